This is an optimization exercise on Yosys and OpenROAD, whose aim is small area, a short achievable clock period and few clock cycles, not a production implementation.
Function was checked by simulation only, so behaviour that the tests miss may differ from the original.
The runs stand in the order in which they began. Some may have run side by side, so a run need not build on the results above it, and the first need not be the original design.
Not every run is shown, and edits may drop behaviour that the tests do not exercise.
No activity file was given, so power comes from the tool's default toggle rates.

## design/flow/constraint.sdc

```tcl
create_clock -name core_clock -period 10.0 [get_ports {clk}]
set_input_delay 2.0000 -clock core_clock [delete_from_list [all_inputs] [get_ports {clk}]]
set_output_delay 2.0000 -clock core_clock [all_outputs]
set_load 0.01 [all_outputs]
```

## design/flow/config.mk

```make
export PLATFORM = sky130hd
export DESIGN_NAME = mat_mul
export DESIGN_NICKNAME = mat_mul
export VERILOG_FILES = /design/flow/design.v
export SDC_FILE = /design/flow/constraint.sdc
export NUM_CORES = 4
export LEC_CHECK = 0
export CAP_MARGIN = 20
export CORE_MARGIN = 2
export CORE_UTILIZATION = 40
export SLEW_MARGIN = 20
```

## design/flow/design.v

```verilog
`timescale 1ns / 1ps
module Bin_CSD_converter (a, csd);
input  [15:0] a ;
output reg [33:0] csd ;
integer i ;
reg [17:0] b ;
reg carry, carry_next ;
always @(*)
begin
    b = {2'b00, a} ;
    carry = 1'b0 ;
    csd = 34'd0 ;
    for (i = 0; i < 17; i = i + 1)
        begin
            carry_next = (b[i] & b[i+1]) | (b[i] & carry) | (b[i+1] & carry) ;
            if (b[i] ^ carry)
                csd[2*i +: 2] = carry_next ? 2'b11 : 2'b01 ;
            carry = carry_next ;
        end
end
endmodule
`timescale 1ns / 1ps
module mul_16 (clk, rst, start, q1, csd, product, done);
input clk, rst, start ;
input [15:0] q1 ;
input [33:0] csd ;
output reg [31:0] product ;
output reg done ;
reg [31:0] shift_q1 ;
reg [33:0] digits ;
reg [4:0] count ;
reg busy ;
always @(posedge clk)
begin
    if (rst)
        begin
            busy <= 1'b0 ;
            done <= 1'b0 ;
        end
    else if (start)
        begin
            shift_q1 <= {16'd0, q1} ;
            digits <= csd ;
            product <= 32'd0 ;
            count <= 5'd0 ;
            busy <= 1'b1 ;
            done <= 1'b0 ;
        end
    else if (busy)
        begin
            case (digits[1:0])
                2'b01: product <= product + shift_q1 ;
                2'b11: product <= product - shift_q1 ;
                default: product <= product ;
            endcase
            shift_q1 <= {shift_q1[30:0], 1'b0} ;
            digits <= {2'b00, digits[33:2]} ;
            count <= count + 5'd1 ;
            if (count == 5'd16)
                begin
                    busy <= 1'b0 ;
                    done <= 1'b1 ;
                end
        end
end
endmodule
`timescale 1ns / 1ps
module mat_mul (clk, rst, load, data, address, done, product);
input clk, rst, load ;
input [15:0] data ;
input [3:0] address ;
output reg done ;
output reg [31:0] product ;
localparam S_LOAD = 2'd0, S_START = 2'd1, S_WAIT = 2'd2, S_DONE = 2'd3 ;
reg [1:0] state ;
reg [4:0] count ;
reg [1:0] row ;
reg start_mul ;
reg [15:0] q1 [0:15] ;
reg [33:0] csd_q2 [0:15] ;
reg [31:0] result [0:15] ;
reg [15:0] row_value_1, row_value_2, row_value_3, row_value_4 ;
wire [33:0] csd_data ;
wire [31:0] par_product [0:15] ;
wire [15:0] done_mul ;
wire [31:0] sum [0:3] ;
Bin_CSD_converter csd_conv (.a(data), .csd(csd_data)) ;
genvar n ;
generate
    for (n = 0; n < 16; n = n + 1)
        begin : mat
            wire [15:0] row_value = (n < 4)  ? row_value_1 :
                                    (n < 8)  ? row_value_2 :
                                    (n < 12) ? row_value_3 : row_value_4 ;
            mul_16 mul (.clk(clk), .rst(rst), .start(start_mul), .q1(row_value),
                        .csd(csd_q2[n]), .product(par_product[n]), .done(done_mul[n])) ;
        end
endgenerate
assign sum[0] = (par_product[0] + par_product[4]) + (par_product[8]  + par_product[12]) ;
assign sum[1] = (par_product[1] + par_product[5]) + (par_product[9]  + par_product[13]) ;
assign sum[2] = (par_product[2] + par_product[6]) + (par_product[10] + par_product[14]) ;
assign sum[3] = (par_product[3] + par_product[7]) + (par_product[11] + par_product[15]) ;
always @(posedge clk)
    product <= result[address] ;
always @(posedge clk)
begin
    if (rst)
        begin
            state <= S_LOAD ;
            count <= 5'd0 ;
            row <= 2'd0 ;
            start_mul <= 1'b0 ;
            done <= 1'b0 ;
        end
    else
        case (state)
            S_LOAD, S_DONE:
                if (load)
                    begin
                        if (count[4] == 1'b0)
                            csd_q2[count[3:0]] <= csd_data ;
                        else
                            q1[count[3:0]] <= data ;
                        count <= count + 5'd1 ;
                        done <= 1'b0 ;
                        if (count == 5'd31)
                            begin
                                row <= 2'd0 ;
                                state <= S_START ;
                            end
                        else
                            state <= S_LOAD ;
                    end
            S_START:
                begin
                    row_value_1 <= q1[{row, 2'b00}] ;
                    row_value_2 <= q1[{row, 2'b01}] ;
                    row_value_3 <= q1[{row, 2'b10}] ;
                    row_value_4 <= q1[{row, 2'b11}] ;
                    start_mul <= 1'b1 ;
                    state <= S_WAIT ;
                end
            S_WAIT:
                begin
                    start_mul <= 1'b0 ;
                    if (done_mul == 16'hffff && !start_mul)
                        begin
                            result[{row, 2'b00}] <= sum[0] ;
                            result[{row, 2'b01}] <= sum[1] ;
                            result[{row, 2'b10}] <= sum[2] ;
                            result[{row, 2'b11}] <= sum[3] ;
                            if (row == 2'd3)
                                begin
                                    done <= 1'b1 ;
                                    count <= 5'd0 ;
                                    state <= S_DONE ;
                                end
                            else
                                begin
                                    row <= row + 2'd1 ;
                                    state <= S_START ;
                                end
                        end
                end
        endcase
end
endmodule
```

## design/flow/run.sh

```bash
#!/bin/bash
# synth_recipe.tcl (not shown) runs the flow's synth.tcl, then flattens the netlist and writes it again
# the make line also repeats each setting of config.mk as NAME=value (left out here)
make -C /OpenROAD-flow-scripts/flow DESIGN_CONFIG=/design/flow/config.mk WORK_HOME=/design/flow/orfs CLKGATE_MAP_FILE= SYNTH_SCRIPT=/design/flow/synth_recipe.tcl finish
```

==> impl_metrics.csv, run 1 <==
group,metric,value,unit
synthesis,yosys.area_share.simple,0.08849,
sta,fin_crit_sh,0.8394,
cts,path_clk_slew,0.06,ns
global_routing,grt_pass1_wl,637.0,mm
synthesis,seq_area_frac_synth,0.5842,
setup_path,cp_slowest_cell,"clkdlybuf4s50_1",
place,hpwl,308.5,mm
synthesis,synth-compound-area-share,0.09064,
synthesis,synthTopCellsByCount,"2992 x edfxtp_1, 981 x nor2_1, 693 x ha_1, 655 x xnor2_1, 522 x o21ai_0",
synthesis,post_synth_main_area_contributors,"edfxtp_1 57%, ha_1 5.5%, xnor2_1 3.7%, mux2_2 3.6%, fa_1 3.4%",
die,core,389100,um2
cts,cts_sinks,3067,
setup_path,crit_path_start_kind,"input port",
layout,layout.nets,12864,
global_routing,grt_usage,0.2135,
synthesis,post-synth-top-area-cell,"edfxtp_1",
sta,tns,0,ns
synthesis,synth_area,156400,um2
cts,clock_latency,0.97,ns
sta,finalMaxSlewViolations,0,
cts,numCtsBuffers,337,
sta,fmax,0.1191,GHz
setup_path,crit_type,"in -> reg",
cts,clock_path_buffers,4,
detailed_routing,drc,0,
global_routing,antenna_found_initial,54,
setup_path,cp-end-kind,"flop",
place,io_buffer_count,55,
layout,areaGrowthSynthToFinish,11.77,%
cts,cts_tree,"yes",
global_routing,grt_pass1_vias,98516,
setup_path,cp_max_fo,17,
setup_path,cp.arrival,9.03,ns
synthesis,avgSynthCellArea,13.42,um2
synthesis,syn_inst,11655,
global_routing,overflow,0,
die,die_w,629.3,um
setup_path,cp.required,10.63,ns
die,die_y,629.3,um
global_routing,grt_max_degree,170,
job,cap_violations,0,
setup_path,crit_path_frequent_cell,"ha_1",
die,die-area,396000,um2
synthesis,synth_fa_ha_area_frac,0.08925,
synthesis,synth.area.mux_share,0.07017,
setup_path,r2r_slack,4.01,ns
sta,final-setup-viol-count,0,
layout,drive_above_1_share,0.1262,
detailed_routing,drt-initial-drc-count,10121,
die,rows,229,
sta,finClkSkew,0.09660,ns
worst_hold_path,min_path_type,"reg -> reg",
detailed_routing,totalWireLength,434.0,mm
synthesis,async_flop_share,0,
detailed_routing,firstDrtPassIters,6,
synthesis,syn-num-nets,12635,
synthesis,synth_edf_count,2992,
synthesis,synth_top_family_by_area,"compound AO/OA/AOI/OAI gates",
synthesis,synth_top_area_share,0.5746,
cts,root_buffer,"clkbuf_16",
cts,postCtsSetupRepairBufs,0,
cts,h-tree-depth,5,
synthesis,yosysMostFrequentCell,"edfxtp_1",
detailed_routing,routed-via-count,97937,
run_status,status,"timing/DRC/antenna clean",
place,routabilityCongestion,0.9156,
sta,worst_pin_slew,1.206,ns
synthesis,yosys_warnings,3,
sta,slew_headroom,0.1904,
sta,min_period,8.394,ns
die,ioPinCount,56,
synthesis,ys.flop_type,"edfxtp_1",
detailed_routing,wire_per_inst,24.96,um
sta,rsz0062_at_grt,"no",
detailed_routing,vias_per_cell,5.631,
setup_path,cpPeakStageDelay,0.66,ns
synthesis,synth_xor_area_frac,0.05769,
detailed_routing,postRouteAntennaNets,0,
cts,hold_buffers,0,
die,floorplan.initialDensity,0.4019,
synthesis,yosysUniqueCellTypes,99,
sta,hold_violations,0,
synthesis,ys_ff_latch,3067,
cts,cts-resized-gates,0,
cells in the final DEF (no fill, tap or decap), types with 148 or more instances in the layout:
cell type and n:
nor3_1 181, clkbuf_16 344, xor2_1 368, nand2_1 458
nor2_1 960, nor2b_1 363, a21oi_1 509, ha_1 693
edfxtp_1 2992, xnor2_1 638, mux4_2 224, buf_4 148
fa_1 264, a21o_1 285, inv_1 452, nand3_1 174
o21ai_0 522, mux2_2 496
critical path: cells and delay by family:
family | cells | cell delay [ns]
simple gates | 15 | 3.14
fa+ha+maj | 13 | 2.98
buf+inv | 1 | 0.66
compound gates | 1 | 0.21
final timing paths:
check,from,to,cells past startpoint
max reg2reg,mat[2].mul.product[4],result[6][30],11
min reg2reg,mat[2].mul.done,mat[2].mul.done,1
max,data[0],csd_q2[1][31],30
min,mat[2].mul.done,mat[2].mul.done,1
cells by family after synthesis:
| logic type | count (synthesis) |
|---|---|
| AOI/OAI and AO/OA | 2221 |
| xor gates and xnor gates | 1030 |
| adders and majority gates | 957 |
| buffers and inverters | 815 |
| DFF | 3067 |
| muxes | 753 |
| and+or+nand+nor | 2812 |
per-layer routing:
layer / vias to the layer above / track usage / share of wire
li1: 44197 / - / -
met1: 49642 / 0.2940 / 0.43
met2: 3341 / 0.3441 / 0.46
met3: 735 / 0.02926 / 0.067
met4: 22 / 0.07948 / 0.037
met5: - / 0 / 0.00031
flip-flops by register name, summed over array words and instances (netlist names), 16 cells and up:
register,cells
csd_q2,528
row_value_3,16
row_value_1,16
mat.mul.count,80
mat.mul.done,16
result,512
mat.mul.busy,16
row_value_4,16
row_value_2,16
q1,256
mat.mul.shift_q1,512
mat.mul.digits,528
mat.mul.product,512
product,32
stage by stage:
step / util / cells / area, um2 / hold WS [ns] / setup WS, ns
final: 0.4492 / 17392 / 174800 / 0.4852 / 1.606
after global routing: 0.4490 / 17360 / 174700 / 0.5091 / 1.282
after CTS: 0.4487 / 17354 / 174600 / 0.4851 / 1.640
after detailed placement: 0.4214 / 16738 / 164000 / 0.4696 / 0.6385
after global placement: 0.4210 / 16736 / 163800 / 0.4662 / 0.3611
after floorplan: - / 11655 / 156400 / 0.4369 / 1.392
final cells by class:
| cell class | instances | area [um2] |
|---|---|---|
| multi-input cells | 7773 | 62480 |
| repair buffers | 214 | 1873 |
| well taps | 5197 | 6502 |
| flip-flops and latches | 3067 | 91360 |
| diodes | 34 | 85.08 |
| inverters | 491 | 1866 |
| fillers | 34624 | 214300 |
| clock inverters | 186 | 1624 |
| clock buffers | 430 | 8991 |
Testbench counts, summed over its fixed seeds: cycles 24,768.
Power of run 1 is not shown: the default activity estimate is doubtful for this run.
==> run 2, diff against run 1 <==
==> design/flow/design.v (replaced) <==
module mul_16 (v, a, a3, b, as, ac, ns, nc);
input v;
input [15:0] a;
input [17:0] a3;
input [15:0] b;
input [31:0] as, ac;
output [31:0] ns, nc;
wire [7:0] s1, s2, s3;
genvar j;
generate for (j = 0; j < 8; j = j + 1) begin : dig
    assign s1[j] = v & ~b[2*j+1] &  b[2*j];
    assign s2[j] = v &  b[2*j+1] & ~b[2*j];
    assign s3[j] = v &  b[2*j+1] &  b[2*j];
end endgenerate
wire pp0_0;
wire pp0_1;
wire pp0_2;
wire pp0_3;
wire pp0_4;
wire pp0_5;
wire pp0_6;
wire pp0_7;
wire pp0_8;
wire pp0_9;
wire pp0_10;
wire pp0_11;
wire pp0_12;
wire pp0_13;
wire pp0_14;
wire pp0_15;
wire pp0_16;
wire pp0_17;
wire pp1_0;
wire pp1_1;
wire pp1_2;
wire pp1_3;
wire pp1_4;
wire pp1_5;
wire pp1_6;
wire pp1_7;
wire pp1_8;
wire pp1_9;
wire pp1_10;
wire pp1_11;
wire pp1_12;
wire pp1_13;
wire pp1_14;
wire pp1_15;
wire pp1_16;
wire pp1_17;
wire pp2_0;
wire pp2_1;
wire pp2_2;
wire pp2_3;
wire pp2_4;
wire pp2_5;
wire pp2_6;
wire pp2_7;
wire pp2_8;
wire pp2_9;
wire pp2_10;
wire pp2_11;
wire pp2_12;
wire pp2_13;
wire pp2_14;
wire pp2_15;
wire pp2_16;
wire pp2_17;
wire pp3_0;
wire pp3_1;
wire pp3_2;
wire pp3_3;
wire pp3_4;
wire pp3_5;
wire pp3_6;
wire pp3_7;
wire pp3_8;
wire pp3_9;
wire pp3_10;
wire pp3_11;
wire pp3_12;
wire pp3_13;
wire pp3_14;
wire pp3_15;
wire pp3_16;
wire pp3_17;
wire pp4_0;
wire pp4_1;
wire pp4_2;
wire pp4_3;
wire pp4_4;
wire pp4_5;
wire pp4_6;
wire pp4_7;
wire pp4_8;
wire pp4_9;
wire pp4_10;
wire pp4_11;
wire pp4_12;
wire pp4_13;
wire pp4_14;
wire pp4_15;
wire pp4_16;
wire pp4_17;
wire pp5_0;
wire pp5_1;
wire pp5_2;
wire pp5_3;
wire pp5_4;
wire pp5_5;
wire pp5_6;
wire pp5_7;
wire pp5_8;
wire pp5_9;
wire pp5_10;
wire pp5_11;
wire pp5_12;
wire pp5_13;
wire pp5_14;
wire pp5_15;
wire pp5_16;
wire pp5_17;
wire pp6_0;
wire pp6_1;
wire pp6_2;
wire pp6_3;
wire pp6_4;
wire pp6_5;
wire pp6_6;
wire pp6_7;
wire pp6_8;
wire pp6_9;
wire pp6_10;
wire pp6_11;
wire pp6_12;
wire pp6_13;
wire pp6_14;
wire pp6_15;
wire pp6_16;
wire pp6_17;
wire pp7_0;
wire pp7_1;
wire pp7_2;
wire pp7_3;
wire pp7_4;
wire pp7_5;
wire pp7_6;
wire pp7_7;
wire pp7_8;
wire pp7_9;
wire pp7_10;
wire pp7_11;
wire pp7_12;
wire pp7_13;
wire pp7_14;
wire pp7_15;
wire pp7_16;
wire pp7_17;
wire fs0;
wire fc0;
wire fs1;
wire fc1;
wire fs2;
wire fc2;
wire fs3;
wire fc3;
wire fs4;
wire fc4;
wire fs5;
wire fc5;
wire fs6;
wire fc6;
wire fs7;
wire fc7;
wire fs8;
wire fc8;
wire fs9;
wire fc9;
wire fs10;
wire fc10;
wire fs11;
wire fc11;
wire fs12;
wire fc12;
wire fs13;
wire fc13;
wire fs14;
wire fc14;
wire fs15;
wire fc15;
wire fs16;
wire fc16;
wire fs17;
wire fc17;
wire fs18;
wire fc18;
wire fs19;
wire fc19;
wire fs20;
wire fc20;
wire fs21;
wire fc21;
wire fs22;
wire fc22;
wire fs23;
wire fc23;
wire fs24;
wire fc24;
wire fs25;
wire fc25;
wire fs26;
wire fc26;
wire fs27;
wire fc27;
wire fs28;
wire fc28;
wire fs29;
wire fc29;
wire fs30;
wire fc30;
wire fs31;
wire fc31;
wire fs32;
wire fc32;
wire fs33;
wire fc33;
wire fs34;
wire fc34;
wire fs35;
wire fc35;
wire fs36;
wire fc36;
wire fs37;
wire fc37;
wire fs38;
wire fc38;
wire fs39;
wire fc39;
wire fs40;
wire fc40;
wire fs41;
wire fc41;
wire fs42;
wire fc42;
wire fs43;
wire fc43;
wire fs44;
wire fc44;
wire fs45;
wire fc45;
wire fs46;
wire fc46;
wire fs47;
wire fc47;
wire fs48;
wire fc48;
wire fs49;
wire fc49;
wire fs50;
wire fc50;
wire fs51;
wire fc51;
wire fs52;
wire fc52;
wire fs53;
wire fc53;
wire fs54;
wire fc54;
wire fs55;
wire fc55;
wire fs56;
wire fc56;
wire fs57;
wire fc57;
wire fs58;
wire fc58;
wire fs59;
wire fc59;
wire fs60;
wire fc60;
wire fs61;
wire fc61;
wire fs62;
wire fc62;
wire fs63;
wire fc63;
wire fs64;
wire fc64;
wire fs65;
wire fc65;
wire fs66;
wire fc66;
wire fs67;
wire fc67;
wire fs68;
wire fc68;
wire fs69;
wire fc69;
wire fs70;
wire fc70;
wire fs71;
wire fc71;
wire fs72;
wire fc72;
wire fs73;
wire fc73;
wire fs74;
wire fc74;
wire fs75;
wire fc75;
wire fs76;
wire fc76;
wire fs77;
wire fc77;
wire fs78;
wire fc78;
wire fs79;
wire fc79;
wire fs80;
wire fc80;
wire fs81;
wire fc81;
wire fs82;
wire fc82;
wire fs83;
wire fc83;
wire fs84;
wire fc84;
wire fs85;
wire fc85;
wire fs86;
wire fc86;
wire fs87;
wire fc87;
wire fs88;
wire fc88;
wire fs89;
wire fc89;
wire fs90;
wire fc90;
wire fs91;
wire fc91;
wire fs92;
wire fc92;
wire fs93;
wire fc93;
wire fs94;
wire fc94;
wire fs95;
wire fc95;
wire fs96;
wire fc96;
wire fs97;
wire fc97;
wire fs98;
wire fc98;
wire fs99;
wire fc99;
wire fs100;
wire fc100;
wire fs101;
wire fc101;
wire fs102;
wire fc102;
wire fs103;
wire fc103;
wire fs104;
wire fc104;
wire fs105;
wire fc105;
wire fs106;
wire fc106;
wire fs107;
wire fc107;
wire fs108;
wire fc108;
wire fs109;
wire fc109;
wire fs110;
wire fc110;
wire fs111;
wire fc111;
wire fs112;
wire fc112;
wire fs113;
wire fc113;
wire fs114;
wire fc114;
wire fs115;
wire fc115;
wire fs116;
wire fc116;
wire fs117;
wire fc117;
wire fs118;
wire fc118;
wire fs119;
wire fc119;
wire fs120;
wire fc120;
wire fs121;
wire fc121;
wire fs122;
wire fc122;
wire fs123;
wire fc123;
wire fs124;
wire fc124;
wire fs125;
wire fc125;
wire fs126;
wire fc126;
wire fs127;
wire fc127;
wire fs128;
wire fc128;
wire fs129;
wire fc129;
wire fs130;
wire fc130;
wire fs131;
wire fc131;
wire fs132;
wire fc132;
wire fs133;
wire fc133;
wire fs134;
wire fc134;
wire fs135;
wire fc135;
wire fs136;
wire fc136;
wire fs137;
wire fc137;
wire fs138;
wire fc138;
wire fs139;
wire fc139;
wire fs140;
wire fc140;
wire fs141;
wire fc141;
wire fs142;
wire fc142;
wire fs143;
wire fc143;
wire fs144;
wire fc144;
wire fs145;
wire fc145;
wire fs146;
wire fc146;
wire fs147;
wire fc147;
wire fs148;
wire fc148;
wire fs149;
wire fc149;
wire fs150;
wire fc150;
wire fs151;
wire fc151;
wire fs152;
wire fc152;
wire fs153;
wire fc153;
wire fs154;
wire fc154;
wire fs155;
wire fc155;
wire fs156;
wire fc156;
wire fs157;
wire fc157;
assign pp0_0 = (s1[0] & a[0]) | (s3[0] & a3[0]);
assign pp0_1 = (s1[0] & a[1]) | (s2[0] & a[0]) | (s3[0] & a3[1]);
assign pp0_2 = (s1[0] & a[2]) | (s2[0] & a[1]) | (s3[0] & a3[2]);
assign pp0_3 = (s1[0] & a[3]) | (s2[0] & a[2]) | (s3[0] & a3[3]);
assign pp0_4 = (s1[0] & a[4]) | (s2[0] & a[3]) | (s3[0] & a3[4]);
assign pp0_5 = (s1[0] & a[5]) | (s2[0] & a[4]) | (s3[0] & a3[5]);
assign pp0_6 = (s1[0] & a[6]) | (s2[0] & a[5]) | (s3[0] & a3[6]);
assign pp0_7 = (s1[0] & a[7]) | (s2[0] & a[6]) | (s3[0] & a3[7]);
assign pp0_8 = (s1[0] & a[8]) | (s2[0] & a[7]) | (s3[0] & a3[8]);
assign pp0_9 = (s1[0] & a[9]) | (s2[0] & a[8]) | (s3[0] & a3[9]);
assign pp0_10 = (s1[0] & a[10]) | (s2[0] & a[9]) | (s3[0] & a3[10]);
assign pp0_11 = (s1[0] & a[11]) | (s2[0] & a[10]) | (s3[0] & a3[11]);
assign pp0_12 = (s1[0] & a[12]) | (s2[0] & a[11]) | (s3[0] & a3[12]);
assign pp0_13 = (s1[0] & a[13]) | (s2[0] & a[12]) | (s3[0] & a3[13]);
assign pp0_14 = (s1[0] & a[14]) | (s2[0] & a[13]) | (s3[0] & a3[14]);
assign pp0_15 = (s1[0] & a[15]) | (s2[0] & a[14]) | (s3[0] & a3[15]);
assign pp0_16 = (s2[0] & a[15]) | (s3[0] & a3[16]);
assign pp0_17 = (s3[0] & a3[17]);
assign pp1_0 = (s1[1] & a[0]) | (s3[1] & a3[0]);
assign pp1_1 = (s1[1] & a[1]) | (s2[1] & a[0]) | (s3[1] & a3[1]);
assign pp1_2 = (s1[1] & a[2]) | (s2[1] & a[1]) | (s3[1] & a3[2]);
assign pp1_3 = (s1[1] & a[3]) | (s2[1] & a[2]) | (s3[1] & a3[3]);
assign pp1_4 = (s1[1] & a[4]) | (s2[1] & a[3]) | (s3[1] & a3[4]);
assign pp1_5 = (s1[1] & a[5]) | (s2[1] & a[4]) | (s3[1] & a3[5]);
assign pp1_6 = (s1[1] & a[6]) | (s2[1] & a[5]) | (s3[1] & a3[6]);
assign pp1_7 = (s1[1] & a[7]) | (s2[1] & a[6]) | (s3[1] & a3[7]);
assign pp1_8 = (s1[1] & a[8]) | (s2[1] & a[7]) | (s3[1] & a3[8]);
assign pp1_9 = (s1[1] & a[9]) | (s2[1] & a[8]) | (s3[1] & a3[9]);
assign pp1_10 = (s1[1] & a[10]) | (s2[1] & a[9]) | (s3[1] & a3[10]);
assign pp1_11 = (s1[1] & a[11]) | (s2[1] & a[10]) | (s3[1] & a3[11]);
assign pp1_12 = (s1[1] & a[12]) | (s2[1] & a[11]) | (s3[1] & a3[12]);
assign pp1_13 = (s1[1] & a[13]) | (s2[1] & a[12]) | (s3[1] & a3[13]);
assign pp1_14 = (s1[1] & a[14]) | (s2[1] & a[13]) | (s3[1] & a3[14]);
assign pp1_15 = (s1[1] & a[15]) | (s2[1] & a[14]) | (s3[1] & a3[15]);
assign pp1_16 = (s2[1] & a[15]) | (s3[1] & a3[16]);
assign pp1_17 = (s3[1] & a3[17]);
assign pp2_0 = (s1[2] & a[0]) | (s3[2] & a3[0]);
assign pp2_1 = (s1[2] & a[1]) | (s2[2] & a[0]) | (s3[2] & a3[1]);
assign pp2_2 = (s1[2] & a[2]) | (s2[2] & a[1]) | (s3[2] & a3[2]);
assign pp2_3 = (s1[2] & a[3]) | (s2[2] & a[2]) | (s3[2] & a3[3]);
assign pp2_4 = (s1[2] & a[4]) | (s2[2] & a[3]) | (s3[2] & a3[4]);
assign pp2_5 = (s1[2] & a[5]) | (s2[2] & a[4]) | (s3[2] & a3[5]);
assign pp2_6 = (s1[2] & a[6]) | (s2[2] & a[5]) | (s3[2] & a3[6]);
assign pp2_7 = (s1[2] & a[7]) | (s2[2] & a[6]) | (s3[2] & a3[7]);
assign pp2_8 = (s1[2] & a[8]) | (s2[2] & a[7]) | (s3[2] & a3[8]);
assign pp2_9 = (s1[2] & a[9]) | (s2[2] & a[8]) | (s3[2] & a3[9]);
assign pp2_10 = (s1[2] & a[10]) | (s2[2] & a[9]) | (s3[2] & a3[10]);
assign pp2_11 = (s1[2] & a[11]) | (s2[2] & a[10]) | (s3[2] & a3[11]);
assign pp2_12 = (s1[2] & a[12]) | (s2[2] & a[11]) | (s3[2] & a3[12]);
assign pp2_13 = (s1[2] & a[13]) | (s2[2] & a[12]) | (s3[2] & a3[13]);
assign pp2_14 = (s1[2] & a[14]) | (s2[2] & a[13]) | (s3[2] & a3[14]);
assign pp2_15 = (s1[2] & a[15]) | (s2[2] & a[14]) | (s3[2] & a3[15]);
assign pp2_16 = (s2[2] & a[15]) | (s3[2] & a3[16]);
assign pp2_17 = (s3[2] & a3[17]);
assign pp3_0 = (s1[3] & a[0]) | (s3[3] & a3[0]);
assign pp3_1 = (s1[3] & a[1]) | (s2[3] & a[0]) | (s3[3] & a3[1]);
assign pp3_2 = (s1[3] & a[2]) | (s2[3] & a[1]) | (s3[3] & a3[2]);
assign pp3_3 = (s1[3] & a[3]) | (s2[3] & a[2]) | (s3[3] & a3[3]);
assign pp3_4 = (s1[3] & a[4]) | (s2[3] & a[3]) | (s3[3] & a3[4]);
assign pp3_5 = (s1[3] & a[5]) | (s2[3] & a[4]) | (s3[3] & a3[5]);
assign pp3_6 = (s1[3] & a[6]) | (s2[3] & a[5]) | (s3[3] & a3[6]);
assign pp3_7 = (s1[3] & a[7]) | (s2[3] & a[6]) | (s3[3] & a3[7]);
assign pp3_8 = (s1[3] & a[8]) | (s2[3] & a[7]) | (s3[3] & a3[8]);
assign pp3_9 = (s1[3] & a[9]) | (s2[3] & a[8]) | (s3[3] & a3[9]);
assign pp3_10 = (s1[3] & a[10]) | (s2[3] & a[9]) | (s3[3] & a3[10]);
assign pp3_11 = (s1[3] & a[11]) | (s2[3] & a[10]) | (s3[3] & a3[11]);
assign pp3_12 = (s1[3] & a[12]) | (s2[3] & a[11]) | (s3[3] & a3[12]);
assign pp3_13 = (s1[3] & a[13]) | (s2[3] & a[12]) | (s3[3] & a3[13]);
assign pp3_14 = (s1[3] & a[14]) | (s2[3] & a[13]) | (s3[3] & a3[14]);
assign pp3_15 = (s1[3] & a[15]) | (s2[3] & a[14]) | (s3[3] & a3[15]);
assign pp3_16 = (s2[3] & a[15]) | (s3[3] & a3[16]);
assign pp3_17 = (s3[3] & a3[17]);
assign pp4_0 = (s1[4] & a[0]) | (s3[4] & a3[0]);
assign pp4_1 = (s1[4] & a[1]) | (s2[4] & a[0]) | (s3[4] & a3[1]);
assign pp4_2 = (s1[4] & a[2]) | (s2[4] & a[1]) | (s3[4] & a3[2]);
assign pp4_3 = (s1[4] & a[3]) | (s2[4] & a[2]) | (s3[4] & a3[3]);
assign pp4_4 = (s1[4] & a[4]) | (s2[4] & a[3]) | (s3[4] & a3[4]);
assign pp4_5 = (s1[4] & a[5]) | (s2[4] & a[4]) | (s3[4] & a3[5]);
assign pp4_6 = (s1[4] & a[6]) | (s2[4] & a[5]) | (s3[4] & a3[6]);
assign pp4_7 = (s1[4] & a[7]) | (s2[4] & a[6]) | (s3[4] & a3[7]);
assign pp4_8 = (s1[4] & a[8]) | (s2[4] & a[7]) | (s3[4] & a3[8]);
assign pp4_9 = (s1[4] & a[9]) | (s2[4] & a[8]) | (s3[4] & a3[9]);
assign pp4_10 = (s1[4] & a[10]) | (s2[4] & a[9]) | (s3[4] & a3[10]);
assign pp4_11 = (s1[4] & a[11]) | (s2[4] & a[10]) | (s3[4] & a3[11]);
assign pp4_12 = (s1[4] & a[12]) | (s2[4] & a[11]) | (s3[4] & a3[12]);
assign pp4_13 = (s1[4] & a[13]) | (s2[4] & a[12]) | (s3[4] & a3[13]);
assign pp4_14 = (s1[4] & a[14]) | (s2[4] & a[13]) | (s3[4] & a3[14]);
assign pp4_15 = (s1[4] & a[15]) | (s2[4] & a[14]) | (s3[4] & a3[15]);
assign pp4_16 = (s2[4] & a[15]) | (s3[4] & a3[16]);
assign pp4_17 = (s3[4] & a3[17]);
assign pp5_0 = (s1[5] & a[0]) | (s3[5] & a3[0]);
assign pp5_1 = (s1[5] & a[1]) | (s2[5] & a[0]) | (s3[5] & a3[1]);
assign pp5_2 = (s1[5] & a[2]) | (s2[5] & a[1]) | (s3[5] & a3[2]);
assign pp5_3 = (s1[5] & a[3]) | (s2[5] & a[2]) | (s3[5] & a3[3]);
assign pp5_4 = (s1[5] & a[4]) | (s2[5] & a[3]) | (s3[5] & a3[4]);
assign pp5_5 = (s1[5] & a[5]) | (s2[5] & a[4]) | (s3[5] & a3[5]);
assign pp5_6 = (s1[5] & a[6]) | (s2[5] & a[5]) | (s3[5] & a3[6]);
assign pp5_7 = (s1[5] & a[7]) | (s2[5] & a[6]) | (s3[5] & a3[7]);
assign pp5_8 = (s1[5] & a[8]) | (s2[5] & a[7]) | (s3[5] & a3[8]);
assign pp5_9 = (s1[5] & a[9]) | (s2[5] & a[8]) | (s3[5] & a3[9]);
assign pp5_10 = (s1[5] & a[10]) | (s2[5] & a[9]) | (s3[5] & a3[10]);
assign pp5_11 = (s1[5] & a[11]) | (s2[5] & a[10]) | (s3[5] & a3[11]);
assign pp5_12 = (s1[5] & a[12]) | (s2[5] & a[11]) | (s3[5] & a3[12]);
assign pp5_13 = (s1[5] & a[13]) | (s2[5] & a[12]) | (s3[5] & a3[13]);
assign pp5_14 = (s1[5] & a[14]) | (s2[5] & a[13]) | (s3[5] & a3[14]);
assign pp5_15 = (s1[5] & a[15]) | (s2[5] & a[14]) | (s3[5] & a3[15]);
assign pp5_16 = (s2[5] & a[15]) | (s3[5] & a3[16]);
assign pp5_17 = (s3[5] & a3[17]);
assign pp6_0 = (s1[6] & a[0]) | (s3[6] & a3[0]);
assign pp6_1 = (s1[6] & a[1]) | (s2[6] & a[0]) | (s3[6] & a3[1]);
assign pp6_2 = (s1[6] & a[2]) | (s2[6] & a[1]) | (s3[6] & a3[2]);
assign pp6_3 = (s1[6] & a[3]) | (s2[6] & a[2]) | (s3[6] & a3[3]);
assign pp6_4 = (s1[6] & a[4]) | (s2[6] & a[3]) | (s3[6] & a3[4]);
assign pp6_5 = (s1[6] & a[5]) | (s2[6] & a[4]) | (s3[6] & a3[5]);
assign pp6_6 = (s1[6] & a[6]) | (s2[6] & a[5]) | (s3[6] & a3[6]);
assign pp6_7 = (s1[6] & a[7]) | (s2[6] & a[6]) | (s3[6] & a3[7]);
assign pp6_8 = (s1[6] & a[8]) | (s2[6] & a[7]) | (s3[6] & a3[8]);
assign pp6_9 = (s1[6] & a[9]) | (s2[6] & a[8]) | (s3[6] & a3[9]);
assign pp6_10 = (s1[6] & a[10]) | (s2[6] & a[9]) | (s3[6] & a3[10]);
assign pp6_11 = (s1[6] & a[11]) | (s2[6] & a[10]) | (s3[6] & a3[11]);
assign pp6_12 = (s1[6] & a[12]) | (s2[6] & a[11]) | (s3[6] & a3[12]);
assign pp6_13 = (s1[6] & a[13]) | (s2[6] & a[12]) | (s3[6] & a3[13]);
assign pp6_14 = (s1[6] & a[14]) | (s2[6] & a[13]) | (s3[6] & a3[14]);
assign pp6_15 = (s1[6] & a[15]) | (s2[6] & a[14]) | (s3[6] & a3[15]);
assign pp6_16 = (s2[6] & a[15]) | (s3[6] & a3[16]);
assign pp6_17 = (s3[6] & a3[17]);
assign pp7_0 = (s1[7] & a[0]) | (s3[7] & a3[0]);
assign pp7_1 = (s1[7] & a[1]) | (s2[7] & a[0]) | (s3[7] & a3[1]);
assign pp7_2 = (s1[7] & a[2]) | (s2[7] & a[1]) | (s3[7] & a3[2]);
assign pp7_3 = (s1[7] & a[3]) | (s2[7] & a[2]) | (s3[7] & a3[3]);
assign pp7_4 = (s1[7] & a[4]) | (s2[7] & a[3]) | (s3[7] & a3[4]);
assign pp7_5 = (s1[7] & a[5]) | (s2[7] & a[4]) | (s3[7] & a3[5]);
assign pp7_6 = (s1[7] & a[6]) | (s2[7] & a[5]) | (s3[7] & a3[6]);
assign pp7_7 = (s1[7] & a[7]) | (s2[7] & a[6]) | (s3[7] & a3[7]);
assign pp7_8 = (s1[7] & a[8]) | (s2[7] & a[7]) | (s3[7] & a3[8]);
assign pp7_9 = (s1[7] & a[9]) | (s2[7] & a[8]) | (s3[7] & a3[9]);
assign pp7_10 = (s1[7] & a[10]) | (s2[7] & a[9]) | (s3[7] & a3[10]);
assign pp7_11 = (s1[7] & a[11]) | (s2[7] & a[10]) | (s3[7] & a3[11]);
assign pp7_12 = (s1[7] & a[12]) | (s2[7] & a[11]) | (s3[7] & a3[12]);
assign pp7_13 = (s1[7] & a[13]) | (s2[7] & a[12]) | (s3[7] & a3[13]);
assign pp7_14 = (s1[7] & a[14]) | (s2[7] & a[13]) | (s3[7] & a3[14]);
assign pp7_15 = (s1[7] & a[15]) | (s2[7] & a[14]) | (s3[7] & a3[15]);
assign pp7_16 = (s2[7] & a[15]) | (s3[7] & a3[16]);
assign pp7_17 = (s3[7] & a3[17]);
assign fs0 = as[0] ^ pp0_0;
assign fc0 = as[0] & pp0_0;
assign fs1 = ac[1] ^ as[1] ^ pp0_1;
assign fc1 = (ac[1] & as[1]) | (ac[1] & pp0_1) | (as[1] & pp0_1);
assign fs2 = as[2] ^ pp0_2 ^ pp1_0;
assign fc2 = (as[2] & pp0_2) | (as[2] & pp1_0) | (pp0_2 & pp1_0);
assign fs3 = fc1 ^ fs2;
assign fc3 = fc1 & fs2;
assign fs4 = ac[3] ^ as[3] ^ pp0_3;
assign fc4 = (ac[3] & as[3]) | (ac[3] & pp0_3) | (as[3] & pp0_3);
assign fs5 = pp1_1 ^ fc2 ^ fs4;
assign fc5 = (pp1_1 & fc2) | (pp1_1 & fs4) | (fc2 & fs4);
assign fs6 = as[4] ^ pp0_4 ^ pp1_2;
assign fc6 = (as[4] & pp0_4) | (as[4] & pp1_2) | (pp0_4 & pp1_2);
assign fs7 = pp2_0 ^ fc4 ^ fs6;
assign fc7 = (pp2_0 & fc4) | (pp2_0 & fs6) | (fc4 & fs6);
assign fs8 = fc5 ^ fs7;
assign fc8 = fc5 & fs7;
assign fs9 = ac[5] ^ as[5] ^ pp0_5;
assign fc9 = (ac[5] & as[5]) | (ac[5] & pp0_5) | (as[5] & pp0_5);
assign fs10 = pp1_3 ^ pp2_1 ^ fc6;
assign fc10 = (pp1_3 & pp2_1) | (pp1_3 & fc6) | (pp2_1 & fc6);
assign fs11 = fs9 ^ fc7 ^ fs10;
assign fc11 = (fs9 & fc7) | (fs9 & fs10) | (fc7 & fs10);
assign fs12 = as[6] ^ pp0_6 ^ pp1_4;
assign fc12 = (as[6] & pp0_6) | (as[6] & pp1_4) | (pp0_6 & pp1_4);
assign fs13 = pp2_2 ^ pp3_0 ^ fc9;
assign fc13 = (pp2_2 & pp3_0) | (pp2_2 & fc9) | (pp3_0 & fc9);
assign fs14 = fs12 ^ fc10 ^ fs13;
assign fc14 = (fs12 & fc10) | (fs12 & fs13) | (fc10 & fs13);
assign fs15 = fc11 ^ fs14;
assign fc15 = fc11 & fs14;
assign fs16 = ac[7] ^ as[7] ^ pp0_7;
assign fc16 = (ac[7] & as[7]) | (ac[7] & pp0_7) | (as[7] & pp0_7);
assign fs17 = pp1_5 ^ pp2_3 ^ pp3_1;
assign fc17 = (pp1_5 & pp2_3) | (pp1_5 & pp3_1) | (pp2_3 & pp3_1);
assign fs18 = fc12 ^ fs16 ^ fs17;
assign fc18 = (fc12 & fs16) | (fc12 & fs17) | (fs16 & fs17);
assign fs19 = fc13 ^ fs18 ^ fc14;
assign fc19 = (fc13 & fs18) | (fc13 & fc14) | (fs18 & fc14);
assign fs20 = as[8] ^ pp0_8 ^ pp1_6;
assign fc20 = (as[8] & pp0_8) | (as[8] & pp1_6) | (pp0_8 & pp1_6);
assign fs21 = pp2_4 ^ pp3_2 ^ pp4_0;
assign fc21 = (pp2_4 & pp3_2) | (pp2_4 & pp4_0) | (pp3_2 & pp4_0);
assign fs22 = fc16 ^ fc17 ^ fs20;
assign fc22 = (fc16 & fc17) | (fc16 & fs20) | (fc17 & fs20);
assign fs23 = fs21 ^ fc18 ^ fs22;
assign fc23 = (fs21 & fc18) | (fs21 & fs22) | (fc18 & fs22);
assign fs24 = fs23 ^ fc19;
assign fc24 = fs23 & fc19;
assign fs25 = ac[9] ^ as[9] ^ pp0_9;
assign fc25 = (ac[9] & as[9]) | (ac[9] & pp0_9) | (as[9] & pp0_9);
assign fs26 = pp1_7 ^ pp2_5 ^ pp3_3;
assign fc26 = (pp1_7 & pp2_5) | (pp1_7 & pp3_3) | (pp2_5 & pp3_3);
assign fs27 = pp4_1 ^ fc20 ^ fc21;
assign fc27 = (pp4_1 & fc20) | (pp4_1 & fc21) | (fc20 & fc21);
assign fs28 = fs25 ^ fs26 ^ fc22;
assign fc28 = (fs25 & fs26) | (fs25 & fc22) | (fs26 & fc22);
assign fs29 = fs27 ^ fc23 ^ fs28;
assign fc29 = (fs27 & fc23) | (fs27 & fs28) | (fc23 & fs28);
assign fs30 = as[10] ^ pp0_10 ^ pp1_8;
assign fc30 = (as[10] & pp0_10) | (as[10] & pp1_8) | (pp0_10 & pp1_8);
assign fs31 = pp2_6 ^ pp3_4 ^ pp4_2;
assign fc31 = (pp2_6 & pp3_4) | (pp2_6 & pp4_2) | (pp3_4 & pp4_2);
assign fs32 = pp5_0 ^ fc25 ^ fc26;
assign fc32 = (pp5_0 & fc25) | (pp5_0 & fc26) | (fc25 & fc26);
assign fs33 = fs30 ^ fs31 ^ fc27;
assign fc33 = (fs30 & fs31) | (fs30 & fc27) | (fs31 & fc27);
assign fs34 = fs32 ^ fc28 ^ fs33;
assign fc34 = (fs32 & fc28) | (fs32 & fs33) | (fc28 & fs33);
assign fs35 = fc29 ^ fs34;
assign fc35 = fc29 & fs34;
assign fs36 = ac[11] ^ as[11] ^ pp0_11;
assign fc36 = (ac[11] & as[11]) | (ac[11] & pp0_11) | (as[11] & pp0_11);
assign fs37 = pp1_9 ^ pp2_7 ^ pp3_5;
assign fc37 = (pp1_9 & pp2_7) | (pp1_9 & pp3_5) | (pp2_7 & pp3_5);
assign fs38 = pp4_3 ^ pp5_1 ^ fc30;
assign fc38 = (pp4_3 & pp5_1) | (pp4_3 & fc30) | (pp5_1 & fc30);
assign fs39 = fc31 ^ fs36 ^ fs37;
assign fc39 = (fc31 & fs36) | (fc31 & fs37) | (fs36 & fs37);
assign fs40 = fc32 ^ fs38 ^ fs39;
assign fc40 = (fc32 & fs38) | (fc32 & fs39) | (fs38 & fs39);
assign fs41 = fc33 ^ fs40 ^ fc34;
assign fc41 = (fc33 & fs40) | (fc33 & fc34) | (fs40 & fc34);
assign fs42 = as[12] ^ pp0_12 ^ pp1_10;
assign fc42 = (as[12] & pp0_12) | (as[12] & pp1_10) | (pp0_12 & pp1_10);
assign fs43 = pp2_8 ^ pp3_6 ^ pp4_4;
assign fc43 = (pp2_8 & pp3_6) | (pp2_8 & pp4_4) | (pp3_6 & pp4_4);
assign fs44 = pp5_2 ^ pp6_0 ^ fc36;
assign fc44 = (pp5_2 & pp6_0) | (pp5_2 & fc36) | (pp6_0 & fc36);
assign fs45 = fc37 ^ fs42 ^ fs43;
assign fc45 = (fc37 & fs42) | (fc37 & fs43) | (fs42 & fs43);
assign fs46 = fc38 ^ fc39 ^ fs44;
assign fc46 = (fc38 & fc39) | (fc38 & fs44) | (fc39 & fs44);
assign fs47 = fs45 ^ fc40 ^ fs46;
assign fc47 = (fs45 & fc40) | (fs45 & fs46) | (fc40 & fs46);
assign fs48 = fs47 ^ fc41;
assign fc48 = fs47 & fc41;
assign fs49 = ac[13] ^ as[13] ^ pp0_13;
assign fc49 = (ac[13] & as[13]) | (ac[13] & pp0_13) | (as[13] & pp0_13);
assign fs50 = pp1_11 ^ pp2_9 ^ pp3_7;
assign fc50 = (pp1_11 & pp2_9) | (pp1_11 & pp3_7) | (pp2_9 & pp3_7);
assign fs51 = pp4_5 ^ pp5_3 ^ pp6_1;
assign fc51 = (pp4_5 & pp5_3) | (pp4_5 & pp6_1) | (pp5_3 & pp6_1);
assign fs52 = fc42 ^ fc43 ^ fs49;
assign fc52 = (fc42 & fc43) | (fc42 & fs49) | (fc43 & fs49);
assign fs53 = fs50 ^ fs51 ^ fc44;
assign fc53 = (fs50 & fs51) | (fs50 & fc44) | (fs51 & fc44);
assign fs54 = fc45 ^ fs52 ^ fc46;
assign fc54 = (fc45 & fs52) | (fc45 & fc46) | (fs52 & fc46);
assign fs55 = fs53 ^ fc47 ^ fs54;
assign fc55 = (fs53 & fc47) | (fs53 & fs54) | (fc47 & fs54);
assign fs56 = as[14] ^ pp0_14 ^ pp1_12;
assign fc56 = (as[14] & pp0_14) | (as[14] & pp1_12) | (pp0_14 & pp1_12);
assign fs57 = pp2_10 ^ pp3_8 ^ pp4_6;
assign fc57 = (pp2_10 & pp3_8) | (pp2_10 & pp4_6) | (pp3_8 & pp4_6);
assign fs58 = pp5_4 ^ pp6_2 ^ pp7_0;
assign fc58 = (pp5_4 & pp6_2) | (pp5_4 & pp7_0) | (pp6_2 & pp7_0);
assign fs59 = fc49 ^ fc50 ^ fc51;
assign fc59 = (fc49 & fc50) | (fc49 & fc51) | (fc50 & fc51);
assign fs60 = fs56 ^ fs57 ^ fs58;
assign fc60 = (fs56 & fs57) | (fs56 & fs58) | (fs57 & fs58);
assign fs61 = fc52 ^ fs59 ^ fs60;
assign fc61 = (fc52 & fs59) | (fc52 & fs60) | (fs59 & fs60);
assign fs62 = fc53 ^ fs61 ^ fc54;
assign fc62 = (fc53 & fs61) | (fc53 & fc54) | (fs61 & fc54);
assign fs63 = fc55 ^ fs62;
assign fc63 = fc55 & fs62;
assign fs64 = ac[15] ^ as[15] ^ pp0_15;
assign fc64 = (ac[15] & as[15]) | (ac[15] & pp0_15) | (as[15] & pp0_15);
assign fs65 = pp1_13 ^ pp2_11 ^ pp3_9;
assign fc65 = (pp1_13 & pp2_11) | (pp1_13 & pp3_9) | (pp2_11 & pp3_9);
assign fs66 = pp4_7 ^ pp5_5 ^ pp6_3;
assign fc66 = (pp4_7 & pp5_5) | (pp4_7 & pp6_3) | (pp5_5 & pp6_3);
assign fs67 = pp7_1 ^ fc56 ^ fc57;
assign fc67 = (pp7_1 & fc56) | (pp7_1 & fc57) | (fc56 & fc57);
assign fs68 = fc58 ^ fs64 ^ fs65;
assign fc68 = (fc58 & fs64) | (fc58 & fs65) | (fs64 & fs65);
assign fs69 = fs66 ^ fc59 ^ fc60;
assign fc69 = (fs66 & fc59) | (fs66 & fc60) | (fc59 & fc60);
assign fs70 = fs67 ^ fs68 ^ fc61;
assign fc70 = (fs67 & fs68) | (fs67 & fc61) | (fs68 & fc61);
assign fs71 = fs69 ^ fs70 ^ fc62;
assign fc71 = (fs69 & fs70) | (fs69 & fc62) | (fs70 & fc62);
assign fs72 = ac[16] ^ as[16] ^ pp0_16;
assign fc72 = (ac[16] & as[16]) | (ac[16] & pp0_16) | (as[16] & pp0_16);
assign fs73 = pp1_14 ^ pp2_12 ^ pp3_10;
assign fc73 = (pp1_14 & pp2_12) | (pp1_14 & pp3_10) | (pp2_12 & pp3_10);
assign fs74 = pp4_8 ^ pp5_6 ^ pp6_4;
assign fc74 = (pp4_8 & pp5_6) | (pp4_8 & pp6_4) | (pp5_6 & pp6_4);
assign fs75 = pp7_2 ^ fc64 ^ fc65;
assign fc75 = (pp7_2 & fc64) | (pp7_2 & fc65) | (fc64 & fc65);
assign fs76 = fc66 ^ fs72 ^ fs73;
assign fc76 = (fc66 & fs72) | (fc66 & fs73) | (fs72 & fs73);
assign fs77 = fs74 ^ fc67 ^ fc68;
assign fc77 = (fs74 & fc67) | (fs74 & fc68) | (fc67 & fc68);
assign fs78 = fs75 ^ fs76 ^ fc69;
assign fc78 = (fs75 & fs76) | (fs75 & fc69) | (fs76 & fc69);
assign fs79 = fs77 ^ fc70 ^ fs78;
assign fc79 = (fs77 & fc70) | (fs77 & fs78) | (fc70 & fs78);
assign fs80 = ac[17] ^ as[17] ^ pp0_17;
assign fc80 = (ac[17] & as[17]) | (ac[17] & pp0_17) | (as[17] & pp0_17);
assign fs81 = pp1_15 ^ pp2_13 ^ pp3_11;
assign fc81 = (pp1_15 & pp2_13) | (pp1_15 & pp3_11) | (pp2_13 & pp3_11);
assign fs82 = pp4_9 ^ pp5_7 ^ pp6_5;
assign fc82 = (pp4_9 & pp5_7) | (pp4_9 & pp6_5) | (pp5_7 & pp6_5);
assign fs83 = pp7_3 ^ fc72 ^ fc73;
assign fc83 = (pp7_3 & fc72) | (pp7_3 & fc73) | (fc72 & fc73);
assign fs84 = fc74 ^ fs80 ^ fs81;
assign fc84 = (fc74 & fs80) | (fc74 & fs81) | (fs80 & fs81);
assign fs85 = fs82 ^ fc75 ^ fc76;
assign fc85 = (fs82 & fc75) | (fs82 & fc76) | (fc75 & fc76);
assign fs86 = fs83 ^ fs84 ^ fc77;
assign fc86 = (fs83 & fs84) | (fs83 & fc77) | (fs84 & fc77);
assign fs87 = fs85 ^ fc78 ^ fs86;
assign fc87 = (fs85 & fc78) | (fs85 & fs86) | (fc78 & fs86);
assign fs88 = as[18] ^ pp1_16 ^ pp2_14;
assign fc88 = (as[18] & pp1_16) | (as[18] & pp2_14) | (pp1_16 & pp2_14);
assign fs89 = pp3_12 ^ pp4_10 ^ pp5_8;
assign fc89 = (pp3_12 & pp4_10) | (pp3_12 & pp5_8) | (pp4_10 & pp5_8);
assign fs90 = pp6_6 ^ pp7_4 ^ fc80;
assign fc90 = (pp6_6 & pp7_4) | (pp6_6 & fc80) | (pp7_4 & fc80);
assign fs91 = fc81 ^ fc82 ^ fs88;
assign fc91 = (fc81 & fc82) | (fc81 & fs88) | (fc82 & fs88);
assign fs92 = fs89 ^ fc83 ^ fc84;
assign fc92 = (fs89 & fc83) | (fs89 & fc84) | (fc83 & fc84);
assign fs93 = fs90 ^ fs91 ^ fc85;
assign fc93 = (fs90 & fs91) | (fs90 & fc85) | (fs91 & fc85);
assign fs94 = fs92 ^ fc86 ^ fs93;
assign fc94 = (fs92 & fc86) | (fs92 & fs93) | (fc86 & fs93);
assign fs95 = fc87 ^ fs94;
assign fc95 = fc87 & fs94;
assign fs96 = as[19] ^ pp1_17 ^ pp2_15;
assign fc96 = (as[19] & pp1_17) | (as[19] & pp2_15) | (pp1_17 & pp2_15);
assign fs97 = pp3_13 ^ pp4_11 ^ pp5_9;
assign fc97 = (pp3_13 & pp4_11) | (pp3_13 & pp5_9) | (pp4_11 & pp5_9);
assign fs98 = pp6_7 ^ pp7_5 ^ fc88;
assign fc98 = (pp6_7 & pp7_5) | (pp6_7 & fc88) | (pp7_5 & fc88);
assign fs99 = fc89 ^ fs96 ^ fs97;
assign fc99 = (fc89 & fs96) | (fc89 & fs97) | (fs96 & fs97);
assign fs100 = fc90 ^ fc91 ^ fs98;
assign fc100 = (fc90 & fc91) | (fc90 & fs98) | (fc91 & fs98);
assign fs101 = fs99 ^ fc92 ^ fs100;
assign fc101 = (fs99 & fc92) | (fs99 & fs100) | (fc92 & fs100);
assign fs102 = fc93 ^ fs101 ^ fc94;
assign fc102 = (fc93 & fs101) | (fc93 & fc94) | (fs101 & fc94);
assign fs103 = fc95 ^ fs102;
assign fc103 = fc95 & fs102;
assign fs104 = ac[20] ^ as[20] ^ pp2_16;
assign fc104 = (ac[20] & as[20]) | (ac[20] & pp2_16) | (as[20] & pp2_16);
assign fs105 = pp3_14 ^ pp4_12 ^ pp5_10;
assign fc105 = (pp3_14 & pp4_12) | (pp3_14 & pp5_10) | (pp4_12 & pp5_10);
assign fs106 = pp6_8 ^ pp7_6 ^ fc96;
assign fc106 = (pp6_8 & pp7_6) | (pp6_8 & fc96) | (pp7_6 & fc96);
assign fs107 = fc97 ^ fs104 ^ fs105;
assign fc107 = (fc97 & fs104) | (fc97 & fs105) | (fs104 & fs105);
assign fs108 = fc98 ^ fc99 ^ fs106;
assign fc108 = (fc98 & fc99) | (fc98 & fs106) | (fc99 & fs106);
assign fs109 = fs107 ^ fc100 ^ fs108;
assign fc109 = (fs107 & fc100) | (fs107 & fs108) | (fc100 & fs108);
assign fs110 = fc101 ^ fs109 ^ fc102;
assign fc110 = (fc101 & fs109) | (fc101 & fc102) | (fs109 & fc102);
assign fs111 = as[21] ^ pp2_17 ^ pp3_15;
assign fc111 = (as[21] & pp2_17) | (as[21] & pp3_15) | (pp2_17 & pp3_15);
assign fs112 = pp4_13 ^ pp5_11 ^ pp6_9;
assign fc112 = (pp4_13 & pp5_11) | (pp4_13 & pp6_9) | (pp5_11 & pp6_9);
assign fs113 = pp7_7 ^ fc104 ^ fc105;
assign fc113 = (pp7_7 & fc104) | (pp7_7 & fc105) | (fc104 & fc105);
assign fs114 = fs111 ^ fs112 ^ fc106;
assign fc114 = (fs111 & fs112) | (fs111 & fc106) | (fs112 & fc106);
assign fs115 = fc107 ^ fs113 ^ fc108;
assign fc115 = (fc107 & fs113) | (fc107 & fc108) | (fs113 & fc108);
assign fs116 = fs114 ^ fc109 ^ fs115;
assign fc116 = (fs114 & fc109) | (fs114 & fs115) | (fc109 & fs115);
assign fs117 = fs116 ^ fc110;
assign fc117 = fs116 & fc110;
assign fs118 = ac[22] ^ as[22] ^ pp3_16;
assign fc118 = (ac[22] & as[22]) | (ac[22] & pp3_16) | (as[22] & pp3_16);
assign fs119 = pp4_14 ^ pp5_12 ^ pp6_10;
assign fc119 = (pp4_14 & pp5_12) | (pp4_14 & pp6_10) | (pp5_12 & pp6_10);
assign fs120 = pp7_8 ^ fc111 ^ fc112;
assign fc120 = (pp7_8 & fc111) | (pp7_8 & fc112) | (fc111 & fc112);
assign fs121 = fs118 ^ fs119 ^ fc113;
assign fc121 = (fs118 & fs119) | (fs118 & fc113) | (fs119 & fc113);
assign fs122 = fs120 ^ fc114 ^ fs121;
assign fc122 = (fs120 & fc114) | (fs120 & fs121) | (fc114 & fs121);
assign fs123 = fc115 ^ fs122 ^ fc116;
assign fc123 = (fc115 & fs122) | (fc115 & fc116) | (fs122 & fc116);
assign fs124 = as[23] ^ pp3_17 ^ pp4_15;
assign fc124 = (as[23] & pp3_17) | (as[23] & pp4_15) | (pp3_17 & pp4_15);
assign fs125 = pp5_13 ^ pp6_11 ^ pp7_9;
assign fc125 = (pp5_13 & pp6_11) | (pp5_13 & pp7_9) | (pp6_11 & pp7_9);
assign fs126 = fc118 ^ fc119 ^ fs124;
assign fc126 = (fc118 & fc119) | (fc118 & fs124) | (fc119 & fs124);
assign fs127 = fs125 ^ fc120 ^ fs126;
assign fc127 = (fs125 & fc120) | (fs125 & fs126) | (fc120 & fs126);
assign fs128 = fc121 ^ fs127 ^ fc122;
assign fc128 = (fc121 & fs127) | (fc121 & fc122) | (fs127 & fc122);
assign fs129 = fs128 ^ fc123;
assign fc129 = fs128 & fc123;
assign fs130 = ac[24] ^ as[24] ^ pp4_16;
assign fc130 = (ac[24] & as[24]) | (ac[24] & pp4_16) | (as[24] & pp4_16);
assign fs131 = pp5_14 ^ pp6_12 ^ pp7_10;
assign fc131 = (pp5_14 & pp6_12) | (pp5_14 & pp7_10) | (pp6_12 & pp7_10);
assign fs132 = fc124 ^ fc125 ^ fs130;
assign fc132 = (fc124 & fc125) | (fc124 & fs130) | (fc125 & fs130);
assign fs133 = fs131 ^ fc126 ^ fs132;
assign fc133 = (fs131 & fc126) | (fs131 & fs132) | (fc126 & fs132);
assign fs134 = fc127 ^ fs133 ^ fc128;
assign fc134 = (fc127 & fs133) | (fc127 & fc128) | (fs133 & fc128);
assign fs135 = as[25] ^ pp4_17 ^ pp5_15;
assign fc135 = (as[25] & pp4_17) | (as[25] & pp5_15) | (pp4_17 & pp5_15);
assign fs136 = pp6_13 ^ pp7_11 ^ fc130;
assign fc136 = (pp6_13 & pp7_11) | (pp6_13 & fc130) | (pp7_11 & fc130);
assign fs137 = fc131 ^ fs135 ^ fc132;
assign fc137 = (fc131 & fs135) | (fc131 & fc132) | (fs135 & fc132);
assign fs138 = fs136 ^ fc133 ^ fs137;
assign fc138 = (fs136 & fc133) | (fs136 & fs137) | (fc133 & fs137);
assign fs139 = fs138 ^ fc134;
assign fc139 = fs138 & fc134;
assign fs140 = ac[26] ^ as[26] ^ pp5_16;
assign fc140 = (ac[26] & as[26]) | (ac[26] & pp5_16) | (as[26] & pp5_16);
assign fs141 = pp6_14 ^ pp7_12 ^ fc135;
assign fc141 = (pp6_14 & pp7_12) | (pp6_14 & fc135) | (pp7_12 & fc135);
assign fs142 = fs140 ^ fc136 ^ fs141;
assign fc142 = (fs140 & fc136) | (fs140 & fs141) | (fc136 & fs141);
assign fs143 = fc137 ^ fs142 ^ fc138;
assign fc143 = (fc137 & fs142) | (fc137 & fc138) | (fs142 & fc138);
assign fs144 = as[27] ^ pp5_17 ^ pp6_15;
assign fc144 = (as[27] & pp5_17) | (as[27] & pp6_15) | (pp5_17 & pp6_15);
assign fs145 = pp7_13 ^ fc140 ^ fs144;
assign fc145 = (pp7_13 & fc140) | (pp7_13 & fs144) | (fc140 & fs144);
assign fs146 = fc141 ^ fs145 ^ fc142;
assign fc146 = (fc141 & fs145) | (fc141 & fc142) | (fs145 & fc142);
assign fs147 = fs146 ^ fc143;
assign fc147 = fs146 & fc143;
assign fs148 = ac[28] ^ as[28] ^ pp6_16;
assign fc148 = (ac[28] & as[28]) | (ac[28] & pp6_16) | (as[28] & pp6_16);
assign fs149 = pp7_14 ^ fc144 ^ fs148;
assign fc149 = (pp7_14 & fc144) | (pp7_14 & fs148) | (fc144 & fs148);
assign fs150 = fc145 ^ fs149 ^ fc146;
assign fc150 = (fc145 & fs149) | (fc145 & fc146) | (fs149 & fc146);
assign fs151 = as[29] ^ pp6_17 ^ pp7_15;
assign fc151 = (as[29] & pp6_17) | (as[29] & pp7_15) | (pp6_17 & pp7_15);
assign fs152 = fc148 ^ fs151 ^ fc149;
assign fc152 = (fc148 & fs151) | (fc148 & fc149) | (fs151 & fc149);
assign fs153 = fs152 ^ fc150;
assign fc153 = fs152 & fc150;
assign fs154 = ac[30] ^ as[30] ^ pp7_16;
assign fc154 = (ac[30] & as[30]) | (ac[30] & pp7_16) | (as[30] & pp7_16);
assign fs155 = fc151 ^ fs154 ^ fc152;
assign fc155 = (fc151 & fs154) | (fc151 & fc152) | (fs154 & fc152);
assign fs156 = as[31] ^ pp7_17 ^ fc154;
assign fc156 = (as[31] & pp7_17) | (as[31] & fc154) | (pp7_17 & fc154);
assign fs157 = fs156 ^ fc155;
assign fc157 = fs156 & fc155;
assign ns[0] = fs0;
assign nc[0] = 1'b0;
assign ns[1] = fc0;
assign nc[1] = fs1;
assign ns[2] = fs3;
assign nc[2] = 1'b0;
assign ns[3] = fc3;
assign nc[3] = fs5;
assign ns[4] = fs8;
assign nc[4] = 1'b0;
assign ns[5] = fc8;
assign nc[5] = fs11;
assign ns[6] = fs15;
assign nc[6] = 1'b0;
assign ns[7] = fc15;
assign nc[7] = fs19;
assign ns[8] = fs24;
assign nc[8] = 1'b0;
assign ns[9] = fs29;
assign nc[9] = fc24;
assign ns[10] = fs35;
assign nc[10] = 1'b0;
assign ns[11] = fc35;
assign nc[11] = fs41;
assign ns[12] = fs48;
assign nc[12] = 1'b0;
assign ns[13] = fs55;
assign nc[13] = fc48;
assign ns[14] = fs63;
assign nc[14] = 1'b0;
assign ns[15] = fc63;
assign nc[15] = fs71;
assign ns[16] = fs79;
assign nc[16] = fc71;
assign ns[17] = fc79;
assign nc[17] = fs87;
assign ns[18] = fs95;
assign nc[18] = 1'b0;
assign ns[19] = fs103;
assign nc[19] = 1'b0;
assign ns[20] = fc103;
assign nc[20] = fs110;
assign ns[21] = fs117;
assign nc[21] = 1'b0;
assign ns[22] = fs123;
assign nc[22] = fc117;
assign ns[23] = fs129;
assign nc[23] = 1'b0;
assign ns[24] = fs134;
assign nc[24] = fc129;
assign ns[25] = fs139;
assign nc[25] = 1'b0;
assign ns[26] = fs143;
assign nc[26] = fc139;
assign ns[27] = fs147;
assign nc[27] = 1'b0;
assign ns[28] = fs150;
assign nc[28] = fc147;
assign ns[29] = fs153;
assign nc[29] = 1'b0;
assign ns[30] = fs155;
assign nc[30] = fc153;
assign ns[31] = fs157;
assign nc[31] = 1'b0;
endmodule
`timescale 1ns / 1ps
module mat_mul (clk, rst, load, data, address, done, product);
input clk, rst, load ;
input [15:0] data ;
input [3:0] address ;
output reg done ;
output reg [31:0] product ;
reg [4:0] count ;            
reg [15:0] a ;               
reg [17:0] a3 ;              
reg v ;                      
reg first ;                  
reg last_row_word ;          
reg last_word ;              
reg wr ;                     
reg [15:0] bw0 [0:3] ;       
reg [15:0] bw1 [0:3] ;       
reg [15:0] bw2 [0:3] ;
reg [15:0] bw3 [0:3] ;
reg [31:0] acc_s [0:3] ;     
reg [31:0] acc_c [0:3] ;
reg [127:0] row0, row1, row2 ;  
wire take_a = load & count[4] ;
wire [17:0] data3 = {2'b00, data} + {1'b0, data, 1'b0} ;
wire [31:0] nxt_s [0:3] ;
wire [31:0] nxt_c [0:3] ;
wire [127:0] res ;           
genvar c ;
generate
    for (c = 0; c < 4; c = c + 1)
        begin : col
            wire take_b = load & ~count[4] & (count[1:0] == c) ;
            always @(posedge clk)
                if (take_b | take_a)
                    begin
                        bw0[c] <= count[4] ? bw3[c] : data ;
                        bw1[c] <= bw0[c] ;
                        bw2[c] <= bw1[c] ;
                        bw3[c] <= bw2[c] ;
                    end
            wire clr = v & first ;
            mul_16 mac (.v(v), .a(a), .a3(a3), .b(bw0[c]),
                        .as(clr ? 32'd0 : acc_s[c]), .ac(clr ? 32'd0 : acc_c[c]),
                        .ns(nxt_s[c]), .nc(nxt_c[c])) ;
            always @(posedge clk)
                begin
                    acc_s[c] <= nxt_s[c] ;
                    acc_c[c] <= nxt_c[c] ;
                end
            assign res[32*c +: 32] = acc_s[c] + acc_c[c] ;
        end
endgenerate
always @(posedge clk)
begin
    a <= data ;
    a3 <= data3 ;
    first <= (count[1:0] == 2'd0) ;
    last_row_word <= (count[1:0] == 2'd3) & (count[3:2] != 2'd3) ;
    last_word <= (count[3:0] == 4'd15) ;
end
always @(posedge clk)
    if (wr)
        begin
            row0 <= row1 ;
            row1 <= row2 ;
            row2 <= res ;
        end
always @(posedge clk)
begin
    if (rst)
        begin
            count <= 5'd0 ;
            v <= 1'b0 ;
            wr <= 1'b0 ;
            done <= 1'b0 ;
        end
    else
        begin
            v <= take_a ;
            wr <= v & last_row_word ;
            if (load)
                begin
                    count <= count + 5'd1 ;
                    done <= 1'b0 ;
                end
            else if (v & last_word)
                done <= 1'b1 ;
        end
end
reg [127:0] rsel ;
always @(*)
    case (address[3:2])
        2'd0: rsel = row0 ;
        2'd1: rsel = row1 ;
        2'd2: rsel = row2 ;
        default: rsel = res ;
    endcase
always @(posedge clk)
    product <= rsel[32*address[1:0] +: 32] ;
endmodule
==> impl_metrics.csv, run 2 <==
group,metric,value,unit
detailed_routing,firstDrtPassIters,8,
detailed_routing,drc,0,
layout,layout.nets,6949,
die,rows,148,
synthesis,ys.flop_type,"edfxtp_1",
setup_path,path_cells,"buf_12 -> buf_4 -> nand3_1 -> fa_1 -> inv_1 -> fa_1 -> fa_1 -> inv_1 -> fa_1 -> fa_1 -> fa_1 -> fa_1 -> inv_1 -> ha_1",
setup_path,cp_slowest_cell,"dfxtp_4",
layout,n_fill_cell,15270,
cts,clock_latency,0.75,ns
detailed_routing,routed-via-count,46701,
synthesis,async_flop_share,0,
setup_path,crit_path_frequent_cell,"fa_1",
power_and_ir_drop,switching_share,0.2703,
synthesis,yosysMostFrequentCell,"nand2_1",
cts,cts_tree,"yes",
sta,slew_headroom,0.1925,
cts,cts-resized-gates,0,
synthesis,synth_top_area_share,0.2933,
cts,root_buffer,"clkbuf_16",
worst_hold_path,min_path_type,"reg -> reg",
cts,numCtsBuffers,98,
layout,mostFrequentLayoutCell,"nand2_1",
global_routing,grt_max_degree,196,
cts,postCtsSetupRepairBufs,0,
power_and_ir_drop,cellLeakagePower,0.02781,uW
global_routing,antenna_found_initial,14,
cts,hold_buffers,0,
power_and_ir_drop,powerDensity,128.9,nW/um2
detailed_routing,wire_per_inst,23.58,um
sta,worst_pin_slew,1.211,ns
detailed_routing,vias_per_cell,5.508,
sta,finClkSkew,0.03809,ns
place,io_buffer_count,55,
power_and_ir_drop,finalPower,9207,uW
power_and_ir_drop,p_int,6718,uW
synthesis,yosys_warnings,13,
synthesis,post_synth_main_area_contributors,"edfxtp_1 29%, fa_1 17%, mux2_2 9.2%, nand2_1 8.2%, dfxtp_1 8.2%",
synthesis,avgSynthCellArea,10.18,um2
sta,rsz0062_at_grt,"no",
synthesis,syn_inst,6436,
sta,fmax,0.1642,GHz
sta,fin_crit_sh,0.6091,
global_routing,overflow,0,
synthesis,post-synth-top-area-cell,"edfxtp_1",
setup_path,cp_max_fo,181,
synthesis,syn-num-nets,7173,
setup_path,cp-end-kind,"flop",
setup_path,crit_path_start_kind,"flop",
sta,tns,0,ns
cts,clock_path_buffers,3,
die,die_w,408.7,um
sta,min_period,6.091,ns
job,cap_violations,0,
detailed_routing,postRouteAntennaNets,0,
synthesis,ys_ff_latch,908,
layout,finalNonFillerCells,8479,
power_and_ir_drop,p_clk_frac,0.417,
power_and_ir_drop,ir_worst_vdd,0.0001368,V
sta,hold_violations,0,
layout,areaGrowthSynthToFinish,9.020,%
sta,final-setup-viol-count,0,
synthesis,yosysUniqueCellTypes,82,
layout,drive_above_1_share,0.1566,
cts,h-tree-depth,3,
synthesis,synthTopCellsByCount,"1436 x nand2_1, 640 x edfxtp_1, 592 x inv_1, 565 x fa_1, 534 x mux2_2",
die,die-area,167100,um2
global_routing,grt_pass1_wl,301.6,mm
synthesis,synth_edf_count,640,
detailed_routing,drt-initial-drc-count,4868,
layout,layout_common_cells,"1435 x nand2_1, 640 x edfxtp_1, 591 x inv_1, 565 x fa_1, 534 x mux2_2",
die,die_y,408.7,um
power_and_ir_drop,combPwrFrac,0.134,
cts,path_clk_slew,0.07,ns
cts,cts_sinks,908,
die,core,162800,um2
setup_path,cp.required,10.61,ns
place,hpwl,136.8,mm
power_and_ir_drop,p_switching,2489,uW
synthesis,seq_area_frac_synth,0.3752,
setup_path,crit_type,"reg -> reg",
global_routing,grt_pass1_vias,46118,
die,ioPinCount,56,
place,routabilityCongestion,0.8957,
setup_path,cpPeakStageDelay,0.90,ns
power_and_ir_drop,pwr-share-seq,0.449,
detailed_routing,totalWireLength,200.0,mm
die,floorplan.initialDensity,0.4026,
setup_path,cp.arrival,6.70,ns
place,post-place-cells,8285,
synthesis,synth_area,65530,um2
global_routing,grt_usage,0.2387,
sta,finalMaxSlewViolations,0,
run_status,status,"timing/DRC/antenna clean",
-- run 2: cell count changes after synthesis, moves of 197 or more --
cell,before,now
xor2_1,375,38
edfxtp_1,2992,640
fa_1,264,565
nor2_1,981,85
ha_1,693,149
xnor2_1,655,104
a21oi_1,509,75
nand2_1,458,1436
nor2b_1,364,61
a21o_1,285,15
clkbuf_1,285,482
-- run 2: per-layer routing --
| layer | vias to the layer above | share of wire | global-route usage |
|---|---|---|---|
| li1 | 20899 | - | - |
| met1 | 23420 | 0.44 | 0.3438 |
| met2 | 2000 | 0.43 | 0.3586 |
| met3 | 374 | 0.096 | 0.05257 |
| met4 | 8 | 0.029 | 0.07196 |
| met5 | - | 0.00028 | 0 |
-- run 2: cell type report --
cell class	count	area [um2]	area share
Tap cell	2175	2721	0.03809
Sequential cell	908	24610	0.3445
Timing Repair Buffer	202	1728	0.02419
Antenna cell	6	15.01	0.0002102
Clock buffer	116	2560	0.03583
Inverter	593	2226	0.03116
Multi-Input combinational cell	4409	36780	0.5148
Clock inverter	70	798.3	0.01117
-- run 2: logic make-up (layout without fill, tap and decap cells) --
logic type / count (synthesis) / count (layout) / synth area share
AO/OA/AOI/OAI: 805 / 805 / 0.07359
XOR/XNOR: 142 / 142 / 0.01898
adder cells (fa/ha/maj): 714 / 714 / 0.2011
buffers and inverters: 1119 / 981 / 0.06427
flip-flops: 908 / 908 / 0.3752
multiplexers: 659 / 659 / 0.1267
other: 0 / 6 / 0
AND/OR/NAND/NOR: 2089 / 2089 / 0.1402
-- run 2: critical path: cells and delay by family (launching register included) --
| kind | cells | cell delay [ns] |
|---|---|---|
| fa+ha+maj | 8 | 3.24 |
| buf+inv | 5 | 1.43 |
| flops | 1 | 0.90 |
| simple gates | 1 | 0.23 |
-- run 2: power groups by stage --
stage	sequential, uW	clock [uW]	combinational (uW)
finish	4140	3830	1240
global route	4140	4050	1310
CTS	4140	3910	1210
detailed placement	4220	0	1200
global placement	4220	0	1190
floorplan	4190	0	777
-- run 2: per-stage QoR --
| stage | cell area, um2 | hold slack [ns] | setup slack (ns) | utilization |
|---|---|---|---|---|
| after global routing | 71430 | 0.4189 | 3.511 | 0.4388 |
| after floorplan | 65530 | 0.3952 | 0.5192 | - |
| after CTS | 71360 | 0.4079 | 3.863 | 0.4384 |
| final | 71440 | 0.4087 | 3.909 | 0.4389 |
| after global placement | 67990 | 0.4003 | 3.958 | 0.4177 |
| after detailed placement | 68000 | 0.4045 | 3.907 | 0.4178 |
-- run 2: path summary, 6_finish.rpt --
check                                     to  cells past startpoint  startpoint  slack (ns)
worst min register to register     bw3[3][4]                      0   bw2[3][4]        0.41
worst min-delay path               bw3[3][4]                      0   bw2[3][4]        0.41
worst max-delay path            acc_s[3][21]                     14           v        3.91
worst max register to register  acc_s[3][21]                     14           v        3.91
Testbench counts for the RTL of run 2, summed over its fixed seeds: cycles 9,600.
==> run 3, diff against run 2 <==
==> design/flow/design.v (replaced) <==
module mul_16 (a, a3, b, ps, pc);
input [15:0] a;
input [17:0] a3;
input [15:0] b;
output [31:0] ps, pc;
wire [7:0] s1, s2, s3;
genvar j;
generate for (j = 0; j < 8; j = j + 1) begin : dig
    assign s1[j] = ~b[2*j+1] &  b[2*j];
    assign s2[j] =  b[2*j+1] & ~b[2*j];
    assign s3[j] =  b[2*j+1] &  b[2*j];
end endgenerate
wire pp0_0;
wire pp0_1;
wire pp0_2;
wire pp0_3;
wire pp0_4;
wire pp0_5;
wire pp0_6;
wire pp0_7;
wire pp0_8;
wire pp0_9;
wire pp0_10;
wire pp0_11;
wire pp0_12;
wire pp0_13;
wire pp0_14;
wire pp0_15;
wire pp0_16;
wire pp0_17;
wire pp1_0;
wire pp1_1;
wire pp1_2;
wire pp1_3;
wire pp1_4;
wire pp1_5;
wire pp1_6;
wire pp1_7;
wire pp1_8;
wire pp1_9;
wire pp1_10;
wire pp1_11;
wire pp1_12;
wire pp1_13;
wire pp1_14;
wire pp1_15;
wire pp1_16;
wire pp1_17;
wire pp2_0;
wire pp2_1;
wire pp2_2;
wire pp2_3;
wire pp2_4;
wire pp2_5;
wire pp2_6;
wire pp2_7;
wire pp2_8;
wire pp2_9;
wire pp2_10;
wire pp2_11;
wire pp2_12;
wire pp2_13;
wire pp2_14;
wire pp2_15;
wire pp2_16;
wire pp2_17;
wire pp3_0;
wire pp3_1;
wire pp3_2;
wire pp3_3;
wire pp3_4;
wire pp3_5;
wire pp3_6;
wire pp3_7;
wire pp3_8;
wire pp3_9;
wire pp3_10;
wire pp3_11;
wire pp3_12;
wire pp3_13;
wire pp3_14;
wire pp3_15;
wire pp3_16;
wire pp3_17;
wire pp4_0;
wire pp4_1;
wire pp4_2;
wire pp4_3;
wire pp4_4;
wire pp4_5;
wire pp4_6;
wire pp4_7;
wire pp4_8;
wire pp4_9;
wire pp4_10;
wire pp4_11;
wire pp4_12;
wire pp4_13;
wire pp4_14;
wire pp4_15;
wire pp4_16;
wire pp4_17;
wire pp5_0;
wire pp5_1;
wire pp5_2;
wire pp5_3;
wire pp5_4;
wire pp5_5;
wire pp5_6;
wire pp5_7;
wire pp5_8;
wire pp5_9;
wire pp5_10;
wire pp5_11;
wire pp5_12;
wire pp5_13;
wire pp5_14;
wire pp5_15;
wire pp5_16;
wire pp5_17;
wire pp6_0;
wire pp6_1;
wire pp6_2;
wire pp6_3;
wire pp6_4;
wire pp6_5;
wire pp6_6;
wire pp6_7;
wire pp6_8;
wire pp6_9;
wire pp6_10;
wire pp6_11;
wire pp6_12;
wire pp6_13;
wire pp6_14;
wire pp6_15;
wire pp6_16;
wire pp6_17;
wire pp7_0;
wire pp7_1;
wire pp7_2;
wire pp7_3;
wire pp7_4;
wire pp7_5;
wire pp7_6;
wire pp7_7;
wire pp7_8;
wire pp7_9;
wire pp7_10;
wire pp7_11;
wire pp7_12;
wire pp7_13;
wire pp7_14;
wire pp7_15;
wire pp7_16;
wire pp7_17;
wire fs0;
wire fc0;
wire fs1;
wire fc1;
wire fs2;
wire fc2;
wire fs3;
wire fc3;
wire fs4;
wire fc4;
wire fs5;
wire fc5;
wire fs6;
wire fc6;
wire fs7;
wire fc7;
wire fs8;
wire fc8;
wire fs9;
wire fc9;
wire fs10;
wire fc10;
wire fs11;
wire fc11;
wire fs12;
wire fc12;
wire fs13;
wire fc13;
wire fs14;
wire fc14;
wire fs15;
wire fc15;
wire fs16;
wire fc16;
wire fs17;
wire fc17;
wire fs18;
wire fc18;
wire fs19;
wire fc19;
wire fs20;
wire fc20;
wire fs21;
wire fc21;
wire fs22;
wire fc22;
wire fs23;
wire fc23;
wire fs24;
wire fc24;
wire fs25;
wire fc25;
wire fs26;
wire fc26;
wire fs27;
wire fc27;
wire fs28;
wire fc28;
wire fs29;
wire fc29;
wire fs30;
wire fc30;
wire fs31;
wire fc31;
wire fs32;
wire fc32;
wire fs33;
wire fc33;
wire fs34;
wire fc34;
wire fs35;
wire fc35;
wire fs36;
wire fc36;
wire fs37;
wire fc37;
wire fs38;
wire fc38;
wire fs39;
wire fc39;
wire fs40;
wire fc40;
wire fs41;
wire fc41;
wire fs42;
wire fc42;
wire fs43;
wire fc43;
wire fs44;
wire fc44;
wire fs45;
wire fc45;
wire fs46;
wire fc46;
wire fs47;
wire fc47;
wire fs48;
wire fc48;
wire fs49;
wire fc49;
wire fs50;
wire fc50;
wire fs51;
wire fc51;
wire fs52;
wire fc52;
wire fs53;
wire fc53;
wire fs54;
wire fc54;
wire fs55;
wire fc55;
wire fs56;
wire fc56;
wire fs57;
wire fc57;
wire fs58;
wire fc58;
wire fs59;
wire fc59;
wire fs60;
wire fc60;
wire fs61;
wire fc61;
wire fs62;
wire fc62;
wire fs63;
wire fc63;
wire fs64;
wire fc64;
wire fs65;
wire fc65;
wire fs66;
wire fc66;
wire fs67;
wire fc67;
wire fs68;
wire fc68;
wire fs69;
wire fc69;
wire fs70;
wire fc70;
wire fs71;
wire fc71;
wire fs72;
wire fc72;
wire fs73;
wire fc73;
wire fs74;
wire fc74;
wire fs75;
wire fc75;
wire fs76;
wire fc76;
wire fs77;
wire fc77;
wire fs78;
wire fc78;
wire fs79;
wire fc79;
wire fs80;
wire fc80;
wire fs81;
wire fc81;
wire fs82;
wire fc82;
wire fs83;
wire fc83;
wire fs84;
wire fc84;
wire fs85;
wire fc85;
wire fs86;
wire fc86;
wire fs87;
wire fc87;
wire fs88;
wire fc88;
wire fs89;
wire fc89;
wire fs90;
wire fc90;
wire fs91;
wire fc91;
wire fs92;
wire fc92;
wire fs93;
wire fc93;
wire fs94;
wire fc94;
wire fs95;
wire fc95;
assign pp0_0 = (s1[0] & a[0]) | (s3[0] & a3[0]);
assign pp0_1 = (s1[0] & a[1]) | (s2[0] & a[0]) | (s3[0] & a3[1]);
assign pp0_2 = (s1[0] & a[2]) | (s2[0] & a[1]) | (s3[0] & a3[2]);
assign pp0_3 = (s1[0] & a[3]) | (s2[0] & a[2]) | (s3[0] & a3[3]);
assign pp0_4 = (s1[0] & a[4]) | (s2[0] & a[3]) | (s3[0] & a3[4]);
assign pp0_5 = (s1[0] & a[5]) | (s2[0] & a[4]) | (s3[0] & a3[5]);
assign pp0_6 = (s1[0] & a[6]) | (s2[0] & a[5]) | (s3[0] & a3[6]);
assign pp0_7 = (s1[0] & a[7]) | (s2[0] & a[6]) | (s3[0] & a3[7]);
assign pp0_8 = (s1[0] & a[8]) | (s2[0] & a[7]) | (s3[0] & a3[8]);
assign pp0_9 = (s1[0] & a[9]) | (s2[0] & a[8]) | (s3[0] & a3[9]);
assign pp0_10 = (s1[0] & a[10]) | (s2[0] & a[9]) | (s3[0] & a3[10]);
assign pp0_11 = (s1[0] & a[11]) | (s2[0] & a[10]) | (s3[0] & a3[11]);
assign pp0_12 = (s1[0] & a[12]) | (s2[0] & a[11]) | (s3[0] & a3[12]);
assign pp0_13 = (s1[0] & a[13]) | (s2[0] & a[12]) | (s3[0] & a3[13]);
assign pp0_14 = (s1[0] & a[14]) | (s2[0] & a[13]) | (s3[0] & a3[14]);
assign pp0_15 = (s1[0] & a[15]) | (s2[0] & a[14]) | (s3[0] & a3[15]);
assign pp0_16 = (s2[0] & a[15]) | (s3[0] & a3[16]);
assign pp0_17 = (s3[0] & a3[17]);
assign pp1_0 = (s1[1] & a[0]) | (s3[1] & a3[0]);
assign pp1_1 = (s1[1] & a[1]) | (s2[1] & a[0]) | (s3[1] & a3[1]);
assign pp1_2 = (s1[1] & a[2]) | (s2[1] & a[1]) | (s3[1] & a3[2]);
assign pp1_3 = (s1[1] & a[3]) | (s2[1] & a[2]) | (s3[1] & a3[3]);
assign pp1_4 = (s1[1] & a[4]) | (s2[1] & a[3]) | (s3[1] & a3[4]);
assign pp1_5 = (s1[1] & a[5]) | (s2[1] & a[4]) | (s3[1] & a3[5]);
assign pp1_6 = (s1[1] & a[6]) | (s2[1] & a[5]) | (s3[1] & a3[6]);
assign pp1_7 = (s1[1] & a[7]) | (s2[1] & a[6]) | (s3[1] & a3[7]);
assign pp1_8 = (s1[1] & a[8]) | (s2[1] & a[7]) | (s3[1] & a3[8]);
assign pp1_9 = (s1[1] & a[9]) | (s2[1] & a[8]) | (s3[1] & a3[9]);
assign pp1_10 = (s1[1] & a[10]) | (s2[1] & a[9]) | (s3[1] & a3[10]);
assign pp1_11 = (s1[1] & a[11]) | (s2[1] & a[10]) | (s3[1] & a3[11]);
assign pp1_12 = (s1[1] & a[12]) | (s2[1] & a[11]) | (s3[1] & a3[12]);
assign pp1_13 = (s1[1] & a[13]) | (s2[1] & a[12]) | (s3[1] & a3[13]);
assign pp1_14 = (s1[1] & a[14]) | (s2[1] & a[13]) | (s3[1] & a3[14]);
assign pp1_15 = (s1[1] & a[15]) | (s2[1] & a[14]) | (s3[1] & a3[15]);
assign pp1_16 = (s2[1] & a[15]) | (s3[1] & a3[16]);
assign pp1_17 = (s3[1] & a3[17]);
assign pp2_0 = (s1[2] & a[0]) | (s3[2] & a3[0]);
assign pp2_1 = (s1[2] & a[1]) | (s2[2] & a[0]) | (s3[2] & a3[1]);
assign pp2_2 = (s1[2] & a[2]) | (s2[2] & a[1]) | (s3[2] & a3[2]);
assign pp2_3 = (s1[2] & a[3]) | (s2[2] & a[2]) | (s3[2] & a3[3]);
assign pp2_4 = (s1[2] & a[4]) | (s2[2] & a[3]) | (s3[2] & a3[4]);
assign pp2_5 = (s1[2] & a[5]) | (s2[2] & a[4]) | (s3[2] & a3[5]);
assign pp2_6 = (s1[2] & a[6]) | (s2[2] & a[5]) | (s3[2] & a3[6]);
assign pp2_7 = (s1[2] & a[7]) | (s2[2] & a[6]) | (s3[2] & a3[7]);
assign pp2_8 = (s1[2] & a[8]) | (s2[2] & a[7]) | (s3[2] & a3[8]);
assign pp2_9 = (s1[2] & a[9]) | (s2[2] & a[8]) | (s3[2] & a3[9]);
assign pp2_10 = (s1[2] & a[10]) | (s2[2] & a[9]) | (s3[2] & a3[10]);
assign pp2_11 = (s1[2] & a[11]) | (s2[2] & a[10]) | (s3[2] & a3[11]);
assign pp2_12 = (s1[2] & a[12]) | (s2[2] & a[11]) | (s3[2] & a3[12]);
assign pp2_13 = (s1[2] & a[13]) | (s2[2] & a[12]) | (s3[2] & a3[13]);
assign pp2_14 = (s1[2] & a[14]) | (s2[2] & a[13]) | (s3[2] & a3[14]);
assign pp2_15 = (s1[2] & a[15]) | (s2[2] & a[14]) | (s3[2] & a3[15]);
assign pp2_16 = (s2[2] & a[15]) | (s3[2] & a3[16]);
assign pp2_17 = (s3[2] & a3[17]);
assign pp3_0 = (s1[3] & a[0]) | (s3[3] & a3[0]);
assign pp3_1 = (s1[3] & a[1]) | (s2[3] & a[0]) | (s3[3] & a3[1]);
assign pp3_2 = (s1[3] & a[2]) | (s2[3] & a[1]) | (s3[3] & a3[2]);
assign pp3_3 = (s1[3] & a[3]) | (s2[3] & a[2]) | (s3[3] & a3[3]);
assign pp3_4 = (s1[3] & a[4]) | (s2[3] & a[3]) | (s3[3] & a3[4]);
assign pp3_5 = (s1[3] & a[5]) | (s2[3] & a[4]) | (s3[3] & a3[5]);
assign pp3_6 = (s1[3] & a[6]) | (s2[3] & a[5]) | (s3[3] & a3[6]);
assign pp3_7 = (s1[3] & a[7]) | (s2[3] & a[6]) | (s3[3] & a3[7]);
assign pp3_8 = (s1[3] & a[8]) | (s2[3] & a[7]) | (s3[3] & a3[8]);
assign pp3_9 = (s1[3] & a[9]) | (s2[3] & a[8]) | (s3[3] & a3[9]);
assign pp3_10 = (s1[3] & a[10]) | (s2[3] & a[9]) | (s3[3] & a3[10]);
assign pp3_11 = (s1[3] & a[11]) | (s2[3] & a[10]) | (s3[3] & a3[11]);
assign pp3_12 = (s1[3] & a[12]) | (s2[3] & a[11]) | (s3[3] & a3[12]);
assign pp3_13 = (s1[3] & a[13]) | (s2[3] & a[12]) | (s3[3] & a3[13]);
assign pp3_14 = (s1[3] & a[14]) | (s2[3] & a[13]) | (s3[3] & a3[14]);
assign pp3_15 = (s1[3] & a[15]) | (s2[3] & a[14]) | (s3[3] & a3[15]);
assign pp3_16 = (s2[3] & a[15]) | (s3[3] & a3[16]);
assign pp3_17 = (s3[3] & a3[17]);
assign pp4_0 = (s1[4] & a[0]) | (s3[4] & a3[0]);
assign pp4_1 = (s1[4] & a[1]) | (s2[4] & a[0]) | (s3[4] & a3[1]);
assign pp4_2 = (s1[4] & a[2]) | (s2[4] & a[1]) | (s3[4] & a3[2]);
assign pp4_3 = (s1[4] & a[3]) | (s2[4] & a[2]) | (s3[4] & a3[3]);
assign pp4_4 = (s1[4] & a[4]) | (s2[4] & a[3]) | (s3[4] & a3[4]);
assign pp4_5 = (s1[4] & a[5]) | (s2[4] & a[4]) | (s3[4] & a3[5]);
assign pp4_6 = (s1[4] & a[6]) | (s2[4] & a[5]) | (s3[4] & a3[6]);
assign pp4_7 = (s1[4] & a[7]) | (s2[4] & a[6]) | (s3[4] & a3[7]);
assign pp4_8 = (s1[4] & a[8]) | (s2[4] & a[7]) | (s3[4] & a3[8]);
assign pp4_9 = (s1[4] & a[9]) | (s2[4] & a[8]) | (s3[4] & a3[9]);
assign pp4_10 = (s1[4] & a[10]) | (s2[4] & a[9]) | (s3[4] & a3[10]);
assign pp4_11 = (s1[4] & a[11]) | (s2[4] & a[10]) | (s3[4] & a3[11]);
assign pp4_12 = (s1[4] & a[12]) | (s2[4] & a[11]) | (s3[4] & a3[12]);
assign pp4_13 = (s1[4] & a[13]) | (s2[4] & a[12]) | (s3[4] & a3[13]);
assign pp4_14 = (s1[4] & a[14]) | (s2[4] & a[13]) | (s3[4] & a3[14]);
assign pp4_15 = (s1[4] & a[15]) | (s2[4] & a[14]) | (s3[4] & a3[15]);
assign pp4_16 = (s2[4] & a[15]) | (s3[4] & a3[16]);
assign pp4_17 = (s3[4] & a3[17]);
assign pp5_0 = (s1[5] & a[0]) | (s3[5] & a3[0]);
assign pp5_1 = (s1[5] & a[1]) | (s2[5] & a[0]) | (s3[5] & a3[1]);
assign pp5_2 = (s1[5] & a[2]) | (s2[5] & a[1]) | (s3[5] & a3[2]);
assign pp5_3 = (s1[5] & a[3]) | (s2[5] & a[2]) | (s3[5] & a3[3]);
assign pp5_4 = (s1[5] & a[4]) | (s2[5] & a[3]) | (s3[5] & a3[4]);
assign pp5_5 = (s1[5] & a[5]) | (s2[5] & a[4]) | (s3[5] & a3[5]);
assign pp5_6 = (s1[5] & a[6]) | (s2[5] & a[5]) | (s3[5] & a3[6]);
assign pp5_7 = (s1[5] & a[7]) | (s2[5] & a[6]) | (s3[5] & a3[7]);
assign pp5_8 = (s1[5] & a[8]) | (s2[5] & a[7]) | (s3[5] & a3[8]);
assign pp5_9 = (s1[5] & a[9]) | (s2[5] & a[8]) | (s3[5] & a3[9]);
assign pp5_10 = (s1[5] & a[10]) | (s2[5] & a[9]) | (s3[5] & a3[10]);
assign pp5_11 = (s1[5] & a[11]) | (s2[5] & a[10]) | (s3[5] & a3[11]);
assign pp5_12 = (s1[5] & a[12]) | (s2[5] & a[11]) | (s3[5] & a3[12]);
assign pp5_13 = (s1[5] & a[13]) | (s2[5] & a[12]) | (s3[5] & a3[13]);
assign pp5_14 = (s1[5] & a[14]) | (s2[5] & a[13]) | (s3[5] & a3[14]);
assign pp5_15 = (s1[5] & a[15]) | (s2[5] & a[14]) | (s3[5] & a3[15]);
assign pp5_16 = (s2[5] & a[15]) | (s3[5] & a3[16]);
assign pp5_17 = (s3[5] & a3[17]);
assign pp6_0 = (s1[6] & a[0]) | (s3[6] & a3[0]);
assign pp6_1 = (s1[6] & a[1]) | (s2[6] & a[0]) | (s3[6] & a3[1]);
assign pp6_2 = (s1[6] & a[2]) | (s2[6] & a[1]) | (s3[6] & a3[2]);
assign pp6_3 = (s1[6] & a[3]) | (s2[6] & a[2]) | (s3[6] & a3[3]);
assign pp6_4 = (s1[6] & a[4]) | (s2[6] & a[3]) | (s3[6] & a3[4]);
assign pp6_5 = (s1[6] & a[5]) | (s2[6] & a[4]) | (s3[6] & a3[5]);
assign pp6_6 = (s1[6] & a[6]) | (s2[6] & a[5]) | (s3[6] & a3[6]);
assign pp6_7 = (s1[6] & a[7]) | (s2[6] & a[6]) | (s3[6] & a3[7]);
assign pp6_8 = (s1[6] & a[8]) | (s2[6] & a[7]) | (s3[6] & a3[8]);
assign pp6_9 = (s1[6] & a[9]) | (s2[6] & a[8]) | (s3[6] & a3[9]);
assign pp6_10 = (s1[6] & a[10]) | (s2[6] & a[9]) | (s3[6] & a3[10]);
assign pp6_11 = (s1[6] & a[11]) | (s2[6] & a[10]) | (s3[6] & a3[11]);
assign pp6_12 = (s1[6] & a[12]) | (s2[6] & a[11]) | (s3[6] & a3[12]);
assign pp6_13 = (s1[6] & a[13]) | (s2[6] & a[12]) | (s3[6] & a3[13]);
assign pp6_14 = (s1[6] & a[14]) | (s2[6] & a[13]) | (s3[6] & a3[14]);
assign pp6_15 = (s1[6] & a[15]) | (s2[6] & a[14]) | (s3[6] & a3[15]);
assign pp6_16 = (s2[6] & a[15]) | (s3[6] & a3[16]);
assign pp6_17 = (s3[6] & a3[17]);
assign pp7_0 = (s1[7] & a[0]) | (s3[7] & a3[0]);
assign pp7_1 = (s1[7] & a[1]) | (s2[7] & a[0]) | (s3[7] & a3[1]);
assign pp7_2 = (s1[7] & a[2]) | (s2[7] & a[1]) | (s3[7] & a3[2]);
assign pp7_3 = (s1[7] & a[3]) | (s2[7] & a[2]) | (s3[7] & a3[3]);
assign pp7_4 = (s1[7] & a[4]) | (s2[7] & a[3]) | (s3[7] & a3[4]);
assign pp7_5 = (s1[7] & a[5]) | (s2[7] & a[4]) | (s3[7] & a3[5]);
assign pp7_6 = (s1[7] & a[6]) | (s2[7] & a[5]) | (s3[7] & a3[6]);
assign pp7_7 = (s1[7] & a[7]) | (s2[7] & a[6]) | (s3[7] & a3[7]);
assign pp7_8 = (s1[7] & a[8]) | (s2[7] & a[7]) | (s3[7] & a3[8]);
assign pp7_9 = (s1[7] & a[9]) | (s2[7] & a[8]) | (s3[7] & a3[9]);
assign pp7_10 = (s1[7] & a[10]) | (s2[7] & a[9]) | (s3[7] & a3[10]);
assign pp7_11 = (s1[7] & a[11]) | (s2[7] & a[10]) | (s3[7] & a3[11]);
assign pp7_12 = (s1[7] & a[12]) | (s2[7] & a[11]) | (s3[7] & a3[12]);
assign pp7_13 = (s1[7] & a[13]) | (s2[7] & a[12]) | (s3[7] & a3[13]);
assign pp7_14 = (s1[7] & a[14]) | (s2[7] & a[13]) | (s3[7] & a3[14]);
assign pp7_15 = (s1[7] & a[15]) | (s2[7] & a[14]) | (s3[7] & a3[15]);
assign pp7_16 = (s2[7] & a[15]) | (s3[7] & a3[16]);
assign pp7_17 = (s3[7] & a3[17]);
assign fs0 = pp0_12 ^ pp1_10;
assign fc0 = pp0_12 & pp1_10;
assign fs1 = pp0_13 ^ pp1_11 ^ pp2_9;
assign fc1 = (pp0_13 & pp1_11) | (pp0_13 & pp2_9) | (pp1_11 & pp2_9);
assign fs2 = pp0_14 ^ pp1_12 ^ pp2_10;
assign fc2 = (pp0_14 & pp1_12) | (pp0_14 & pp2_10) | (pp1_12 & pp2_10);
assign fs3 = pp3_8 ^ pp4_6;
assign fc3 = pp3_8 & pp4_6;
assign fs4 = pp0_15 ^ pp1_13 ^ pp2_11;
assign fc4 = (pp0_15 & pp1_13) | (pp0_15 & pp2_11) | (pp1_13 & pp2_11);
assign fs5 = pp3_9 ^ pp4_7 ^ pp5_5;
assign fc5 = (pp3_9 & pp4_7) | (pp3_9 & pp5_5) | (pp4_7 & pp5_5);
assign fs6 = pp0_16 ^ pp1_14 ^ pp2_12;
assign fc6 = (pp0_16 & pp1_14) | (pp0_16 & pp2_12) | (pp1_14 & pp2_12);
assign fs7 = pp3_10 ^ pp4_8 ^ pp5_6;
assign fc7 = (pp3_10 & pp4_8) | (pp3_10 & pp5_6) | (pp4_8 & pp5_6);
assign fs8 = pp0_17 ^ pp1_15 ^ pp2_13;
assign fc8 = (pp0_17 & pp1_15) | (pp0_17 & pp2_13) | (pp1_15 & pp2_13);
assign fs9 = pp3_11 ^ pp4_9 ^ pp5_7;
assign fc9 = (pp3_11 & pp4_9) | (pp3_11 & pp5_7) | (pp4_9 & pp5_7);
assign fs10 = pp1_16 ^ pp2_14 ^ pp3_12;
assign fc10 = (pp1_16 & pp2_14) | (pp1_16 & pp3_12) | (pp2_14 & pp3_12);
assign fs11 = pp4_10 ^ pp5_8;
assign fc11 = pp4_10 & pp5_8;
assign fs12 = pp1_17 ^ pp2_15 ^ pp3_13;
assign fc12 = (pp1_17 & pp2_15) | (pp1_17 & pp3_13) | (pp2_15 & pp3_13);
assign fs13 = pp4_11 ^ pp5_9;
assign fc13 = pp4_11 & pp5_9;
assign fs14 = pp2_16 ^ pp3_14 ^ pp4_12;
assign fc14 = (pp2_16 & pp3_14) | (pp2_16 & pp4_12) | (pp3_14 & pp4_12);
assign fs15 = pp2_17 ^ pp3_15;
assign fc15 = pp2_17 & pp3_15;
assign fs16 = pp0_8 ^ pp1_6;
assign fc16 = pp0_8 & pp1_6;
assign fs17 = pp0_9 ^ pp1_7 ^ pp2_5;
assign fc17 = (pp0_9 & pp1_7) | (pp0_9 & pp2_5) | (pp1_7 & pp2_5);
assign fs18 = pp0_10 ^ pp1_8 ^ pp2_6;
assign fc18 = (pp0_10 & pp1_8) | (pp0_10 & pp2_6) | (pp1_8 & pp2_6);
assign fs19 = pp3_4 ^ pp4_2;
assign fc19 = pp3_4 & pp4_2;
assign fs20 = pp0_11 ^ pp1_9 ^ pp2_7;
assign fc20 = (pp0_11 & pp1_9) | (pp0_11 & pp2_7) | (pp1_9 & pp2_7);
assign fs21 = pp3_5 ^ pp4_3 ^ pp5_1;
assign fc21 = (pp3_5 & pp4_3) | (pp3_5 & pp5_1) | (pp4_3 & pp5_1);
assign fs22 = pp2_8 ^ pp3_6 ^ pp4_4;
assign fc22 = (pp2_8 & pp3_6) | (pp2_8 & pp4_4) | (pp3_6 & pp4_4);
assign fs23 = pp5_2 ^ pp6_0 ^ fs0;
assign fc23 = (pp5_2 & pp6_0) | (pp5_2 & fs0) | (pp6_0 & fs0);
assign fs24 = pp3_7 ^ pp4_5 ^ pp5_3;
assign fc24 = (pp3_7 & pp4_5) | (pp3_7 & pp5_3) | (pp4_5 & pp5_3);
assign fs25 = pp6_1 ^ fc0 ^ fs1;
assign fc25 = (pp6_1 & fc0) | (pp6_1 & fs1) | (fc0 & fs1);
assign fs26 = pp5_4 ^ pp6_2 ^ pp7_0;
assign fc26 = (pp5_4 & pp6_2) | (pp5_4 & pp7_0) | (pp6_2 & pp7_0);
assign fs27 = fs3 ^ fc1 ^ fs2;
assign fc27 = (fs3 & fc1) | (fs3 & fs2) | (fc1 & fs2);
assign fs28 = pp6_3 ^ pp7_1 ^ fc3;
assign fc28 = (pp6_3 & pp7_1) | (pp6_3 & fc3) | (pp7_1 & fc3);
assign fs29 = fc2 ^ fs4 ^ fs5;
assign fc29 = (fc2 & fs4) | (fc2 & fs5) | (fs4 & fs5);
assign fs30 = pp6_4 ^ pp7_2 ^ fc4;
assign fc30 = (pp6_4 & pp7_2) | (pp6_4 & fc4) | (pp7_2 & fc4);
assign fs31 = fc5 ^ fs6 ^ fs7;
assign fc31 = (fc5 & fs6) | (fc5 & fs7) | (fs6 & fs7);
assign fs32 = pp6_5 ^ pp7_3 ^ fc6;
assign fc32 = (pp6_5 & pp7_3) | (pp6_5 & fc6) | (pp7_3 & fc6);
assign fs33 = fc7 ^ fs8 ^ fs9;
assign fc33 = (fc7 & fs8) | (fc7 & fs9) | (fs8 & fs9);
assign fs34 = pp6_6 ^ pp7_4 ^ fs11;
assign fc34 = (pp6_6 & pp7_4) | (pp6_6 & fs11) | (pp7_4 & fs11);
assign fs35 = fc8 ^ fc9 ^ fs10;
assign fc35 = (fc8 & fc9) | (fc8 & fs10) | (fc9 & fs10);
assign fs36 = pp6_7 ^ pp7_5 ^ fc11;
assign fc36 = (pp6_7 & pp7_5) | (pp6_7 & fc11) | (pp7_5 & fc11);
assign fs37 = fs13 ^ fc10 ^ fs12;
assign fc37 = (fs13 & fc10) | (fs13 & fs12) | (fc10 & fs12);
assign fs38 = pp5_10 ^ pp6_8 ^ pp7_6;
assign fc38 = (pp5_10 & pp6_8) | (pp5_10 & pp7_6) | (pp6_8 & pp7_6);
assign fs39 = fc13 ^ fc12 ^ fs14;
assign fc39 = (fc13 & fc12) | (fc13 & fs14) | (fc12 & fs14);
assign fs40 = pp4_13 ^ pp5_11 ^ pp6_9;
assign fc40 = (pp4_13 & pp5_11) | (pp4_13 & pp6_9) | (pp5_11 & pp6_9);
assign fs41 = pp7_7 ^ fs15 ^ fc14;
assign fc41 = (pp7_7 & fs15) | (pp7_7 & fc14) | (fs15 & fc14);
assign fs42 = pp3_16 ^ pp4_14 ^ pp5_12;
assign fc42 = (pp3_16 & pp4_14) | (pp3_16 & pp5_12) | (pp4_14 & pp5_12);
assign fs43 = pp6_10 ^ pp7_8 ^ fc15;
assign fc43 = (pp6_10 & pp7_8) | (pp6_10 & fc15) | (pp7_8 & fc15);
assign fs44 = pp3_17 ^ pp4_15 ^ pp5_13;
assign fc44 = (pp3_17 & pp4_15) | (pp3_17 & pp5_13) | (pp4_15 & pp5_13);
assign fs45 = pp6_11 ^ pp7_9;
assign fc45 = pp6_11 & pp7_9;
assign fs46 = pp4_16 ^ pp5_14 ^ pp6_12;
assign fc46 = (pp4_16 & pp5_14) | (pp4_16 & pp6_12) | (pp5_14 & pp6_12);
assign fs47 = pp4_17 ^ pp5_15;
assign fc47 = pp4_17 & pp5_15;
assign fs48 = pp0_6 ^ pp1_4;
assign fc48 = pp0_6 & pp1_4;
assign fs49 = pp0_7 ^ pp1_5 ^ pp2_3;
assign fc49 = (pp0_7 & pp1_5) | (pp0_7 & pp2_3) | (pp1_5 & pp2_3);
assign fs50 = pp2_4 ^ pp3_2 ^ pp4_0;
assign fc50 = (pp2_4 & pp3_2) | (pp2_4 & pp4_0) | (pp3_2 & pp4_0);
assign fs51 = pp3_3 ^ pp4_1 ^ fc16;
assign fc51 = (pp3_3 & pp4_1) | (pp3_3 & fc16) | (pp4_1 & fc16);
assign fs52 = pp5_0 ^ fs19 ^ fc17;
assign fc52 = (pp5_0 & fs19) | (pp5_0 & fc17) | (fs19 & fc17);
assign fs53 = fc19 ^ fc18 ^ fs20;
assign fc53 = (fc19 & fc18) | (fc19 & fs20) | (fc18 & fs20);
assign fs54 = fc20 ^ fc21 ^ fs22;
assign fc54 = (fc20 & fc21) | (fc20 & fs22) | (fc21 & fs22);
assign fs55 = fc22 ^ fs24 ^ fc23;
assign fc55 = (fc22 & fs24) | (fc22 & fc23) | (fs24 & fc23);
assign fs56 = fc24 ^ fs26 ^ fc25;
assign fc56 = (fc24 & fs26) | (fc24 & fc25) | (fs26 & fc25);
assign fs57 = fc26 ^ fs28 ^ fc27;
assign fc57 = (fc26 & fs28) | (fc26 & fc27) | (fs28 & fc27);
assign fs58 = fc28 ^ fs30 ^ fc29;
assign fc58 = (fc28 & fs30) | (fc28 & fc29) | (fs30 & fc29);
assign fs59 = fc30 ^ fs32 ^ fc31;
assign fc59 = (fc30 & fs32) | (fc30 & fc31) | (fs32 & fc31);
assign fs60 = fs34 ^ fc32 ^ fc33;
assign fc60 = (fs34 & fc32) | (fs34 & fc33) | (fc32 & fc33);
assign fs61 = fc34 ^ fs36 ^ fc35;
assign fc61 = (fc34 & fs36) | (fc34 & fc35) | (fs36 & fc35);
assign fs62 = fs38 ^ fc36 ^ fc37;
assign fc62 = (fs38 & fc36) | (fs38 & fc37) | (fc36 & fc37);
assign fs63 = fc38 ^ fs40 ^ fs41;
assign fc63 = (fc38 & fs40) | (fc38 & fs41) | (fs40 & fs41);
assign fs64 = fc40 ^ fs42 ^ fs43;
assign fc64 = (fc40 & fs42) | (fc40 & fs43) | (fs42 & fs43);
assign fs65 = fs45 ^ fc42 ^ fs44;
assign fc65 = (fs45 & fc42) | (fs45 & fs44) | (fc42 & fs44);
assign fs66 = pp7_10 ^ fc45 ^ fc44;
assign fc66 = (pp7_10 & fc45) | (pp7_10 & fc44) | (fc45 & fc44);
assign fs67 = pp6_13 ^ pp7_11 ^ fs47;
assign fc67 = (pp6_13 & pp7_11) | (pp6_13 & fs47) | (pp7_11 & fs47);
assign fs68 = pp5_16 ^ pp6_14 ^ pp7_12;
assign fc68 = (pp5_16 & pp6_14) | (pp5_16 & pp7_12) | (pp6_14 & pp7_12);
assign fs69 = pp5_17 ^ pp6_15;
assign fc69 = pp5_17 & pp6_15;
assign fs70 = pp0_4 ^ pp1_2;
assign fc70 = pp0_4 & pp1_2;
assign fs71 = pp0_5 ^ pp1_3 ^ pp2_1;
assign fc71 = (pp0_5 & pp1_3) | (pp0_5 & pp2_1) | (pp1_3 & pp2_1);
assign fs72 = pp2_2 ^ pp3_0 ^ fs48;
assign fc72 = (pp2_2 & pp3_0) | (pp2_2 & fs48) | (pp3_0 & fs48);
assign fs73 = pp3_1 ^ fc48 ^ fs49;
assign fc73 = (pp3_1 & fc48) | (pp3_1 & fs49) | (fc48 & fs49);
assign fs74 = fs16 ^ fc49 ^ fs50;
assign fc74 = (fs16 & fc49) | (fs16 & fs50) | (fc49 & fs50);
assign fs75 = fc50 ^ fs17 ^ fs51;
assign fc75 = (fc50 & fs17) | (fc50 & fs51) | (fs17 & fs51);
assign fs76 = fs18 ^ fc51 ^ fs52;
assign fc76 = (fs18 & fc51) | (fs18 & fs52) | (fc51 & fs52);
assign fs77 = fs21 ^ fc52 ^ fs53;
assign fc77 = (fs21 & fc52) | (fs21 & fs53) | (fc52 & fs53);
assign fs78 = fs23 ^ fc53 ^ fs54;
assign fc78 = (fs23 & fc53) | (fs23 & fs54) | (fc53 & fs54);
assign fs79 = fc54 ^ fs25 ^ fs55;
assign fc79 = (fc54 & fs25) | (fc54 & fs55) | (fs25 & fs55);
assign fs80 = fs27 ^ fc55 ^ fs56;
assign fc80 = (fs27 & fc55) | (fs27 & fs56) | (fc55 & fs56);
assign fs81 = fs29 ^ fc56 ^ fs57;
assign fc81 = (fs29 & fc56) | (fs29 & fs57) | (fc56 & fs57);
assign fs82 = fs31 ^ fc57 ^ fs58;
assign fc82 = (fs31 & fc57) | (fs31 & fs58) | (fc57 & fs58);
assign fs83 = fs33 ^ fc58 ^ fs59;
assign fc83 = (fs33 & fc58) | (fs33 & fs59) | (fc58 & fs59);
assign fs84 = fs35 ^ fc59 ^ fs60;
assign fc84 = (fs35 & fc59) | (fs35 & fs60) | (fc59 & fs60);
assign fs85 = fs37 ^ fc60 ^ fs61;
assign fc85 = (fs37 & fc60) | (fs37 & fs61) | (fc60 & fs61);
assign fs86 = fs39 ^ fc61 ^ fs62;
assign fc86 = (fs39 & fc61) | (fs39 & fs62) | (fc61 & fs62);
assign fs87 = fc39 ^ fc62 ^ fs63;
assign fc87 = (fc39 & fc62) | (fc39 & fs63) | (fc62 & fs63);
assign fs88 = fc41 ^ fs64 ^ fc63;
assign fc88 = (fc41 & fs64) | (fc41 & fc63) | (fs64 & fc63);
assign fs89 = fc43 ^ fs65 ^ fc64;
assign fc89 = (fc43 & fs65) | (fc43 & fc64) | (fs65 & fc64);
assign fs90 = fs46 ^ fs66 ^ fc65;
assign fc90 = (fs46 & fs66) | (fs46 & fc65) | (fs66 & fc65);
assign fs91 = fc46 ^ fs67 ^ fc66;
assign fc91 = (fc46 & fs67) | (fc46 & fc66) | (fs67 & fc66);
assign fs92 = fc47 ^ fs68 ^ fc67;
assign fc92 = (fc47 & fs68) | (fc47 & fc67) | (fs68 & fc67);
assign fs93 = pp7_13 ^ fs69 ^ fc68;
assign fc93 = (pp7_13 & fs69) | (pp7_13 & fc68) | (fs69 & fc68);
assign fs94 = pp6_16 ^ pp7_14 ^ fc69;
assign fc94 = (pp6_16 & pp7_14) | (pp6_16 & fc69) | (pp7_14 & fc69);
assign fs95 = pp6_17 ^ pp7_15;
assign fc95 = pp6_17 & pp7_15;
assign ps[0] = pp0_0;
assign pc[0] = 1'b0;
assign ps[1] = pp0_1;
assign pc[1] = 1'b0;
assign ps[2] = pp0_2;
assign pc[2] = pp1_0;
assign ps[3] = pp0_3;
assign pc[3] = pp1_1;
assign ps[4] = pp2_0;
assign pc[4] = fs70;
assign ps[5] = fc70;
assign pc[5] = fs71;
assign ps[6] = fc71;
assign pc[6] = fs72;
assign ps[7] = fc72;
assign pc[7] = fs73;
assign ps[8] = fc73;
assign pc[8] = fs74;
assign ps[9] = fc74;
assign pc[9] = fs75;
assign ps[10] = fc75;
assign pc[10] = fs76;
assign ps[11] = fc76;
assign pc[11] = fs77;
assign ps[12] = fc77;
assign pc[12] = fs78;
assign ps[13] = fc78;
assign pc[13] = fs79;
assign ps[14] = fc79;
assign pc[14] = fs80;
assign ps[15] = fc80;
assign pc[15] = fs81;
assign ps[16] = fc81;
assign pc[16] = fs82;
assign ps[17] = fc82;
assign pc[17] = fs83;
assign ps[18] = fc83;
assign pc[18] = fs84;
assign ps[19] = fc84;
assign pc[19] = fs85;
assign ps[20] = fc85;
assign pc[20] = fs86;
assign ps[21] = fc86;
assign pc[21] = fs87;
assign ps[22] = fc87;
assign pc[22] = fs88;
assign ps[23] = fs89;
assign pc[23] = fc88;
assign ps[24] = fs90;
assign pc[24] = fc89;
assign ps[25] = fc90;
assign pc[25] = fs91;
assign ps[26] = fs92;
assign pc[26] = fc91;
assign ps[27] = fs93;
assign pc[27] = fc92;
assign ps[28] = fs94;
assign pc[28] = fc93;
assign ps[29] = fs95;
assign pc[29] = fc94;
assign ps[30] = pp7_16;
assign pc[30] = fc95;
assign ps[31] = pp7_17;
assign pc[31] = 1'b0;
endmodule
`timescale 1ns / 1ps
module mat_mul (clk, rst, load, data, address, done, product);
input clk, rst, load ;
input [15:0] data ;
input [3:0] address ;
output reg done ;
output reg [31:0] product ;
reg [4:0] count ;            
reg [15:0] a ;               
reg [17:0] a3 ;              
reg first1, first2 ;         
reg last1, last2 ;           
reg end1, end2, end3 ;       
reg [15:0] bw0 [0:3] ;       
reg [15:0] bw1 [0:3] ;       
reg [15:0] bw2 [0:3] ;
reg [15:0] bw3 [0:3] ;
reg [31:0] ps [0:3] ;        
reg [31:0] pc [0:3] ;
reg [127:0] acc ;            
reg [127:0] row0, row1, row2 ;  
wire take_a = load & count[4] ;
wire [17:0] data3 = {2'b00, data} + {1'b0, data, 1'b0} ;
genvar c ;
generate
    for (c = 0; c < 4; c = c + 1)
        begin : col
            wire take_b = load & ~count[4] & (count[1:0] == c) ;
            always @(posedge clk)
                if (take_b | take_a)
                    begin
                        bw0[c] <= count[4] ? bw3[c] : data ;
                        bw1[c] <= bw0[c] ;
                        bw2[c] <= bw1[c] ;
                        bw3[c] <= bw2[c] ;
                    end
            wire [31:0] nps, npc ;
            mul_16 mul (.a(a), .a3(a3), .b(bw0[c]), .ps(nps), .pc(npc)) ;
            always @(posedge clk)
                begin
                    ps[c] <= nps ;
                    pc[c] <= npc ;
                    acc[32*c +: 32] <= (first2 ? 32'd0 : acc[32*c +: 32]) + ps[c] + pc[c] ;
                end
        end
endgenerate
always @(posedge clk)
begin
    a <= take_a ? data : 16'd0 ;
    a3 <= take_a ? data3 : 18'd0 ;
end
always @(posedge clk)
    if (end3)
        begin
            row0 <= row1 ;
            row1 <= row2 ;
            row2 <= acc ;
        end
always @(posedge clk)
begin
    if (rst)
        begin
            count <= 5'd0 ;
            first1 <= 1'b0 ;
            first2 <= 1'b0 ;
            last1 <= 1'b0 ;
            last2 <= 1'b0 ;
            end1 <= 1'b0 ;
            end2 <= 1'b0 ;
            end3 <= 1'b0 ;
            done <= 1'b0 ;
        end
    else
        begin
            first1 <= take_a & (count[1:0] == 2'd0) ;
            first2 <= first1 ;
            last1 <= take_a & (count[3:0] == 4'd15) ;
            last2 <= last1 ;
            end1 <= take_a & (count[1:0] == 2'd3) & (count[3:2] != 2'd3) ;
            end2 <= end1 ;
            end3 <= end2 ;
            if (load)
                begin
                    count <= count + 5'd1 ;
                    done <= 1'b0 ;
                end
            else if (last2)
                done <= 1'b1 ;
        end
end
reg [127:0] rsel ;
always @(*)
    case (address[3:2])
        2'd0: rsel = row0 ;
        2'd1: rsel = row1 ;
        2'd2: rsel = row2 ;
        default: rsel = acc ;
    endcase
always @(posedge clk)
    product <= rsel[32*address[1:0] +: 32] ;
endmodule
==> design/flow/flow/run.sh (new file) <==
#!/bin/bash
set -euo pipefail
MARGIN=$(cat flow/margin.txt)
bash standard.sh SETUP_SLACK_MARGIN=$MARGIN finish > standard_flow.log 2>&1
==> design/flow/flow/margin.txt (new file) <==
6.5
==> design/flow/standard.sh (new file) <==
#!/bin/bash
# synth_recipe.tcl (not shown) runs the flow's synth.tcl, then flattens the netlist and writes it again
# the make line also repeats each setting of config.mk as NAME=value (left out here)
make -C /OpenROAD-flow-scripts/flow DESIGN_CONFIG=/design/flow/config.mk WORK_HOME=/design/flow/orfs CLKGATE_MAP_FILE= SYNTH_SCRIPT=/design/flow/synth_recipe.tcl "${@:-finish}"
removed: design/flow/run.sh
==> impl_metrics.csv, run 3 <==
group,metric,value,unit
synthesis,yosysUniqueCellTypes,79,
place,hpwl,123.0,mm
setup_path,ff2ff_path_depth,10,
setup_path,cp.required,8.00,ns
cts,h-tree-depth,3,
worst_hold_path,hold_path_depth,0,
synthesis,synth_edf_count,640,
cts,numCtsBuffers,115,
setup_path,path_cells,"dlygate4sd2_1",
global_routing,overflow,0,
setup_path,cp.depth,1,
place,io_buffer_count,55,
setup_path,crit_path_start_kind,"flop",
place,preCtsSetupSlack,5.091,ns
cts,cts_tree,"yes",
synthesis,seq_area_frac_synth,0.4424,
detailed_routing,drt-initial-drc-count,4442,
sta,fin_crit_sh,0.3439,
layout,areaGrowthSynthToFinish,13.10,%
detailed_routing,routed-via-count,42378,
setup_path,critical-path-top-delay-family,"flip-flops",
synthesis,synth_top_area_share,0.3012,
synthesis,post_synth_main_area_contributors,"edfxtp_1 30%, fa_1 14%, dfxtp_1 14%, mux2_2 8.6%, a22o_1 5.6%",
sta,worst_pin_slew,1.057,ns
global_routing,antenna_found_initial,15,
synthesis,synth_top_family_by_area,"adder cells",
synthesis,syn-num-nets,5829,
setup_path,crit_type,"reg -> out",
layout,layout.nets,5790,
die,rows,146,
setup_path,cp-end-kind,"output pin",
detailed_routing,postRouteAntennaNets,0,
synthesis,post-synth-top-area-cell,"edfxtp_1",
synthesis,synth_xor_area_frac,0.01812,
setup_path,cp_slowest_cell,"dfxtp_1",
layout,n_fill_cell,14147,
place,post-place-cells,6975,
layout,drive_above_1_share,0.2232,
sta,hold_violations,0,
detailed_routing,drc,0,
sta,min_period,3.439,ns
sta,finClkSkew,0.05435,ns
synthesis,syn_inst,5152,
die,core,158400,um2
setup_path,cp_max_fo,1,
cts,root_buffer,"clkbuf_16",
power_and_ir_drop,powerDensity,135.0,nW/um2
sta,slew_headroom,0.2952,
cts,clock_latency,0.76,ns
cts,clock_path_buffers,3,
global_routing,grt_pass1_wl,277.6,mm
synthesis,synth-compound-area-share,0.1201,
detailed_routing,wire_per_inst,25.85,um
layout,stdcell_area,72170,um2
global_routing,grt_usage,0.2251,
synthesis,synthTopCellsByCount,"640 x edfxtp_1, 488 x mux2_2, 453 x fa_1, 450 x dfxtp_1, 410 x a22o_1",
sta,setup_ws,6.561,ns
synthesis,synth_fa_ha_area_frac,0.1815,
die,die_w,403.4,um
detailed_routing,vias_per_cell,5.812,
place,routabilityCongestion,0.8392,
place,dpl_cell_area,66380,um2
layout,mostFrequentLayoutCell,"edfxtp_1",
synthesis,ys.flop_type,"edfxtp_1",
synthesis,synth.area.mux_share,0.1280,
cts,cts_sinks,1090,
power_and_ir_drop,cellLeakagePower,0.02998,uW
setup_path,cp.arrival,1.44,ns
synthesis,yosysMostFrequentCell,"edfxtp_1",
die,die_y,403.4,um
die,die-area,162700,um2
setup_path,cpPeakStageDelay,0.40,ns
run_status,status,"timing/DRC/antenna clean",
cts,path_clk_slew,0.07,ns
die,floorplan.initialDensity,0.4029,
global_routing,grt_max_degree,88,
worst_hold_path,min_path_type,"reg -> reg",
synthesis,synth_area,63810,um2
global_routing,grt_pass1_vias,42053,
sta,final-setup-viol-count,0,
sta,fmax,0.2908,GHz
power_and_ir_drop,ir_worst_vdd,0.0001477,V
synthesis,yosys.area_share.simple,0.06293,
synthesis,yosys_warnings,13,
synthesis,async_flop_share,0,
detailed_routing,totalWireLength,188.5,mm
layout,finalNonFillerCells,7291,
die,ioPinCount,56,
synthesis,ys_ff_latch,1090,
detailed_routing,firstDrtPassIters,6,
setup_path,cp_num_buf_inv,1,
sta,finalMaxSlewViolations,0,
synthesis,avgSynthCellArea,12.38,um2
job,cap_violations,0,
sta,tns,0,ns
layout,layout_common_cells,"640 x edfxtp_1, 488 x mux2_2, 445 x fa_1, 418 x dfxtp_1, 410 x a22o_1",
sta,rsz0062_at_grt,"yes",
[run 3: changes by cell type in the layout (fill, tap and decap cells not counted), moves of 120 or more]
cell / previous run / this run
nand2_1: 1435 / 253
o21ai_0: 472 / 84
a22o_1: 30 / 410
and2_1: 293 / 36
inv_1: 591 / 353
dfxtp_1: 249 / 418
nor2b_1: 61 / 191
fa_1: 565 / 445
[run 3: through the flow]
step / utilization / hold slack [ns] / total power [uW]
floorplan: - / 0.4003 / 5156
detailed placement: 0.4191 / 0.4045 / 5311
finish: 0.4556 / 0.4046 / 9744
global route: 0.4556 / 0.4009 / 10020
global placement: 0.4191 / 0.4002 / 5306
CTS: 0.4490 / 0.4009 / 9812
[run 3: cell type report]
type | count | area [um2] | share of cell area
Tap cell | 2072 | 2592 | 0.03592
Clock inverter | 64 | 737.0 | 0.01021
Inverter | 355 | 1338 | 0.01853
Clock buffer | 155 | 3309 | 0.04586
Timing Repair Buffer | 276 | 2744 | 0.03802
Antenna cell | 4 | 10.01 | 0.0001387
Multi-Input combinational cell | 3275 | 33150 | 0.4594
Sequential cell | 1090 | 28280 | 0.3919
[run 3: worst paths after layout]
| path | start | end | slack (ns) |
|---|---|---|---|
| worst max-delay path | product[7] | product[7] | 6.56 |
| worst min-delay path | bw2[3][3] | bw3[3][3] | 0.40 |
| worst max register to register | bw0[3][4] | pc[3][16] | 6.57 |
| worst min register to register | bw2[3][3] | bw3[3][3] | 0.40 |
[run 3: where the power goes]
group | leakage [uW] | total, uW | switching (uW) | internal [uW]
Combinational | 0.0190 | 422 | 267 | 155
Sequential | 0.00905 | 4820 | 37.4 | 4780
Clock | 0.00198 | 4500 | 1900 | 2600
[run 3: what timing repair did]
action / 4_1_cts / 5_1_grt
hold endpoints to repair: 0 / 0
endpoints found under the setup margin: 478 / 328
setup buffers: 49 / 38
gates resized for setup: 115 / 149
cloned: 1 / 4
hold buffers: 0 / 0
pin swaps: 7 / 31
[run 3: layer usage]
metal	up-vias	track usage	wire length (um)
met3	401	0.04439	15770
met2	2004	0.3338	81280
met4	12	0.06893	6216
li1	18455	-	-
met5	-	0.002081	114
met1	21506	0.3314	85080
[run 3: cells by family (layout without fill, tap and decap cells)]
kind of cell             count (synthesis)  in the layout
AND/OR/NAND/NOR                        811            811
adder cells (fa/ha/maj)                654            654
buffers and inverters                  787            850
flip-flops                            1090           1090
AO/OA/AOI/OAI                         1033           1033
XOR/XNOR                               132            132
other                                    0              4
multiplexers                           645            645
Testbench counts for the RTL of run 3, summed over its fixed seeds: cycles 9,792.
==> run 4, diff against run 3 <==
--- a/design/flow/config.mk
+++ b/design/flow/config.mk
@@ -6,6 +6,7 @@
 export NUM_CORES = 4
 export LEC_CHECK = 0
+export ABC_AREA = 1
 export CAP_MARGIN = 20
 export CORE_MARGIN = 2
-export CORE_UTILIZATION = 40
+export CORE_UTILIZATION = 70
 export SLEW_MARGIN = 20
==> impl_metrics.csv, run 4 <==
group,metric,value,unit
run_status,status,"timing/DRC/antenna clean",
place,io_buffer_count,55,
synthesis,ys.flop_type,"edfxtp_1",
synthesis,synth_edf_count,640,
synthesis,post_synth_main_area_contributors,"edfxtp_1 31%, fa_1 14%, dfxtp_1 14%, nand2_1 13%, inv_1 6.0%",
power_and_ir_drop,ir_worst_vdd,0.0001730,V
power_and_ir_drop,cellLeakagePower,0.03151,uW
synthesis,yosysUniqueCellTypes,36,
cts,path_clk_slew,0.07,ns
sta,slew_headroom,0.2344,
synthesis,post-synth-top-area-cell,"edfxtp_1",
synthesis,seq_area_frac_synth,0.4488,
cts,clock_latency,0.75,ns
detailed_routing,routed-via-count,53900,
synthesis,yosys_warnings,13,
worst_hold_path,min_path_type,"reg -> reg",
layout,areaGrowthSynthToFinish,10.19,%
detailed_routing,totalWireLength,221.5,mm
detailed_routing,vias_per_cell,6.699,
layout,layout_common_cells,"2072 x nand2_1, 977 x inv_1, 640 x edfxtp_1, 449 x fa_1, 441 x dfxtp_1",
die,ioPinCount,56,
sta,hold_violations,0,
global_routing,grt_pass1_wl,320.6,mm
power_and_ir_drop,powerDensity,142.2,nW/um2
detailed_routing,drc,0,
synthesis,async_flop_share,0,
die,rows,109,
sta,rsz0062_at_grt,"yes",
cts,cts_tree,"yes",
synthesis,ys_ff_latch,1090,
synthesis,syn_inst,6853,
detailed_routing,postRouteAntennaNets,0,
place,hpwl,142.7,mm
die,core,88650,um2
setup_path,crit_path_start_kind,"flop",
setup_path,cp.arrival,4.14,ns
power_and_ir_drop,finalPower,9858,uW
detailed_routing,wire_per_inst,27.52,um
cts,h-tree-depth,3,
setup_path,cp_slowest_cell,"fa_1",
die,die_y,303.8,um
layout,utilization,0.7818,
die,die_w,303.8,um
sta,worst_pin_slew,1.148,ns
cts,clock_path_buffers,3,
sta,finClkSkew,0.04881,ns
synthesis,synth_top_area_share,0.3056,
layout,layout.nets,7459,
synthesis,syn-num-nets,7530,
global_routing,grt_max_degree,179,
setup_path,cp.required,10.61,ns
global_routing,grt_pass1_vias,52365,
sta,finalMaxSlewViolations,0,
setup_path,cp_num_buf_inv,4,
global_routing,overflow,0,
die,floorplan.initialDensity,0.7095,
sta,fmax,0.2831,GHz
layout,drive_above_1_share,0.06238,
setup_path,cp-end-kind,"flop",
detailed_routing,drt-initial-drc-count,10582,
setup_path,path_cells,"inv_1 -> buf_4 -> o221ai_1 -> ha_1 -> fa_1 -> inv_1 -> fa_1 -> inv_1 -> fa_1",
sta,min_period,3.532,ns
sta,fin_crit_sh,0.3532,
cts,cts_sinks,1090,
cts,numCtsBuffers,107,
setup_path,cpPeakStageDelay,0.70,ns
sta,final-setup-viol-count,0,
synthesis,yosysMostFrequentCell,"nand2_1",
job,cap_violations,0,
die,die-area,92260,um2
global_routing,grt_usage,0.4665,
sta,tns,0,ns
place,routabilityCongestion,0.9930,
setup_path,crit_type,"reg -> reg",
cts,root_buffer,"clkbuf_16",
global_routing,antenna_found_initial,15,
setup_path,cp_max_fo,32,
cts,hold_buffers,0,
setup_path,critical-path-top-delay-family,"adder cells",
layout,mostFrequentLayoutCell,"nand2_1",
synthesis,avgSynthCellArea,9.178,um2
detailed_routing,firstDrtPassIters,17,
synthesis,synthTopCellsByCount,"2121 x nand2_1, 1002 x inv_1, 640 x edfxtp_1, 453 x fa_1, 450 x dfxtp_1",
synthesis,synth_area,62900,um2
run 4: cell count changes in the layout (fill, tap and decap cells not counted), moves of 191 or more:
| cell | previous run | this run |
|---|---|---|
| nand2_1 | 253 | 2072 |
| a22o_1 | 410 | 0 |
| nor2_1 | 144 | 388 |
| inv_1 | 353 | 977 |
| nor2b_1 | 191 | 0 |
| o221ai_1 | 1 | 394 |
| mux2_2 | 488 | 0 |
run 4: final cells by class:
cell class / count / area [um2]
antenna: 4 / 10.01
clock buffer: 149 / 3183
clock inverter: 55 / 579.3
fill: 5604 / 19340
inverter: 1007 / 3877
multi-input combinational: 4401 / 29940
sequential: 1090 / 28250
tap: 1165 / 1458
timing repair buffer: 175 / 2011
run 4: power breakdown:
part | switching, uW | internal (uW)
clock network | 1890 | 2410
registers | 86.7 | 4810
logic | 485 | 182
total | 2460 | 7400
run 4: per-layer routing:
metal  share of wire  GRT usage  routed length [um]  up-vias
met5          0.0018          0                 389        -
met4           0.083     0.2672               18350       22
met3            0.18     0.1965               38780     1481
met2            0.39     0.6420               87030     5228
met1            0.35     0.6216               76900    24785
li1                -          -                   -    22384
run 4: path summary, 6_finish.rpt:
kind | from | endpoint | slack [ns] | depth (start not counted)
worst min register to register | bw2[0][8] | bw3[0][8] | 0.41 | 0
worst max-delay path | a[15] | pc[0][22] | 6.47 | 9
worst min-delay path | bw2[0][8] | bw3[0][8] | 0.41 | 0
worst max register to register | a[15] | pc[0][22] | 6.47 | 9
run 4: through the flow:
stage / worst slack (ns) / hold slack [ns] / cell area [um2] / instances
2_1_floorplan: 4.744 / 0.3787 / 62910 / 6853
3_3_place_gp: 4.999 / 0.3992 / 64060 / 7785
3_5_place_dp: 4.902 / 0.4045 / 64070 / 7786
4_1_cts: 6.500 / 0.4053 / 68430 / 8004
5_1_grt: 6.433 / 0.4115 / 69300 / 8042
6_report: 6.468 / 0.4129 / 69310 / 8046
run 4: cell families (layout without fill, tap and decap cells):
family	count (synthesis)	count (layout)	synth area share
xor+xnor	69	69	0.009609
other cells	0	4	0
simple gates	2781	2783	0.1715
compound gates	894	895	0.1029
buf+inv	1365	1386	0.08307
fa+ha+maj	654	654	0.1842
flops	1090	1090	0.4488
run 4: repair_timing:
action / 4_1_cts / 5_1_grt
endpoints found under the setup margin: 285 / 206
resized for setup: 148 / 122
pin swaps: 1 / 6
buffers inserted: 6 / 30
cloned: 8 / 7
endpoints found under the hold margin: 0 / 0
==> run 5, diff against run 4 <==
==> design/flow/flow/margin.txt (replaced) <==
6.8
--- a/design/flow/config.mk
+++ b/design/flow/config.mk
@@ -9,4 +9,4 @@
 export CAP_MARGIN = 20
 export CORE_MARGIN = 2
-export CORE_UTILIZATION = 70
+export CORE_UTILIZATION = 45
 export SLEW_MARGIN = 20
==> impl_metrics.csv, run 5 <==
group,metric,value,unit
synthesis,avgSynthCellArea,9.178,um2
global_routing,grt_max_degree,177,
setup_path,cp.required,10.62,ns
sta,finClkSkew,0.04849,ns
place,io_buffer_count,55,
layout,areaGrowthSynthToFinish,18.41,%
place,hpwl,147.6,mm
setup_path,cp_max_fo,17,
die,die-area,142800,um2
cts,clock_path_buffers,3,
layout,n_fill_cell,12370,
layout,seqCellArea,28330,um2
global_routing,grt_pass1_wl,336.4,mm
synthesis,yosysUniqueCellTypes,36,
detailed_routing,routed-via-count,53130,
synthesis,post-synth-top-area-cell,"edfxtp_1",
detailed_routing,wire_per_inst,26.15,um
sta,finalMaxSlewViolations,0,
synthesis,synthTopCellsByCount,"2121 x nand2_1, 1002 x inv_1, 640 x edfxtp_1, 453 x fa_1, 450 x dfxtp_1",
detailed_routing,totalWireLength,236.5,mm
global_routing,overflow,0,
sta,slew_headroom,0.2599,
worst_hold_path,min_path_type,"reg -> reg",
die,floorplan.initialDensity,0.4519,
layout,finalNonFillerCells,9047,
synthesis,ys.flop_type,"edfxtp_1",
synthesis,async_flop_share,0,
sta,tns,0,ns
layout,drive_above_1_share,0.1299,
power_and_ir_drop,cellLeakagePower,0.03343,uW
layout,layout.nets,7746,
sta,worst_pin_slew,1.110,ns
die,ioPinCount,56,
sta,min_period,3.294,ns
cts,cts_sinks,1090,
setup_path,r2r_slack,6.71,ns
layout,mostFrequentLayoutCell,"nand2_1",
synthesis,ys_ff_latch,1090,
synthesis,syn-num-nets,7530,
cts,path_clk_slew,0.06,ns
sta,rsz0062_at_grt,"yes",
sta,hold_violations,0,
sta,fmax,0.3036,GHz
run_status,status,"timing/DRC/antenna clean",
setup_path,crit_path_start_kind,"flop",
place,post-place-cells,8512,
place,routabilityCongestion,0.8957,
die,die_y,377.9,um
setup_path,crit_type,"reg -> reg",
synthesis,synth-compound-area-share,0.1029,
synthesis,synth_xor_area_frac,0.009608,
power_and_ir_drop,ir_worst_vdd,0.0001441,V
detailed_routing,firstDrtPassIters,12,
sta,final-setup-viol-count,0,
detailed_routing,drt-initial-drc-count,7666,
detailed_routing,drc,0,
synthesis,seq_area_frac_synth,0.4488,
global_routing,grt_usage,0.3212,
cts,cts_tree,"yes",
synthesis,yosys.area_share.simple,0.1715,
detailed_routing,postRouteAntennaNets,0,
synthesis,synth_top_family_by_area,"adder cells",
global_routing,antenna_found_initial,6,
die,die_w,377.9,um
synthesis,synth_area,62900,um2
synthesis,synth.area.mux_share,0,
power_and_ir_drop,powerDensity,134.2,nW/um2
setup_path,cp-end-kind,"flop",
die,rows,137,
setup_path,cp.arrival,3.91,ns
sta,fin_crit_sh,0.3294,
layout,multi_input_area,30840,um2
synthesis,yosysMostFrequentCell,"nand2_1",
cts,h-tree-depth,3,
synthesis,synth_edf_count,640,
die,core,139200,um2
detailed_routing,vias_per_cell,5.873,
cts,root_buffer,"clkbuf_16",
synthesis,yosys_warnings,13,
global_routing,grt_pass1_vias,49819,
synthesis,syn_inst,6853,
synthesis,synth_top_area_share,0.3056,
cts,clock_latency,0.79,ns
layout,utilization,0.5351,
synthesis,synth_fa_ha_area_frac,0.1842,
cts,numCtsBuffers,113,
job,cap_violations,0,
layout,layout_common_cells,"2048 x nand2_1, 940 x inv_1, 640 x edfxtp_1, 424 x fa_1, 400 x dfxtp_1",
synthesis,post_synth_main_area_contributors,"edfxtp_1 31%, fa_1 14%, dfxtp_1 14%, nand2_1 13%, inv_1 6.0%",
## run 5: cell counts after synthesis
Identical to the previous run, type by type.
## run 5: final cells by class
type                       count  area share
clock buffer                 160     0.04393
inverter                    1007     0.05218
multi-input combinational   4401      0.4142
clock inverter                54    0.007610
sequential                  1090      0.3804
tap                         1876     0.03152
timing repair inverter         2   0.0002352
antenna                        3   0.0001008
timing repair buffer         454     0.06992
## run 5: per-layer routing
metal  up-vias  global-route usage  wire (um)
met1     25187              0.4481      96000
met2      3867              0.4360      91720
met5         -            0.003087         80
li1      22977                   -          -
met4        10              0.1701      16350
met3      1089              0.1107      32390
## run 5: kinds of logic after synthesis
family                   Yosys count
AO/OA/AOI/OAI                    894
adder cells (fa/ha/maj)          654
buffers and inverters           1365
flip-flops                      1090
XOR/XNOR                          69
AND/OR/NAND/NOR                 2781
## run 5: timing repair
| item | 4_1_cts | 5_1_grt |
|---|---|---|
| gates cloned | 34 | 5 |
| endpoints found under the setup margin | 499 | 289 |
| hold buffers | 0 | 0 |
| setup buffers | 124 | 155 |
| pin swaps | 17 | 72 |
| resized for setup | 530 | 250 |
## run 5: worst max-delay path, stage by stage, from the launching register on
cell      delay, ns
dfxtp_2        0.40
buf_12         0.24
inv_2          0.10
buf_12         0.20
o221ai_1       0.26
fa_1           0.47
fa_1           0.43
inv_1          0.08
fa_1           0.39
inv_1          0.09
fa_1           0.49
## run 5: stage by stage
stage / worst slack (ns) / cell area (um2) / power [uW] / hold slack (ns)
after floorplan: 6.372 / 62970 / 5314 / 0.3787
after global placement: 4.647 / 65090 / 5587 / 0.3935
after detailed placement: 5.017 / 65130 / 5594 / 0.4029
after CTS: 6.692 / 72190 / 9983 / 0.3950
after global routing: 6.689 / 74470 / 10280 / 0.3961
final: 6.706 / 74480 / 9996 / 0.3979
## run 5: final timing paths
check	start	to	cells past startpoint
worst max-delay path	a[5]	pc[0][17]	10
worst min-delay path	bw1[2][10]	bw2[2][10]	0
worst min register to register	bw1[2][10]	bw2[2][10]	0
worst max register to register	a[5]	pc[0][17]	10
## run 5: power breakdown
group          leakage (uW)  internal [uW]  switching, uW
Clock               0.00188           2450           1900
Sequential          0.00951           4820           78.2
Combinational        0.0220            251            501
==> run 6, diff against run 5 <==
==> design/flow/flow/margin.txt (replaced) <==
6.6
--- a/design/flow/config.mk
+++ b/design/flow/config.mk
@@ -9,4 +9,4 @@
 export CAP_MARGIN = 20
 export CORE_MARGIN = 2
-export CORE_UTILIZATION = 45
+export CORE_UTILIZATION = 40
 export SLEW_MARGIN = 20
==> impl_metrics.csv, run 6 <==
group,metric,value,unit
run_status,status,"timing/DRC/antenna clean",
synthesis,synth_area,62900,um2
synthesis,synth_top_area_share,0.3056,
setup_path,path_cells,"inv_4 -> buf_4 -> nor2_1 -> ha_1 -> fa_1 -> inv_1 -> fa_1 -> inv_1 -> fa_1",
setup_path,crit_path_start_kind,"flop",
die,die-area,160400,um2
synthesis,post-synth-top-area-cell,"edfxtp_1",
synthesis,yosys_warnings,13,
synthesis,ys.flop_type,"edfxtp_1",
die,rows,145,
synthesis,synthTopCellsByCount,"2121 x nand2_1, 1002 x inv_1, 640 x edfxtp_1, 453 x fa_1, 450 x dfxtp_1",
detailed_routing,vias_per_cell,5.654,
setup_path,critical-path-top-delay-family,"adder cells",
cts,path_clk_slew,0.06,ns
sta,worst_pin_slew,1.109,ns
detailed_routing,drt-initial-drc-count,6935,
power_and_ir_drop,pwr-share-seq,0.487,
detailed_routing,firstDrtPassIters,10,
power_and_ir_drop,ir_worst_vdd,0.0001503,V
place,hpwl,150.8,mm
sta,fin_crit_sh,0.3431,
detailed_routing,drc,0,
power_and_ir_drop,combPwrFrac,0.063,
global_routing,grt_usage,0.2689,
setup_path,cp_slowest_cell,"fa_1",
cts,hold_buffers,0,
die,floorplan.initialDensity,0.4026,
die,core,156200,um2
sta,hold_violations,0,
cts,clock_latency,0.76,ns
cts,h-tree-depth,3,
synthesis,syn_inst,6853,
setup_path,cp_num_buf_inv,4,
layout,drive_above_1_share,0.08033,
layout,layout.nets,7520,
power_and_ir_drop,switching_share,0.2435,
power_and_ir_drop,p_switching,2448,uW
setup_path,cp.arrival,4.11,ns
setup_path,crit_path_frequent_cell,"fa_1",
sta,finalMaxSlewViolations,0,
cts,clock_path_buffers,3,
layout,layout_common_cells,"2069 x nand2_1, 966 x inv_1, 640 x edfxtp_1, 443 x fa_1, 417 x dfxtp_1",
synthesis,syn-num-nets,7530,
synthesis,yosysMostFrequentCell,"nand2_1",
cts,cts_sinks,1090,
synthesis,ys_ff_latch,1090,
synthesis,yosysUniqueCellTypes,36,
sta,finClkSkew,0.02952,ns
synthesis,synth_edf_count,640,
power_and_ir_drop,p_int,7606,uW
sta,fmax,0.2914,GHz
power_and_ir_drop,p_clk_frac,0.450,
setup_path,cp_max_fo,15,
layout,areaGrowthSynthToFinish,13.20,%
global_routing,grt_max_degree,184,
place,routabilityCongestion,0.8901,
job,cap_violations,0,
sta,whs,0.4023,ns
global_routing,antenna_found_initial,6,
sta,slew_headroom,0.2606,
power_and_ir_drop,cellLeakagePower,0.03191,uW
sta,tns,0,ns
place,io_buffer_count,55,
sta,rsz0062_at_grt,"yes",
sta,min_period,3.431,ns
die,die_w,400.5,um
die,ioPinCount,56,
synthesis,async_flop_share,0,
synthesis,post_synth_main_area_contributors,"edfxtp_1 31%, fa_1 14%, dfxtp_1 14%, nand2_1 13%, inv_1 6.0%",
layout,mostFrequentLayoutCell,"nand2_1",
worst_hold_path,min_path_type,"reg -> reg",
layout,utilization,0.4558,
cts,root_buffer,"clkbuf_16",
setup_path,cp-end-kind,"flop",
detailed_routing,totalWireLength,224.3,mm
detailed_routing,routed-via-count,50963,
global_routing,grt_pass1_wl,324.3,mm
die,die_y,400.5,um
synthesis,avgSynthCellArea,9.178,um2
setup_path,cp.required,10.68,ns
setup_path,crit_type,"reg -> reg",
detailed_routing,postRouteAntennaNets,0,
global_routing,grt_pass1_vias,48457,
cts,numCtsBuffers,117,
sta,final-setup-viol-count,0,
power_and_ir_drop,powerDensity,141.2,nW/um2
setup_path,cpPeakStageDelay,0.63,ns
detailed_routing,wire_per_inst,24.88,um
cts,cts_tree,"yes",
global_routing,overflow,0,
synthesis,seq_area_frac_synth,0.4488,
==> run 6: cell count changes in the layout (fill, tap and decap cells not counted), sizes merged, moves of 4 or more <==
| cell | before | now |
|---|---|---|
| buf | 399 | 175 |
| bufbuf | 25 | 4 |
| clkdlybuf4s15 | 0 | 21 |
| bufinv | 6 | 13 |
| clkbuf | 169 | 163 |
| diode | 3 | 9 |
| clkdlybuf4s50 | 11 | 16 |
| dlymetal6s2s | 6 | 1 |
| inv | 1008 | 1012 |
==> run 6: power by group through the flow <==
stage | Combinational (uW) | Clock (uW) | Sequential, uW
after floorplan | 366 | 0 | 4950
after global placement | 596 | 0 | 4990
after detailed placement | 603 | 0 | 4990
after CTS | 607 | 4590 | 4900
after global routing | 689 | 4750 | 4900
final | 633 | 4520 | 4900
==> run 6: final timing paths <==
| check | start | endpoint | slack, ns | cells past startpoint |
|---|---|---|---|---|
| setup / recovery | a3[17] | pc[3][21] | 6.57 | 9 |
| hold / removal | end1 | end2 | 0.40 | 2 |
| setup reg to reg | a3[17] | pc[3][21] | 6.57 | 9 |
| hold reg to reg | end1 | end2 | 0.40 | 2 |
==> run 6: metal layers <==
| metal | global-route usage | vias to the layer above | wire, um |
|---|---|---|---|
| met5 | 0.002081 | - | 21 |
| met4 | 0.1126 | 4 | 11960 |
| met3 | 0.07497 | 825 | 26060 |
| met2 | 0.3797 | 3276 | 90210 |
| met1 | 0.3852 | 24333 | 96010 |
| li1 | - | 22525 | - |
==> run 6: logic make-up after synthesis <==
family / after synthesis / share of synthesized area
AND/OR/NAND/NOR: 2781 / 0.1715
buffers and inverters: 1365 / 0.08307
flip-flops: 1090 / 0.4488
AO/OA/AOI/OAI: 894 / 0.1029
adder cells (fa/ha/maj): 654 / 0.1842
XOR/XNOR: 69 / 0.009609
==> run 6: layout make-up <==
cell class	instances	area, um2
fill	14676	85010
multi-input combinational	4398	29970
sequential	1090	28290
inverter	1007	3884
clock buffer	155	3211
tap	2058	2575
timing repair buffer	228	2436
clock inverter	67	799.5
antenna	9	22.52
timing repair inverter	1	8.758
==> run 6: metrics by stage <==
step           power, uW  cell area (um2)  std cells  worst slack, ns
6_report           10050            71200       9013            6.569
5_1_grt            10340            71180       9004            6.562
4_1_cts            10090            70160       8944            6.516
3_5_place_dp        5591            65310       8695            4.584
3_3_place_gp        5584            65300       8694            4.563
2_1_floorplan       5313            62910       6853            4.744
==> run 6: what timing repair did <==
item                       in CTS  in global routing
setup endpoints to repair     344                212
pin swaps                       0                  6
resized for setup             294                129
gates cloned                    5                  5
setup buffers                  22                 55
==> run 6: worst min-delay path, stage by stage, from the launching register on <==
cell,delay (ns)
dfxtp_1,0.30
inv_1,0.04
nor2_1,0.03

-- port drivers added, routing unchanged --
How much do the figures lean on ideal ports? The routed layouts below were timed once more, with nothing changed but the port constraints. Step 1: set_driving_cell puts a clkbuf_16 on clk and a buf_2 on each other input, an assumption about the parent block. Step 2, shift: input delay + t, output delay - t, t = (earliest + latest rising clock arrival at the registers) / 2. This alone moves slack from input paths to output paths. Three values: no drivers, after step 1, after step 2; two values: the first two.
run | shift t [ns] | slack for setup (ns) | worst hold slack (ns) | worst data-port slew with drivers (ns) | cell pins on the clock port's net
run 1 | 1.023 | 1.606 / 1.619 / 0.595 | 0.485 / 0.485 / 0.485 | 0.25 | 1
run 2 | 0.818 | 3.909 / 3.909 / 3.909 | 0.409 / 0.409 / 0.409 | 0.07 | 1
run 3 | 0.813 | 6.561 / 6.482 / 5.834 | 0.405 / 0.405 / 0.405 | 0.09 | 1
run 4 | 0.804 | 6.468 / 6.406 / 5.746 | 0.413 / 0.413 / 0.413 | 0.04 | 1
run 5 | 0.845 | 6.706 / 6.635 / 6.080 | 0.398 / 0.398 / 0.398 | 0.04 | 1
run 6 | 0.829 | 6.569 / 6.553 / 5.910 | 0.402 / 0.402 / 0.402 | 0.04 | 1
After both steps every run listed still meets setup and hold. The setup slack of run 1, which loses most, moves by +0.013 ns with the drivers and by -1.011 ns with both steps.
